What follows belongs to an exercise in optimizing a design on an open flow for small area; a production flow would make more cautious choices.
RTL that was checked went through simulation tests only; none was proved equivalent to the original.
The runs stand in the order in which they began. Some may have run side by side, so a run need not build on the results above it, and the first need not be the original design.
The series may have gaps, and a smaller design here may also do less where the tests do not look.
Only the layout flow was run in run 12; the RTL was not checked for function there.
The clock port is modelled as an ideal driver, which makes a skipped or thinned clock tree look cheaper than it is; a real chip needs a root buffer or a tree.
Power and IR drop assume default switching activity.

==> design.v <==
module VGA(
    input wire clk,
	input wire rst,
	input wire [15:0] H_Sync,
	input wire [15:0] H_BP,
	input wire [15:0] H_Act,
	input wire [15:0] H_FP,
	input wire [15:0] V_Sync,
	input wire [15:0] V_BP,
	input wire [15:0] V_Act,
	input wire [15:0] V_FP,
	output reg  DE_out,
	output reg 	H_Sync_out,
	output reg 	V_Sync_out,
	output reg tc,
	output reg [12:0] Hor_cnt,
	output reg [11:0] Ver_cnt
);
	reg H_DE;
	reg V_DE;
	always @(posedge clk) begin
		if(rst == 1'b0) begin
			Hor_cnt 	<= 1'b0;
			H_Sync_out	<= 1'b0;
			H_DE		<= 1'b0;
			tc			<= 1'b0;
		end else begin
			if(Hor_cnt == H_Sync + H_BP + H_Act + H_FP - 1'b1) begin
				Hor_cnt <= 1'b0;
			end else begin
				Hor_cnt <= Hor_cnt + 1'b1;
			end
			if(Hor_cnt == H_Sync + H_BP + H_Act + H_FP - 1'b1) begin  
				H_Sync_out	<= 1'b1;
				H_DE 		<= 1'b0;
			end
			else if(Hor_cnt == H_Sync - 1'b1 ) begin	 
				H_Sync_out 	<= 1'b0;
				H_DE		<= 1'b0;
			end
			else if(Hor_cnt == H_Sync + H_BP - 1'b1) begin  
				H_Sync_out	<= 1'b0;
				H_DE		<= 1'b1;
			end
			else if (Hor_cnt == H_Sync + H_BP + H_Act - 1'b1)begin  
				H_Sync_out	<= 1'b0;
				H_DE 		<= 1'b0;
			end
			if (Hor_cnt == H_Sync + H_BP + H_Act + H_FP - 2'b10) begin
				tc <= 1'b1;
			end else begin
				tc <= 1'b0;
			end
		end
	end
	always @(posedge clk) begin
		if(rst == 1'b0) begin
			Ver_cnt		<= 1'b0;
			V_Sync_out 	<= 1'b0;
			V_DE 		<= 1'b0;
			DE_out 		<= 1'b0;
		end else if(tc) begin
			if(Ver_cnt == V_Sync + V_BP + V_Act + V_FP - 1'b1) begin
				Ver_cnt <= 1'b0;
			end else begin
				Ver_cnt <= Ver_cnt + 1'b1;
			end
			if(Ver_cnt == V_Sync + V_BP + V_Act + V_FP - 1'b1) begin  
				V_Sync_out	<= 1'b1;
				V_DE 		<= 1'b0;
			end
			else if(Ver_cnt == V_Sync - 1'b1) begin	 
				V_Sync_out	<= 1'b0;
				V_DE 		<= 1'b0;
			end
			else if(Ver_cnt == V_Sync + V_BP - 1'b1) begin  
				V_Sync_out	<= 1'b0;
				V_DE		<= 1'b1;
			end
			else if(Ver_cnt  == V_Sync + V_BP + V_Act - 1'b1) begin  
				V_Sync_out	<= 1'b0;
				V_DE		<= 1'b0;
			end
		end else begin
			DE_out <= H_DE & V_DE;
		end
	end
endmodule
==> run.sh <==
#!/bin/bash
# synth_recipe.tcl (not shown) runs the flow's synth.tcl, then flattens the netlist and writes it again
# the make line also repeats each setting of config.mk as NAME=value (left out here)
make -C /OpenROAD-flow-scripts/flow DESIGN_CONFIG=/design/flow/config.mk WORK_HOME=/design/flow/orfs CLKGATE_MAP_FILE= SYNTH_SCRIPT=/design/flow/synth_recipe.tcl finish
==> config.mk <==
export PLATFORM = sky130hd
export DESIGN_NAME = VGA
export DESIGN_NICKNAME = VGA
export VERILOG_FILES = /design/flow/design.v
export SDC_FILE = /design/flow/constraint.sdc
export NUM_CORES = 4
export LEC_CHECK = 0
export CAP_MARGIN = 20
export CORE_MARGIN = 2
export CORE_UTILIZATION = 40
export SLEW_MARGIN = 20
==> constraint.sdc <==
create_clock -name core_clock -period 10.0 [get_ports {clk}]
set_input_delay 2.0000 -clock core_clock [delete_from_list [all_inputs] [get_ports {clk}]]
set_output_delay 2.0000 -clock core_clock [all_outputs]
set_load 0.01 [all_outputs]
==> key figures, run 1 <==
Yosys
  – Synth area leaders: ha_1, xnor2_1, xor2_1
  – Most numerous cell in the Yosys netlist: xnor2_1
  – Synthesized netlist cell count: roughly 1.4k
  – Register area share after synthesis: 6.08%
  – Ys flop type: dfxtp_1
  – Cell Area, Synth: 10200 µm²
  – Distinct cell type count after synthesis: 98
  – Syn Nets: ~1.7k
  – Ys async rst share: 0%
  – FF+latch count, synth: 31
  – Post-Syn Area per Cell: between 7 and 8 µm²
  – Warnings from Yosys: 1
  – Post-synth top cells: xnor2_1, inv_1, ha_1
  – EDFF count, synth: 0
  – Post-synth top area share: around 14%
  – Synth area leader: ha_1

Place
  – DPL Wire Length: 26000 µm
  – Placement-stage cell area: between 10000 and 15000 µm²
  – Setup slack at placement: roughly 0.7 ns
  – Number of port buffers: 158
  – GP Congestion: approximately 0.90
  – Placed Cells: approximately 1.9k

Floorplanning
  – Die H: between 150 and 200 µm
  – Die area: around 27000 µm²
  – Core area: between 20000 and 30000 µm²
  – Starting Density: between 40% and 50%
  – # IOs: approximately 160
  – Die X: about 160 µm
  – # rows: 58

Cells and area
  – Fin cells: approximately 1.9k
  – Synth-to-Final Area Change: 19.4%
  – Final instance area: around 12000 µm²
  – Final design utilization: 48.6%
  – Layout cell share with drive strength beyond 1: around 2.8%
  – Nets: around 1.8k

Drt
  – Drt wl/cell: around 17 µm
  – Via density: 5.68
  – Iteration-0 DRC count of the detailed router: 798
  – Routed Antenna Nets: 0
  – Via count: between 10k and 15k
  – Remaining DRCs: 0
  – Router iterations before antenna repair: 5
  – WL final: roughly 31000 µm

Clocking
  – Gates resized, CTS repair: 0
  – Reg clk slew, reported paths: approximately 0.050 ns
  – Buffer levels on the longest clock path: 2
  – TritonCTS sink count: 31
  – TritonCTS buffer count: 5
  – Insertion delay to the later sink of the worst-skew pair: around 0.28 ns
  – Post-CTS Setup Repair Bufs: 0
  – H-tree Lvls: 2
  – Clock Root Buffer: clkbuf_16
  – CTS tree: yes
  – Hold_buf cts: 0

Timing
  – Minimum clock period: just over 9 ns
  – Final Hold Vio Count: 0
  – Worst Skew: between 0.003 and 0.004 ns
  – Tcrit/Tclk final: around nine tenths
  – Maximum clock rate: between 100 and 150 MHz
  – Final slew viol count: 0
  – Final setup margin: 0.910 ns
  – Slew of the pin with the lowest slew margin: approximately 0.88 ns
  – Setup TNS: 0 ns
  – Unrepaired setup endpoints after global routing: no
  – Relative slew margins: about two fifths
  – Hold_ws: approximately 0.5 ns
  – Final Setup Violations: 0

Worst setup path
  – Setup crit start kind: input port
  – Crit Path Max Fanout: 11
  – Kind of critical path: in2reg
  – CP arrival: 9.26 ns
  – Worst setup EP type: register
  – Req. time, crit path: between 10 and 15 ns

Power
  – Power per cell area: roughly 180 nW/µm²
  – Power, Total: 2.19 mW
  – Worst VDD drop: 123 µV
  – Leakage: a little under 5 nW

Global route
  – First-pass GRT wire length: approximately 50000 µm
  – Pin count of the biggest net entering global routing: 19
  – Vias in the first global route: around 10k
  – Total track usage: between 20% and 30%
  – Initial antenna violation count: 1
  – GRT overflow: 0

Min path
  – Hold WC Path Type: reg2reg

Run status
  – Outcome: finished clean

Run
  – Max cap viols: 0
==> worst max-delay path: stages <==
cell and delay (ns):
clkdlybuf4s50_1 0.50, ha_1 0.36, a211o_1 0.28, a21o_1 0.18, a2111oi_0 0.59, o21bai_1 0.22, and2_1 0.23, ha_1 0.34
a2111oi_0 0.57, a21oi_1 0.17, xor2_1 0.39, inv_1 0.13, ha_1 0.30, inv_1 0.04, ha_1 0.42, a21oi_1 0.33
nor3_1 0.11, or4_1 0.49, nand4b_1 0.19, or4_1 0.42, a211o_1 0.29, or2_2 0.30, o21ai_1 0.12, buf_4 0.20
nor2_1 0.07
==> registers in the layout (all words and copies together), names as in the netlist <==
signal,count
DE_out,1
H_DE,1
H_Sync_out,1
Hor_cnt,13
V_DE,1
V_Sync_out,1
Ver_cnt,12
tc,1
==> metal layers <==
layer,global-route usage [%],vias to the layer above,share of wire [%]
li1,-,5484,-
met1,28.9,4881,45
met2,40.6,258,48
met3,2.90,33,5.3
met4,3.55,0,1.4
met5,0,-,0
==> layout make-up <==
cell class	count	area, µm²
Fill cell	2631	12900
Antenna cell	1	2.50
Multi-Input combinational cell	1225	8960
Sequential cell	31	621
Clock inverter	1	5.00
Inverter	121	454
Clock buffer	7	133
Timing Repair Buffer	161	1600
Tap cell	330	413
==> final timing paths <==
| path | start | end | slack (ns) | depth (start not counted) |
|---|---|---|---|---|
| max | V_Sync[1] | Ver_cnt[11] | 0.91 | 25 |
| min | V_DE | DE_out | 0.49 | 2 |
| max reg2reg | Ver_cnt[9] | Ver_cnt[11] | 6.59 | 11 |
| min reg2reg | V_DE | DE_out | 0.49 | 2 |
==> report_power, final <==
part	leakage, nW	internal [mW]	switching (mW)
logic	4.55	0.814	1.10
clock network	0.0679	0.0919	0.0557
registers	0.250	0.125	0.00422
total	4.87	1.03	1.16
==> cells in the final DEF, fill, tap and decap left out, types with 8 or more instances in the layout <==
cell type and n:
a211o_1 12, nand2_1 84, mux2i_1 9, nand2b_1 14, dfxtp_1 31, a21o_1 35
nand3b_1 8, o21ai_0 66, nor4_1 20, a31oi_1 17, nand3_1 60, ha_1 115
o2111ai_1 8, xor2_1 79, or3_1 19, and2_1 20, inv_1 120, o211ai_1 15
nand4_1 27, o21ai_1 9, o21a_1 12, o22ai_1 8, a21oi_1 63, o21bai_1 10
or4_1 9, clkdlybuf4s50_1 158, and3_1 12, nor2b_1 14, nor3_1 67, a2111oi_0 8
nor2_1 94, nor3b_1 11, a211oi_1 16, or2_2 10, xnor2_1 135
==> cell families (layout without fill, tap and decap cells) <==
| kind of cell | after synthesis | after routing | synth area share, % |
|---|---|---|---|
| AO/OA/AOI/OAI | 374 | 374 | 26.2 |
| XOR/XNOR | 219 | 219 | 19.4 |
| adder cells (fa/ha/maj) | 121 | 121 | 15.3 |
| buffers and inverters | 165 | 290 | 6.15 |
| flip-flops | 31 | 31 | 6.08 |
| multiplexers | 10 | 10 | 0.993 |
| other | 0 | 1 | 0 |
| AND/OR/NAND/NOR | 501 | 501 | 25.9 |
==> run 2: changes to the inputs <==
==> design.v (replaced) <==
module VGA(
    input wire clk,
	input wire rst,
	input wire [15:0] H_Sync,
	input wire [15:0] H_BP,
	input wire [15:0] H_Act,
	input wire [15:0] H_FP,
	input wire [15:0] V_Sync,
	input wire [15:0] V_BP,
	input wire [15:0] V_Act,
	input wire [15:0] V_FP,
	output reg  DE_out,
	output reg 	H_Sync_out,
	output reg 	V_Sync_out,
	output wire tc,
	output reg [12:0] Hor_cnt,
	output reg [11:0] Ver_cnt
);
	reg [12:0] hd;
	reg [1:0]  hnp;
	reg [11:0] vd;
	reg [1:0]  vnp;
	wire hev = (hd == 13'd1);
	wire vev = (vd == 12'd1);
	assign tc = hev & (hnp == 2'd0);
	wire H_DE = (hnp == 2'd3);
	wire V_DE = (vnp == 2'd3);
	wire [1:0] hsel = rst ? hnp : 2'd0;
	wire [1:0] vsel = rst ? vnp : 2'd0;
	reg [12:0] hlen;
	reg [11:0] vlen;
	always @(*) begin
		case (hsel)
			2'd0: hlen = H_Sync[12:0];
			2'd1: hlen = H_BP[12:0];
			2'd2: hlen = H_Act[12:0];
			default: hlen = H_FP[12:0];
		endcase
		case (vsel)
			2'd0: vlen = V_Sync[11:0];
			2'd1: vlen = V_BP[11:0];
			2'd2: vlen = V_Act[11:0];
			default: vlen = V_FP[11:0];
		endcase
	end
	always @(posedge clk) begin
		if (rst == 1'b0 || hev)
			hd <= hlen;
		else
			hd <= hd - 1'b1;
		if (rst == 1'b0) begin
			hnp        <= 2'd1;
			Hor_cnt    <= 13'd0;
			H_Sync_out <= 1'b0;
		end else begin
			if (hev) begin
				hnp        <= hnp + 1'b1;
				H_Sync_out <= (hnp == 2'd0);
			end
			if (tc)
				Hor_cnt <= 13'd0;
			else
				Hor_cnt <= Hor_cnt + 1'b1;
		end
	end
	always @(posedge clk) begin
		if (rst == 1'b0 || (tc && vev))
			vd <= vlen;
		else if (tc)
			vd <= vd - 1'b1;
		if (rst == 1'b0) begin
			vnp        <= 2'd1;
			Ver_cnt    <= 12'd0;
			V_Sync_out <= 1'b0;
			DE_out     <= 1'b0;
		end else if (tc) begin
			if (vev) begin
				vnp        <= vnp + 1'b1;
				V_Sync_out <= (vnp == 2'd0);
			end
			if (vev && vnp == 2'd0)
				Ver_cnt <= 12'd0;
			else
				Ver_cnt <= Ver_cnt + 1'b1;
		end else begin
			DE_out <= H_DE & V_DE;
		end
	end
endmodule
--- a/config.mk
+++ b/config.mk
@@ -5,6 +5,7 @@
 export SDC_FILE = /design/flow/constraint.sdc
 export NUM_CORES = 4
 export LEC_CHECK = 0
+export ABC_AREA = 1
 export CAP_MARGIN = 20
 export CORE_MARGIN = 2
 export CORE_UTILIZATION = 40
==> key figures, run 2 <==
Worst setup path
  – Setup crit start kind: input port
  – Crit path from: rst
  – Reg-to-reg critical path startpoint: hd[0]
  – Req. time, crit path: between 10 and 15 ns
  – Cell Chain, Critical Path: clkdlybuf4s50_1 > nand2_1 > nor2_1 > nand2_1 > nand3_1 > a21oi_1 > o21ai_0
  – Worst setup EP type: register
  – Largest stage delay, worst path: a little over 0.8 ns
  – Buf+Inv Stages, Crit Path: 1
  – CP delay by family, top: simple AND/OR/NAND/NOR gates
  – Top cell by count, worst path: nand2_1
  – Kind of critical path: in2reg
  – Critical-path top delay cell: clkdlybuf4s50_1
  – CP arrival: 4.22 ns
  – Crit Path Max Fanout: 13

Clocking
  – CTS tree: yes
  – Clock Root Buffer: clkbuf_8
  – Post-CTS Setup Repair Bufs: 0
  – Buffer levels on the longest clock path: 2
  – TritonCTS sink count: 57
  – Gates resized, CTS repair: 0
  – H-tree Lvls: 3
  – Insertion delay to the later sink of the worst-skew pair: ~0.34 ns
  – Hold_buf cts: 0
  – TritonCTS buffer count: 9
  – Reg clk slew, reported paths: 0.07 ns

Floorplanning
  – # IOs: ~160
  – # rows: 34
  – Die H: slightly below 100 µm
  – Core area: slightly below 9000 µm²
  – Starting Density: roughly two fifths
  – Die area: 9890 µm²
  – Die X: just under 100 µm

Yosys
  – Post-synth top area share: between 20% and 30%
  – Ys async rst share: 0%
  – Cell Area, Synth: ~3600 µm²
  – Post-synth top cells: nand2_1, nor2_1, dfxtp_1
  – Synth area leader: dfxtp_1
  – Register area share after synthesis: 34.6%
  – Synthesized netlist cell count: roughly 550
  – Synth area leaders: dfxtp_1, nand2_1, edfxtp_1
  – Post-Syn Area per Cell: between 6 and 7 µm²
  – EDFF count, synth: 12
  – FF+latch count, synth: 57
  – Most numerous cell in the Yosys netlist: nand2_1
  – Ys flop type: dfxtp_1
  – Warnings from Yosys: 1
  – Syn Nets: 693
  – Distinct cell type count after synthesis: 34

Global route
  – Vias in the first global route: between 3k and 4k
  – Total track usage: between 20% and 30%
  – Pin count of the biggest net entering global routing: 28
  – GRT overflow: 0
  – Initial antenna violation count: 0
  – First-pass GRT wire length: about 18000 µm

Timing
  – Slew of the pin with the lowest slew margin: a little over 1 ns
  – Final Hold Vio Count: 0
  – Worst Skew: between 0.008 and 0.009 ns
  – Unrepaired setup endpoints after global routing: no
  – Maximum clock rate: roughly 250 MHz
  – Minimum clock period: 4.05 ns
  – Final Setup Violations: 0
  – Final slew viol count: 0
  – Hold_ws: between 0.4 and 0.5 ns
  – Relative slew margins: between 30% and 40%
  – Setup TNS: 0 ns
  – Tcrit/Tclk final: approximately two fifths

Place
  – Number of port buffers: 130
  – GP Congestion: about 0.87
  – DPL Wire Length: approximately 8000 µm

Drt
  – Via count: a little under 4k
  – Remaining DRCs: 0
  – WL final: ~10000 µm
  – Routed Antenna Nets: 0
  – Via density: about 4.9
  – Router iterations before antenna repair: 4
  – Drt wl/cell: 13.1 µm
  – Iteration-0 DRC count of the detailed router: between 100 and 150

Cells and area
  – FF/Latch Area: roughly 1300 µm²
  – # fillers: 840
  – Area of the multi-input gates: ~2100 µm²
  – Most common cell after layout, fill and taps aside: nand2_1
  – Top flop regs: Hor_cnt (13), hd (13)
  – Layout cell share with drive strength beyond 1: 5.10%
  – Synth-to-Final Area Change: 42.2%
  – Nets: about 820
  – # diodes: 0
  – Commonest cells after routing, fill and taps aside: nand2_1, clkdlybuf4s50_1, nor2_1

Min path
  – Hold WC Path Type: reg2reg
  – HP Start: V_Sync_out

Power
  – Power per cell area: between 100 and 150 nW/µm²
  – Leakage: 2.01 nW
  – Worst VDD drop: about 66 µV

Run status
  – Outcome: finished clean

Run
  – Max cap viols: 0
==> run 2: final cells by class <==
| type | instances | area share, % |
|---|---|---|
| multi-input cells | 439 | 41.1 |
| repair buffers | 130 | 25.1 |
| clock inverters | 6 | 0.772 |
| well taps | 108 | 2.61 |
| inverters | 44 | 3.23 |
| flip-flops and latches | 57 | 24.3 |
| clock buffers | 10 | 2.87 |
==> run 2: logic make-up (layout without fill, tap and decap cells) <==
group	count (synthesis)	after routing	synth area share (%)
adder cells (fa/ha/maj)	10	10	3.43
AO/OA/AOI/OAI	69	69	9.89
XOR/XNOR	18	18	4.33
flip-flops	57	57	34.6
buffers and inverters	57	190	6.97
AND/OR/NAND/NOR	342	342	40.8
==> run 2: final timing paths <==
kind	endpoint	slack (ns)	depth (start not counted)
worst max register to register	vd[8]	7.81	5
worst min register to register	V_Sync_out	0.48	2
worst max-delay path	vd[6]	5.95	7
worst min-delay path	V_Sync_out	0.48	2
==> run 2: worst register-to-register path, delay by kind of cell, from the launching register on <==
| kind | cells | cell delay (ns) |
|---|---|---|
| adder cells (fa/ha/maj) | 1 | 0.20 |
| flip-flops | 1 | 0.38 |
| AND/OR/NAND/NOR | 4 | 1.23 |
==> run 2: power breakdown <==
group	internal (mW)	switching, mW	total [mW]
Sequential	0.250	0.0130	0.263
Combinational	0.0624	0.0538	0.116
Clock	0.104	0.0980	0.202
==> run 2: stage by stage <==
step	setup slack [ns]	cells	utilization, %	cell area [µm²]	power [mW]
floorplan	7.06	553	-	3640	0.327
global placement	5.64	778	57.0	4990	0.382
detailed placement	5.62	778	57.0	4990	0.384
CTS	5.97	794	59.2	5180	0.589
global route	5.67	794	59.2	5180	0.615
finish	5.95	794	59.2	5180	0.582
==> run 2: per-layer routing <==
metal / up-vias / routed length [µm] / track usage [%]
met5: - / 0 / 0
met4: 0 / 123 / 6.74
met3: 12 / 474 / 4.92
met2: 76 / 5010 / 37.3
met1: 1758 / 4800 / 28.1
li1: 2052 / - / -
==> run 3: changes to the inputs <==
==> flow/run.sh (new file) <==
#!/bin/bash
# Standard ORFS layout, with three changes that only reduce cell area:
#  - the combinational logic of the standard synthesis is re-mapped by ABC for area
#    (registers untouched),
#  - ports are buffered with sky130_fd_sc_hd__buf_1,
#  - CTS uses small clock buffers and no dummy loads.
set -euo pipefail
W=$PWD
F=$W/flow
R=$W/orfs/results/$FLOW_PLATFORM/VGA/base
LIBF=$FLOW_HOME/platforms/sky130hd/lib/sky130_fd_sc_hd__tt_025C_1v80.lib
DONTUSE=$(sed -n '/DONT_USE_CELLS +=/,/^#/p' $FLOW_HOME/platforms/sky130hd/config.mk | grep -o 'sky130_fd_sc_hd__[a-z0-9_]*' | tr '\n' ' ')
export BUFFER_PORTS_ARGS="-buffer_cell sky130_fd_sc_hd__buf_1"
export CTS_ARGS="-sink_clustering_enable -repair_clock_nets -buf_list sky130_fd_sc_hd__clkbuf_4 -root_buf sky130_fd_sc_hd__clkbuf_4 -dont_use_dummy_load"

bash standard.sh synth > $W/log_std_synth.txt 2>&1
cp $R/1_2_yosys.v $W/std_1_2_yosys.v
LIBF=$LIBF INV=$W/std_1_2_yosys.v OUTV=$W/reabc_1_2_yosys.v ABCS=$F/area.abc DONTUSE="$DONTUSE" \
  yosys -c $F/reabc.tcl > $W/log_reabc.txt 2>&1
cp $W/reabc_1_2_yosys.v $R/1_2_yosys.v
rm -f $R/1_synth.odb
bash standard.sh synth > $W/log_std_synth2.txt 2>&1
bash standard.sh finish > $W/log_std_finish.txt 2>&1
==> flow/area.abc (new file) <==
strash
dch -f
amap
==> flow/reabc.tcl (new file) <==
# Re-map the combinational logic of the standard synthesis netlist for area.
# Registers and tie cells are kept as they are (same instances, names and cells).
yosys -import
set lib $::env(LIBF)
read_liberty -ignore_miss_func $lib
foreach m [list dfxtp_1 dfxtp_2 dfxtp_4 edfxtp_1 dfrtp_1 dfstp_2 conb_1] { catch { blackbox sky130_fd_sc_hd__$m } }
read_verilog $::env(INV)
hierarchy -top $::env(FLOW_TOP)
flatten
opt_clean
techmap
opt -fast
set dont [list]
foreach c $::env(DONTUSE) { lappend dont -dont_use $c }
abc -script $::env(ABCS) -liberty $lib {*}$dont
opt_clean -purge
stat -liberty $lib
write_verilog -noattr -nohex -nodec $::env(OUTV)
==> standard.sh (new file) <==
#!/bin/bash
# synth_recipe.tcl (not shown) runs the flow's synth.tcl, then flattens the netlist and writes it again
# the make line also repeats each setting of config.mk as NAME=value (left out here)
make -C /OpenROAD-flow-scripts/flow DESIGN_CONFIG=/design/flow/config.mk WORK_HOME=/design/flow/orfs CLKGATE_MAP_FILE= SYNTH_SCRIPT=/design/flow/synth_recipe.tcl "${@:-finish}"
--- a/config.mk
+++ b/config.mk
@@ -5,7 +5,6 @@
 export SDC_FILE = /design/flow/constraint.sdc
 export NUM_CORES = 4
 export LEC_CHECK = 0
-export ABC_AREA = 1
 export CAP_MARGIN = 20
 export CORE_MARGIN = 2
 export CORE_UTILIZATION = 40
removed: run.sh
==> key figures, run 3 <==
Worst setup path
  – Top cell by count, worst path: clkinv_1
  – CP arrival: 4.52 ns
  – Reg-to-reg critical path startpoint: hnp[0]
  – Worst r2r dst: vd[7]
  – Cell Chain, Critical Path: buf_1 > clkinv_1 > nor2_2 > clkinv_1 > o22a_1
  – Worst setup EP type: register
  – Worst reg2reg setup slack: 6.31 ns
  – Kind of critical path: in2reg
  – Setup crit start kind: input port
  – Largest stage delay, worst path: about 0.70 ns
  – Critical-path top delay cell: nor2_2
  – Crit Path Max Fanout: 16
  – Worst reg2reg path depth: 7
  – Req. time, crit path: ~10 ns

Drt
  – Iteration-0 DRC count of the detailed router: 179
  – Via density: 5.41
  – Via count: between 3k and 4k
  – Remaining DRCs: 0
  – Router iterations before antenna repair: 5
  – WL final: 8590 µm
  – Routed Antenna Nets: 0
  – Drt wl/cell: about 14 µm

Clocking
  – H-tree Lvls: 3
  – CTS tree: yes
  – Gates resized, CTS repair: 0
  – Post-CTS Setup Repair Bufs: 0
  – Buffer levels on the longest clock path: 2
  – TritonCTS sink count: between 50 and 60
  – Hold_buf cts: 0
  – TritonCTS buffer count: 9
  – Clock Root Buffer: clkbuf_4
  – Reg clk slew, reported paths: about 0.08 ns
  – Insertion delay to the later sink of the worst-skew pair: a little over 0.4 ns

Floorplanning
  – Die X: ~91 µm
  – Die area: slightly above 8000 µm²
  – Starting Density: between 40 and 50%
  – Core area: 7290 µm²
  – # rows: 31
  – # IOs: roughly 160
  – Die H: just over 90 µm

Global route
  – Initial antenna violation count: 0
  – First-pass GRT wire length: 14100 µm
  – Total track usage: between 20% and 30%
  – GRT overflow: 0
  – Vias in the first global route: slightly above 3k
  – Pin count of the biggest net entering global routing: 28

Place
  – Placement-stage cell area: approximately 3600 µm²
  – Number of port buffers: between 100 and 150
  – DPL Wire Length: around 6300 µm
  – GP Congestion: slightly below 0.8

Cells and area
  – Top flop regs: Hor_cnt (13), hd (13)
  – Nets: roughly 650
  – Final instance area: 3710 µm²
  – Synth-to-Final Area Change: 23.2%
  – Commonest cells after routing, fill and taps aside: buf_1, nor2_1, dfxtp_1
  – Layout cell share with drive strength beyond 1: under 10%
  – # diodes: 0
  – Most common cell after layout, fill and taps aside: buf_1

Timing
  – Maximum clock rate: approximately 230 MHz
  – Relative slew margins: a little over a third
  – Setup TNS: 0 ns
  – Worst Skew: approximately 0.040 ns
  – Final Hold Vio Count: 0
  – Slew of the pin with the lowest slew margin: between 0.9 and 1 ns
  – Unrepaired setup endpoints after global routing: no
  – Final slew viol count: 0
  – Minimum clock period: roughly 4.4 ns
  – Tcrit/Tclk final: between 40% and 50%
  – Final Setup Violations: 0

Run status
  – Outcome: finished clean

Power
  – Worst VDD drop: around 65 µV
  – Leakage: ~1.2 nW
  – Power per cell area: between 100 and 150 nW/µm²

Yosys
  – Synthesized netlist cell count: 380
  – Warnings from Yosys: 1
  – Cell Area, Synth: between 3000 and 4000 µm²
  – Syn Nets: 510
  – Post-Syn Area per Cell: between 7 and 8 µm²

Run
  – Max cap viols: 0

Min path
  – Hold WC Path Type: reg2reg
  – HP Start: Hor_cnt[12]
  – Hold Path Cell Cnt: 1
  – Hold endpoint: Hor_cnt[12]
## run 3: worst max-delay path by stage
stage          start  endpoint  slack (ns)  depth (start not counted)
6_report         rst     vd[7]        5.61                          5
3_3_place_gp     rst    vd[11]        4.86                          5
3_5_place_dp     rst     vd[7]        4.87                          5
5_1_grt          rst     vd[7]        5.32                          5
4_1_cts          rst     vd[7]        5.24                          5
2_1_floorplan    rst     vd[0]        5.93                          3
## run 3: worst max-delay path, delay by kind of cell
| family | cells | cell delay [ns] |
|---|---|---|
| AND/OR/NAND/NOR | 1 | 0.70 |
| buffers and inverters | 3 | 1.48 |
| AO/OA/AOI/OAI | 1 | 0.33 |
## run 3: metrics by stage
stage               hold WS, ns  cells  setup WS, ns  total power, mW  utilization (%)
floorplan                 0.459    380          5.93            0.305                -
global placement          0.456    611          4.86            0.334             49.9
detailed placement        0.456    611          4.87            0.335             49.9
CTS                       0.469    620          5.24            0.450             50.9
global route              0.488    620          5.32            0.471             50.9
finish                    0.468    620          5.61            0.446             50.9
## run 3: report_power, final
| group | switching [mW] | leakage [nW] | internal [mW] |
|---|---|---|---|
| clock network | 0.0744 | 0.0414 | 0.0417 |
| registers | 0.00967 | 0.482 | 0.249 |
| logic | 0.0385 | 0.716 | 0.0320 |
## run 3: routing by layer
metal / share of wire, % / GRT usage [%] / vias to the layer above / wire length [µm]
li1: - / - / 1726 / -
met1: 46 / 27.2 / 1503 / 3960
met2: 45 / 34.1 / 118 / 3830
met3: 8.2 / 5.34 / 10 / 704
met4: 1.0 / 7.07 / 0 / 89
met5: 0 / 0 / - / 0
## run 3: cell type report
type                       count  area [µm²]
fill                         752        3580
multi-input combinational    281        1600
sequential                    57        1260
timing repair buffer         132         503
inverter                      42         158
tap                           99         124
clock buffer                   9        67.6
==> run 4: changes to the inputs <==
==> design.v (replaced) <==
module VGA(
    input wire clk,
	input wire rst,
	input wire [15:0] H_Sync,
	input wire [15:0] H_BP,
	input wire [15:0] H_Act,
	input wire [15:0] H_FP,
	input wire [15:0] V_Sync,
	input wire [15:0] V_BP,
	input wire [15:0] V_Act,
	input wire [15:0] V_FP,
	output reg  DE_out,
	output reg 	H_Sync_out,
	output reg 	V_Sync_out,
	output wire tc,
	output reg [12:0] Hor_cnt,
	output reg [11:0] Ver_cnt
);
	reg [12:0] hd;
	reg [1:0]  hnp;
	reg [11:0] vd;
	reg [1:0]  vnp;
	wire hev = (hd == 13'd1);
	wire vev = (vd == 12'd1);
	assign tc = hev & (hnp == 2'd0);
	wire H_DE = (hnp == 2'd3);
	wire V_DE = (vnp == 2'd3);
	wire hl0 = ~rst | (hev & (hnp == 2'd0));
	wire hl1 =  rst &  hev & (hnp == 2'd1);
	wire hl2 =  rst &  hev & (hnp == 2'd2);
	wire hl3 =  rst &  hev & (hnp == 2'd3);
	wire vt  = tc & vev;
	wire vl0 = ~rst | (vt & (vnp == 2'd0));
	wire vl1 =  rst &  vt & (vnp == 2'd1);
	wire vl2 =  rst &  vt & (vnp == 2'd2);
	wire vl3 =  rst &  vt & (vnp == 2'd3);
	wire [12:0] hdec = hd - 1'b1;
	wire [11:0] vdec = vd - tc;
	always @(posedge clk) begin
		hd <= ({13{rst}} & hdec)
		    | ({13{hl0}} & H_Sync[12:0]) | ({13{hl1}} & H_BP[12:0])
		    | ({13{hl2}} & H_Act[12:0])  | ({13{hl3}} & H_FP[12:0]);
		vd <= ({12{rst}} & vdec)
		    | ({12{vl0}} & V_Sync[11:0]) | ({12{vl1}} & V_BP[11:0])
		    | ({12{vl2}} & V_Act[11:0])  | ({12{vl3}} & V_FP[11:0]);
		if (rst == 1'b0 || tc)
			Hor_cnt <= 13'd0;
		else
			Hor_cnt <= Hor_cnt + 1'b1;
		if (rst == 1'b0 || (vt && vnp == 2'd0))
			Ver_cnt <= 12'd0;
		else
			Ver_cnt <= Ver_cnt + tc;
		if (rst == 1'b0) begin
			hnp        <= 2'd1;
			H_Sync_out <= 1'b0;
		end else if (hev) begin
			hnp        <= hnp + 1'b1;
			H_Sync_out <= (hnp == 2'd0);
		end
		if (rst == 1'b0) begin
			vnp        <= 2'd1;
			V_Sync_out <= 1'b0;
		end else if (vt) begin
			vnp        <= vnp + 1'b1;
			V_Sync_out <= (vnp == 2'd0);
		end
		if (rst == 1'b0)
			DE_out <= 1'b0;
		else if (!tc)
			DE_out <= H_DE & V_DE;
	end
endmodule
==> flow/run.sh (replaced) <==
#!/bin/bash
# Standard ORFS layout, with three changes that only reduce cell area:
#  - the combinational logic of the standard synthesis is re-mapped by ABC for area
#    (registers untouched); the smallest of a few ABC scripts is kept,
#  - ports are buffered with sky130_fd_sc_hd__buf_1,
#  - CTS uses small clock buffers, large sink clusters and no dummy loads.
set -euo pipefail
W=$PWD
F=$W/flow
R=$W/orfs/results/$FLOW_PLATFORM/VGA/base
LIBF=$FLOW_HOME/platforms/sky130hd/lib/sky130_fd_sc_hd__tt_025C_1v80.lib
DONTUSE=$(sed -n '/DONT_USE_CELLS +=/,/^#/p' $FLOW_HOME/platforms/sky130hd/config.mk | grep -o 'sky130_fd_sc_hd__[a-z0-9_]*' | tr '\n' ' ')
export BUFFER_PORTS_ARGS="-buffer_cell sky130_fd_sc_hd__buf_1"
export CTS_ARGS="${CTS_OVERRIDE:--sink_clustering_enable -repair_clock_nets -sink_clustering_size 64 -sink_clustering_max_diameter 300 -buf_list sky130_fd_sc_hd__clkbuf_8 -root_buf sky130_fd_sc_hd__clkbuf_8 -dont_use_dummy_load}"

bash standard.sh synth > $W/log_std_synth.txt 2>&1
cp $R/1_2_yosys.v $W/std_1_2_yosys.v
best=""; besta=""
for s in $F/area*.abc; do
  n=$(basename $s .abc)
  LIBF=$LIBF INV=$W/std_1_2_yosys.v OUTV=$W/reabc_$n.v ABCS=$s DONTUSE="$DONTUSE" \
    yosys -c $F/reabc.tcl > $W/log_reabc_$n.txt 2>&1 || continue
  a=$(grep 'Chip area' $W/log_reabc_$n.txt | tail -1 | awk '{print $NF}')
  if [[ -z "$best" ]] || awk "BEGIN{exit !($a < $besta)}"; then best=$n; besta=$a; fi
done
echo "re-mapped netlist: $best ($besta um2)" > $W/log_reabc_choice.txt
cp $W/reabc_$best.v $R/1_2_yosys.v
rm -f $R/1_synth.odb
bash standard.sh synth > $W/log_std_synth2.txt 2>&1
bash standard.sh finish > $W/log_std_finish.txt 2>&1
==> flow/area1.abc (new file) <==
strash
dch -f
amap
==> flow/area2.abc (new file) <==
strash
&get -n
&dch -f
&nf -R 1000
&put
==> flow/area3.abc (new file) <==
strash
&get -n
&fraig -x
&put
scorr
dc2
strash
&get -n
&dch -f
&nf -a
&put
==> flow/area4.abc (new file) <==
strash
dch -f
map -a
strash
dch -f
amap
--- a/flow/reabc.tcl
+++ b/flow/reabc.tcl
@@ -14,5 +14,7 @@
 foreach c $::env(DONTUSE) { lappend dont -dont_use $c }
 abc -script $::env(ABCS) -liberty $lib {*}$dont
 opt_clean -purge
+yosys rename -hide w:*.*
+opt_clean -purge
 stat -liberty $lib
 write_verilog -noattr -nohex -nodec $::env(OUTV)
--- a/config.mk
+++ b/config.mk
@@ -5,6 +5,7 @@
 export SDC_FILE = /design/flow/constraint.sdc
 export NUM_CORES = 4
 export LEC_CHECK = 0
+export ABC_AREA = 1
 export CAP_MARGIN = 20
 export CORE_MARGIN = 2
 export CORE_UTILIZATION = 40
removed: flow/area.abc
==> key figures, run 4 <==
Run status
  – Outcome: finished clean

Min path
  – Hold WC Path Type: reg2reg
  – HP Start: DE_out

Timing
  – Slew of the pin with the lowest slew margin: between 0.7 and 0.8 ns
  – Unrepaired setup endpoints after global routing: no
  – Setup TNS: 0 ns
  – Final Setup Violations: 0
  – Maximum clock rate: roughly 230 MHz
  – Worst Skew: roughly 0.021 ns
  – Final slew viol count: 0
  – Tcrit/Tclk final: roughly 44%
  – Minimum clock period: 4.42 ns
  – Final Hold Vio Count: 0
  – Relative slew margins: 52.5%

Cells and area
  – Fin cells: 551
  – Most common cell after layout, fill and taps aside: buf_1
  – # fillers: 645
  – Nets: between 600 and 700
  – Top flop regs: Hor_cnt (13), hd (13)
  – Final instance area: ~3400 µm²
  – Synth-to-Final Area Change: 29.1%
  – Commonest cells after routing, fill and taps aside: buf_1, nor2_1, dfxtp_1
  – # diodes: 0
  – Layout cell share with drive strength beyond 1: 3.38%

Floorplanning
  – # IOs: 159
  – Die X: 84.8 µm
  – Die H: 84.8 µm
  – Starting Density: approximately 41%
  – Die area: between 7000 and 8000 µm²
  – Core area: approximately 6300 µm²
  – # rows: 29

Global route
  – Total track usage: ~20%
  – Pin count of the biggest net entering global routing: 31
  – Initial antenna violation count: 0
  – Vias in the first global route: 2597
  – First-pass GRT wire length: between 10000 and 15000 µm
  – GRT overflow: 0

Run
  – Max cap viols: 0

Drt
  – Via count: ~2.9k
  – Via density: around 5.3
  – Remaining DRCs: 0
  – WL final: 7080 µm
  – Iteration-0 DRC count of the detailed router: 151
  – Drt wl/cell: roughly 13 µm
  – Router iterations before antenna repair: 5
  – Routed Antenna Nets: 0

Yosys
  – Warnings from Yosys: 1
  – Synthesized netlist cell count: roughly 330
  – Syn Nets: 458
  – Post-Syn Area per Cell: ~8 µm²
  – Cell Area, Synth: 2610 µm²

Power
  – Worst VDD drop: approximately 80 µV
  – Power per cell area: about 130 nW/µm²
  – Leakage: between 1 and 1.5 nW

Worst setup path
  – Req. time, crit path: approximately 10 ns
  – Crit Path Max Fanout: 30
  – CP arrival: approximately 4.6 ns
  – Crit path from: rst
  – Kind of critical path: in2reg
  – Worst setup EP type: register
  – Reg-to-reg critical path startpoint: hd[6]
  – Setup crit start kind: input port

Clocking
  – Clock Root Buffer: clkbuf_8
  – TritonCTS buffer count: 9
  – H-tree Lvls: 3
  – Reg clk slew, reported paths: 0.06 ns
  – Hold_buf cts: 0
  – Buffer levels on the longest clock path: 2
  – Gates resized, CTS repair: 0
  – TritonCTS sink count: 57
  – Post-CTS Setup Repair Bufs: 0
  – Insertion delay to the later sink of the worst-skew pair: between 0.3 and 0.4 ns
  – CTS tree: yes

Place
  – DPL Wire Length: between 5000 and 6000 µm
  – Number of port buffers: 130
  – Placed Cells: about 540
  – Placement-stage cell area: roughly 3200 µm²
  – GP Congestion: between 0.7 and 0.8
run 4: through the flow:
step                util (%)  total power, mW  hold WS (ns)  worst slack (ns)
CTS                     53.4            0.459         0.461              5.53
global route            53.4            0.477         0.501              5.31
floorplan                  -            0.277         0.470              6.19
global placement        51.4            0.299         0.445              5.26
detailed placement      51.4            0.300         0.453              5.23
finish                  53.4            0.453         0.459              5.58
run 4: path summary, 6_finish.rpt:
| kind | to | slack (ns) | cells after the start |
|---|---|---|---|
| min | DE_out | 0.46 | 2 |
| min reg2reg | DE_out | 0.46 | 2 |
| max reg2reg | vd[11] | 6.12 | 16 |
| max | vd[7] | 5.58 | 7 |
run 4: critical path, stage by stage:
cell and delay, ns:
buf_1 0.39, clkinv_1 0.12, buf_4 0.26, nor2_1 0.55, clkinv_1 0.64, a221oi_1 0.48, o21ai_0 0.14
run 4: cell type report:
class | instances | area [µm²] | share of cell area [%]
Clock buffer | 9 | 124 | 3.67
Inverter | 30 | 113 | 3.34
Multi-Input combinational cell | 241 | 1360 | 40.3
Sequential cell | 57 | 1140 | 33.8
Tap cell | 77 | 96.3 | 2.86
Timing Repair Buffer | 137 | 541 | 16.0
run 4: metal layers:
metal / wire, µm / track usage (%)
met1: 3330 / 26.4
met2: 3130 / 32.1
met3: 563 / 6.69
met4: 59 / 4.33
met5: 0 / 0
run 4: power breakdown:
group / switching [mW] / total, mW / internal (mW)
clock: 0.0778 / 0.158 / 0.0797
combinational: 0.0241 / 0.0483 / 0.0242
sequential: 0.00802 / 0.247 / 0.239
==> run 5: changes to the inputs <==
--- a/flow/run.sh
+++ b/flow/run.sh
@@ -3,7 +3,8 @@
 #  - the combinational logic of the standard synthesis is re-mapped by ABC for area
 #    (registers untouched); the smallest of a few ABC scripts is kept,
 #  - ports are buffered with sky130_fd_sc_hd__buf_1,
-#  - CTS uses small clock buffers, large sink clusters and no dummy loads.
+#  - the clock tree is one level: the clock port drives 4 clkbuf_8, one per quarter
+#    of the registers (flow/clock_groups.tcl, run after CTS).
 set -euo pipefail
 W=$PWD
 F=$W/flow
@@ -11,7 +12,9 @@
 LIBF=$FLOW_HOME/platforms/sky130hd/lib/sky130_fd_sc_hd__tt_025C_1v80.lib
 DONTUSE=$(sed -n '/DONT_USE_CELLS +=/,/^#/p' $FLOW_HOME/platforms/sky130hd/config.mk | grep -o 'sky130_fd_sc_hd__[a-z0-9_]*' | tr '\n' ' ')
 export BUFFER_PORTS_ARGS="-buffer_cell sky130_fd_sc_hd__buf_1"
-export CTS_ARGS="${CTS_OVERRIDE:--sink_clustering_enable -repair_clock_nets -sink_clustering_size 64 -sink_clustering_max_diameter 300 -buf_list sky130_fd_sc_hd__clkbuf_8 -root_buf sky130_fd_sc_hd__clkbuf_8 -dont_use_dummy_load}"
+export CTS_ARGS="-sink_clustering_enable -repair_clock_nets -buf_list sky130_fd_sc_hd__clkbuf_8 -root_buf sky130_fd_sc_hd__clkbuf_8 -dont_use_dummy_load"
+export POST_CTS_TCL=$F/clock_groups.tcl
+export FLOW_CLK=clk CLK_GROUPS=4 CLK_GROUP_BUF=sky130_fd_sc_hd__clkbuf_8
 
 bash standard.sh synth > $W/log_std_synth.txt 2>&1
 cp $R/1_2_yosys.v $W/std_1_2_yosys.v
==> flow/clock_groups.tcl (new file) <==
# Rebuild the clock network as a single level: the clock port drives
# CLK_GROUPS buffers (CLK_GROUP_BUF), each placed at the centre of its group of
# flip-flops and driving that group's clock pins. Every register goes through
# exactly one buffer of the same type, so the tree stays balanced.
set block [ord::get_db_block]
set clkport [$block findBTerm $::env(FLOW_CLK)]
set clknet [$clkport getNet]

# collect the register clock pins and the clock buffers that CTS left
set sinks {}
set bufs {}
set todo [list $clknet]
while {[llength $todo]} {
  set n [lindex $todo 0]; set todo [lrange $todo 1 end]
  foreach it [$n getITerms] {
    set inst [$it getInst]
    set m [[$inst getMaster] getName]
    if {[$it isOutputSignal]} { continue }
    if {[string match "sky130_fd_sc_hd__clkbuf_*" $m] || [string match "sky130_fd_sc_hd__clkinv_*" $m]} {
      lappend bufs $inst
      lappend todo [[$inst findITerm X] getNet]
    } else {
      lappend sinks $it
    }
  }
}
foreach inst $bufs {
  set out [[$inst findITerm X] getNet]
  foreach it [$inst getITerms] { $it disconnect }
  odb::dbInst_destroy $inst
  if {$out != $clknet} { catch { odb::dbNet_destroy $out } }
}

# split the sinks into groups: halves by x, then each half by y, as often as needed
proc pin_xy {it} {
  set inst [$it getInst]
  set b [$inst getBBox]
  return [list [expr {([$b xMin] + [$b xMax]) / 2}] [expr {([$b yMin] + [$b yMax]) / 2}]]
}
proc split_groups {groups want} {
  set axis 0
  while {[llength $groups] < $want} {
    set next {}
    foreach g $groups {
      set sorted [lsort -integer -index $axis [lmap it $g { concat [pin_xy $it] [list $it] }]]
      set h [expr {[llength $sorted] / 2}]
      lappend next [lmap e [lrange $sorted 0 [expr {$h - 1}]] { lindex $e 2 }]
      lappend next [lmap e [lrange $sorted $h end] { lindex $e 2 }]
    }
    set groups $next
    set axis [expr {1 - $axis}]
  }
  return $groups
}
set groups [split_groups [list $sinks] $::env(CLK_GROUPS)]

set master [[ord::get_db] findMaster $::env(CLK_GROUP_BUF)]
set k 0
foreach g $groups {
  set net [odb::dbNet_create $block "clknet_grp_$k"]
  $net setSigType CLOCK
  set inst [odb::dbInst_create $block $master "clkbuf_grp_$k"]
  $inst setSourceType TIMING
  [$inst findITerm A] connect $clknet
  [$inst findITerm X] connect $net
  set sx 0; set sy 0
  foreach it $g {
    $it disconnect
    $it connect $net
    lassign [pin_xy $it] x y
    incr sx $x; incr sy $y
  }
  set n [llength $g]
  $inst setLocation [expr {$sx / $n}] [expr {$sy / $n}]
  $inst setPlacementStatus PLACED
  puts "clock group $k: [llength $g] sinks"
  incr k
}

detailed_placement
check_placement -verbose
estimate_parasitics -placement
set worst 0
foreach pin [get_pins -hierarchical */CLK] {
  set s [get_property $pin slew_max]; if {$s > $worst} {set worst $s}
}
puts "clock groups: worst register clock pin slew $worst"
--- a/config.mk
+++ b/config.mk
@@ -6,7 +6,7 @@
 export NUM_CORES = 4
 export LEC_CHECK = 0
 export ABC_AREA = 1
-export CAP_MARGIN = 20
+export CAP_MARGIN = 0
 export CORE_MARGIN = 2
 export CORE_UTILIZATION = 40
-export SLEW_MARGIN = 20
+export SLEW_MARGIN = 0
==> key figures, run 5 <==
Place
  – Number of port buffers: 130
  – GP Congestion: between 0.7 and 0.8
  – DPL Wire Length: between 5000 and 6000 µm

Worst setup path
  – CP delay by family, top: buffers and inverters
  – Critical-path top delay cell: clkinv_1
  – CP arrival: 4.57 ns
  – Req. time, crit path: around 10 ns
  – Buf+Inv Stages, Crit Path: 4
  – Crit Path Max Fanout: 30
  – Cell Chain, Critical Path: buf_1 > clkinv_1 > buf_4 > nor2_1 > clkinv_1 > a221oi_1 > o21ai_0
  – Worst reg2reg path depth: 16
  – Kind of critical path: in2reg
  – Top cell by count, worst path: clkinv_1
  – Worst setup EP type: register
  – Setup crit start kind: input port
  – Largest stage delay, worst path: between 0.6 and 0.7 ns
  – CP Depth: 7

Floorplanning
  – # IOs: 159
  – Die area: 7190 µm²
  – Die X: 84.8 µm
  – Core area: approximately 6300 µm²
  – Die H: between 80 and 90 µm
  – # rows: 29
  – Starting Density: about two fifths

Run
  – Max cap viols: 0

Run status
  – Outcome: finished clean

Global route
  – Met2 usage: 31.6%
  – Grt peak-use layer: met2
  – First-pass GRT wire length: 11700 µm
  – GRT met1 Usage: 26.7%
  – Pin count of the biggest net entering global routing: 31
  – Vias in the first global route: 2563
  – Met3 GRT Util: approximately 5.2%
  – Total track usage: approximately a fifth
  – Initial antenna violation count: 0
  – GRT overflow: 0

Cells and area
  – Nets: 601
  – Top flop regs: Hor_cnt (13), hd (13)
  – Layout cell share with drive strength beyond 1: 2.35%
  – # fillers: 651
  – # diodes: 0
  – Synth-to-Final Area Change: 26.5%
  – Most common cell after layout, fill and taps aside: buf_1
  – Final design utilization: between 50% and 60%
  – Commonest cells after routing, fill and taps aside: buf_1, nor2_1, dfxtp_1

Timing
  – Tcrit/Tclk final: approximately 45%
  – Slew of the pin with the lowest slew margin: between 0.7 and 0.8 ns
  – Minimum clock period: around 4.5 ns
  – Relative slew margins: 53.0%
  – Setup TNS: 0 ns
  – Final Hold Vio Count: 0
  – Maximum clock rate: approximately 220 MHz
  – Unrepaired setup endpoints after global routing: no
  – Worst Skew: approximately 0.0075 ns
  – Final Setup Violations: 0
  – Final slew viol count: 0

Clocking
  – TritonCTS sink count: 57
  – Insertion delay to the later sink of the worst-skew pair: roughly 0.15 ns
  – Reg clk slew, reported paths: ~0.090 ns

Power
  – Power per cell area: approximately 120 nW/µm²
  – Worst VDD drop: between 80 and 90 µV
  – Leakage: approximately 1.1 nW

Yosys
  – Warnings from Yosys: 1
  – Cell Area, Synth: around 2600 µm²
  – Synthesized netlist cell count: 328
  – Post-Syn Area per Cell: 7.96 µm²
  – Syn Nets: 458

Drt
  – Drt wl/cell: around 13 µm
  – Iteration-0 DRC count of the detailed router: 144
  – WL final: 6990 µm
  – Router iterations before antenna repair: 5
  – Via density: 5.29
  – Routed Antenna Nets: 0
  – Via count: a little under 3k
  – Remaining DRCs: 0

Min path
  – Hold WC Path Type: reg2reg
  – Hold Path Cell Cnt: 2
[run 5: changes by cell type in the layout (fill, tap and decap cells not counted)]
cell,previous run,this run
clkbuf_8,9,4
[run 5: through the flow]
| stage | power, mW | hold slack, ns | setup slack [ns] | cell area [µm²] | cells |
|---|---|---|---|---|---|
| after global placement | 0.299 | 0.445 | 5.26 | 3250 | 542 |
| after global routing | 0.412 | 0.510 | 5.15 | 3300 | 546 |
| after detailed placement | 0.300 | 0.453 | 5.23 | 3250 | 542 |
| final | 0.389 | 0.462 | 5.46 | 3300 | 546 |
| after floorplan | 0.277 | 0.470 | 6.19 | 2610 | 328 |
[run 5: layout make-up, clock buffers not listed]
cell class	instances	area, µm²	share of cell area (%)
Multi-Input combinational cell	241	1360	41.1
Tap cell	77	96.3	2.92
Timing Repair Buffer	137	541	16.4
Sequential cell	57	1140	34.5
Inverter	30	113	3.41
[run 5: power by group]
part	switching, mW	internal, mW	leakage (nW)
combinational	0.0239	0.0242	0.641
sequential	0.00801	0.238	0.469
clock	0.0576	0.0369	0.0288
[run 5: per-layer routing]
metal	share of wire, %	vias up	wire (µm)
li1	-	1513	-
met1	47	1271	3310
met2	45	107	3120
met3	8.0	0	560
met4	0	0	0
met5	0	-	0
[run 5: worst register-to-register path, stage by stage, from the launching register on]
cell and delay, ns:
dfxtp_1 0.33, nor4_1 0.33, nand3_1 0.15, nor2_1 0.20, clkinv_1 0.18, nor3_1 0.34, clkinv_1 0.21, nor2_1 0.17
clkinv_1 0.10, nor2_1 0.16, nand2_1 0.16, nor2_1 0.18, or4b_1 0.47, nor4_1 0.47, nand2_1 0.09, o21ai_0 0.08
o221ai_1 0.11
[run 5: path summary, 6_finish.rpt]
kind | to | startpoint | slack, ns
min | DE_out | DE_out | 0.46
min reg2reg | DE_out | DE_out | 0.46
max | vd[7] | rst | 5.46
max reg2reg | vd[11] | hd[6] | 6.11
==> run 6: changes to the inputs <==
--- a/config.mk
+++ b/config.mk
@@ -6,7 +6,7 @@
 export NUM_CORES = 4
 export LEC_CHECK = 0
 export ABC_AREA = 1
-export CAP_MARGIN = 0
+export CAP_MARGIN = 20
 export CORE_MARGIN = 2
 export CORE_UTILIZATION = 40
-export SLEW_MARGIN = 0
+export SLEW_MARGIN = 20
==> key figures, run 6 <==
Run status
  – Outcome: finished clean

Worst setup path
  – Crit Path Max Fanout: 30
  – Req. time, crit path: around 10 ns
  – CP arrival: 4.57 ns
  – Crit path from: rst
  – Reg-to-reg critical path startpoint: hd[6]
  – Worst setup EP type: register
  – Critical-path top delay cell: clkinv_1
  – CP Depth: 7
  – CP delay by family, top: buffers and inverters
  – Setup crit start kind: input port
  – Worst reg2reg setup slack: 6.11 ns
  – Worst reg2reg path depth: 16
  – Buf+Inv Stages, Crit Path: 4
  – Cell Chain, Critical Path: buf_1 > clkinv_1 > buf_4 > nor2_1 > clkinv_1 > a221oi_1 > o21ai_0
  – Largest stage delay, worst path: 0.63 ns
  – Top cell by count, worst path: clkinv_1
  – Worst r2r dst: vd[11]
  – CP endpoint: vd[7]
  – Kind of critical path: in2reg

Cells and area
  – # diodes: 0
  – Area of the multi-input gates: 1360 µm²
  – Final design utilization: 52.3%
  – Nets: 601
  – Layout cell share with drive strength beyond 1: under 10%
  – Most common cell after layout, fill and taps aside: buf_1
  – Commonest cells after routing, fill and taps aside: buf_1, nor2_1, dfxtp_1
  – # fillers: about 650
  – FF/Latch Area: ~1100 µm²
  – Synth-to-Final Area Change: 26.5%
  – Top flop regs: Hor_cnt (13), hd (13)

Global route
  – Vias in the first global route: around 2.6k
  – GRT overflow: 0
  – Pin count of the biggest net entering global routing: 31
  – Initial antenna violation count: 0
  – First-pass GRT wire length: roughly 12000 µm
  – Total track usage: 19.7%

Timing
  – Unrepaired setup endpoints after global routing: no
  – Relative slew margins: 53.0%
  – Final Setup Violations: 0
  – Setup TNS: 0 ns
  – Slew of the pin with the lowest slew margin: approximately 0.70 ns
  – Worst Skew: roughly 0.0075 ns
  – Maximum clock rate: ~220 MHz
  – Tcrit/Tclk final: between 40 and 50%
  – Final Hold Vio Count: 0
  – Final slew viol count: 0
  – Minimum clock period: 4.54 ns

Clocking
  – TritonCTS sink count: between 50 and 60
  – Insertion delay to the later sink of the worst-skew pair: approximately 0.15 ns
  – Reg clk slew, reported paths: around 0.090 ns

Floorplanning
  – Starting Density: about two fifths
  – Die X: 84.8 µm
  – # IOs: around 160
  – Die H: about 85 µm
  – # rows: 29
  – Die area: around 7200 µm²
  – Core area: 6310 µm²

Yosys
  – Post-Syn Area per Cell: between 7 and 8 µm²
  – Synthesized netlist cell count: around 330
  – Warnings from Yosys: 1
  – Cell Area, Synth: roughly 2600 µm²
  – Syn Nets: 458

Min path
  – Hold WC Path Type: reg2reg

Place
  – Number of port buffers: between 100 and 150
  – GP Congestion: about 0.75
  – DPL Wire Length: between 5000 and 6000 µm

Power
  – Worst VDD drop: around 86 µV
  – Leakage: about 1.1 nW
  – Power per cell area: between 100 and 150 nW/µm²

Drt
  – Remaining DRCs: 0
  – Router iterations before antenna repair: 5
  – Iteration-0 DRC count of the detailed router: between 100 and 150
  – Via density: 5.29
  – Routed Antenna Nets: 0
  – Drt wl/cell: between 10 and 15 µm
  – Via count: approximately 2.9k
  – WL final: ~7000 µm

Run
  – Max cap viols: 0
[run 6: cell counts in the layout (fill, tap and decap cells not counted)]
No cell type changed its count.
[run 6: through the flow]
| step | std cells | total power, mW | area, µm² | setup slack, ns | hold slack (ns) |
|---|---|---|---|---|---|
| floorplan | 328 | 0.277 | 2610 | 6.19 | 0.470 |
| global placement | 542 | 0.299 | 3250 | 5.26 | 0.445 |
| detailed placement | 542 | 0.300 | 3250 | 5.23 | 0.453 |
| global route | 546 | 0.412 | 3300 | 5.15 | 0.510 |
| finish | 546 | 0.389 | 3300 | 5.46 | 0.462 |
[run 6: power breakdown]
part | leakage (nW) | internal, mW | total [mW] | switching, mW
registers | 0.469 | 0.238 | 0.246 | 0.00801
logic | 0.641 | 0.0242 | 0.0481 | 0.0239
clock network | 0.0288 | 0.0369 | 0.0945 | 0.0576
[run 6: area by class of cell, clock buffers not listed]
class	instances	area share [%]
multi-input combinational	241	41.1
sequential	57	34.5
timing repair buffer	137	16.4
inverter	30	3.41
tap	77	2.92
[run 6: per-layer routing]
layer / GRT usage (%) / part of all wire [%] / routed length [µm] / vias to the layer above
li1: - / - / - / 1513
met1: 26.7 / 47 / 3310 / 1271
met2: 31.6 / 45 / 3120 / 107
met3: 5.21 / 8.0 / 560 / 0
met4: 4.33 / 0 / 0 / 0
met5: 0 / 0 / 0 / -
[run 6: how the worst min path moves through the flow]
stage	start	endpoint	slack [ns]	cells after the start
floorplan	Hor_cnt[0]	Hor_cnt[0]	0.47	1
global placement	Hor_cnt[0]	Hor_cnt[0]	0.45	1
detailed placement	DE_out	DE_out	0.45	2
global route	Hor_cnt[0]	Hor_cnt[0]	0.51	1
finish	DE_out	DE_out	0.46	2
[run 6: worst reg2reg max path: stages (launching register included)]
cell and delay, ns:
dfxtp_1 0.33, nor4_1 0.33, nand3_1 0.15, nor2_1 0.20
clkinv_1 0.18, nor3_1 0.34, clkinv_1 0.21, nor2_1 0.17
clkinv_1 0.10, nor2_1 0.16, nand2_1 0.16, nor2_1 0.18
or4b_1 0.47, nor4_1 0.47, nand2_1 0.09, o21ai_0 0.08
o221ai_1 0.11
==> run 7: changes to the inputs <==
--- a/config.mk
+++ b/config.mk
@@ -9,4 +9,5 @@
 export CAP_MARGIN = 20
 export CORE_MARGIN = 2
 export CORE_UTILIZATION = 40
+export GPL_TIMING_DRIVEN = 0
 export SLEW_MARGIN = 20
==> key figures, run 7 <==
Timing
  – Unrepaired setup endpoints after global routing: no
  – Final Hold Vio Count: 0
  – Final slew viol count: 0
  – Worst Skew: slightly below 0.009 ns
  – Slew of the pin with the lowest slew margin: roughly 0.9 ns
  – Final Setup Violations: 0
  – Hold_ws: ~0.47 ns
  – Setup TNS: 0 ns
  – Tcrit/Tclk final: 52.2%
  – Maximum clock rate: between 150 and 200 MHz
  – Minimum clock period: around 5.2 ns
  – Relative slew margins: a little under two fifths

Cells and area
  – Commonest cells after routing, fill and taps aside: buf_1, nor2_1, dfxtp_1
  – Fin cells: between 500 and 600
  – Top flop regs: Hor_cnt (13), hd (13)
  – Synth-to-Final Area Change: 25.4%
  – Nets: between 500 and 600
  – # fillers: about 640
  – Final instance area: approximately 3300 µm²
  – Final design utilization: about half
  – Most common cell after layout, fill and taps aside: buf_1
  – Layout cell share with drive strength beyond 1: under 10%
  – # diodes: 0

Drt
  – Drt wl/cell: roughly 13 µm
  – Iteration-0 DRC count of the detailed router: 151
  – Via density: ~5.4
  – Routed Antenna Nets: 0
  – Remaining DRCs: 0
  – Router iterations before antenna repair: 4
  – WL final: around 6900 µm
  – Via count: between 2k and 3k

Worst setup path
  – Buf+Inv Stages, Crit Path: 3
  – CP delay by family, top: buffers and inverters
  – Req. time, crit path: approximately 10 ns
  – Cell Chain, Critical Path: buf_1 > clkinv_1 > nor2_1 > clkinv_1 > a221oi_1 > o21ai_0
  – Setup crit start kind: input port
  – Largest stage delay, worst path: 0.81 ns
  – Kind of critical path: in2reg
  – Worst setup EP type: register
  – Crit Path Max Fanout: 30
  – Worst reg2reg path depth: 16
  – CP Depth: 6
  – Worst reg2reg setup slack: between 5 and 6 ns
  – Critical-path top delay cell: clkinv_1
  – Top cell by count, worst path: clkinv_1
  – CP arrival: 5.24 ns

Yosys
  – Syn Nets: approximately 460
  – Warnings from Yosys: 1
  – Cell Area, Synth: roughly 2600 µm²
  – Synthesized netlist cell count: 328
  – Post-Syn Area per Cell: between 7 and 8 µm²

Power
  – Pint: ~0.3 mW
  – Worst VDD drop: ~94 µV
  – NetSw: 0.0911 mW
  – Power per cell area: 119 nW/µm²
  – Combinational group share of total power: 12.2%
  – Clock power share: about a quarter
  – Sw Ratio: a little under a quarter
  – Leakage: 1.11 nW
  – Flop pwr share: 63.1%

Place
  – Placed Cells: around 540
  – Number of port buffers: 130
  – GP Congestion: roughly 0.76
  – DPL Wire Length: between 5000 and 6000 µm
  – Placement-stage cell area: 3220 µm²

Floorplanning
  – Die X: 84.8 µm
  – Starting Density: between 40 and 50%
  – Die area: between 7000 and 8000 µm²
  – # IOs: around 160
  – Die H: 84.8 µm
  – Core area: 6310 µm²
  – # rows: 29

Global route
  – Initial antenna violation count: 0
  – Total track usage: between 10% and 20%
  – First-pass GRT wire length: approximately 12000 µm
  – Vias in the first global route: between 2k and 3k
  – Pin count of the biggest net entering global routing: 31
  – GRT overflow: 0

Clocking
  – TritonCTS sink count: 57
  – Insertion delay to the later sink of the worst-skew pair: ~0.15 ns
  – Reg clk slew, reported paths: 0.10 ns

Run status
  – Outcome: finished clean

Min path
  – Hold WC Path Type: reg2reg
  – Hold Path Cell Cnt: 1

Run
  – Max cap viols: 0
## run 7: final cells by class, clock buffers not listed
type	instances	area, µm²	share of cell area [%]
Timing Repair Buffer	130	488	14.9
Multi-Input combinational cell	241	1380	42.2
Sequential cell	57	1140	34.8
Tap cell	77	96.3	2.94
Inverter	30	113	3.44
## run 7: final timing paths
kind	end	from
max	vd[7]	rst
min	Hor_cnt[0]	Hor_cnt[0]
max reg2reg	vd[11]	hd[6]
min reg2reg	Hor_cnt[0]	Hor_cnt[0]
## run 7: power groups by stage
stage	logic, mW	registers [mW]	clock network (mW)
floorplan	0.0266	0.250	0
global placement	0.0472	0.251	0
detailed placement	0.0481	0.251	0
global route	0.0553	0.248	0.108
finish	0.0478	0.246	0.0963
## run 7: through the flow
step           setup slack [ns]  power [mW]
3_5_place_dp               4.50       0.300
3_3_place_gp               4.45       0.298
2_1_floorplan              6.19       0.277
5_1_grt                    4.43       0.412
6_report                   4.78       0.390
## run 7: layer usage
| layer | vias to the layer above | global-route usage, % | part of all wire [%] |
|---|---|---|---|
| li1 | 1498 | - | - |
| met1 | 1273 | 26.4 | 46 |
| met2 | 108 | 31.3 | 44 |
| met3 | 8 | 5.80 | 8.5 |
| met4 | 0 | 4.18 | 1.5 |
| met5 | - | 0 | 0 |
==> run 8: changes to the inputs <==
--- a/config.mk
+++ b/config.mk
@@ -8,6 +8,7 @@
 export ABC_AREA = 1
 export CAP_MARGIN = 20
 export CORE_MARGIN = 2
-export CORE_UTILIZATION = 40
+export CORE_UTILIZATION = 70
 export GPL_TIMING_DRIVEN = 0
+export PLACE_DENSITY = 0.8
 export SLEW_MARGIN = 20
==> key figures, run 8 <==
Drt
  – Routed Antenna Nets: 0
  – Router iterations before antenna repair: 5
  – Drt wl/cell: about 16 µm
  – Via density: roughly 6.4
  – Iteration-0 DRC count of the detailed router: 353
  – Remaining DRCs: 0
  – WL final: 8370 µm
  – Via count: around 3.2k

Worst setup path
  – Crit Path Max Fanout: 30
  – Worst setup EP type: register
  – Req. time, crit path: 10.02 ns
  – CP arrival: 5.35 ns
  – Largest stage delay, worst path: about 0.8 ns
  – Critical-path top delay cell: clkinv_1
  – Worst reg2reg setup slack: ~5.5 ns
  – Cell Chain, Critical Path: buf_1 > clkinv_1 > nor2_1 > clkinv_1 > a221oi_1 > o21ai_0
  – CP delay by family, top: buffers and inverters
  – Kind of critical path: in2reg
  – Top cell by count, worst path: clkinv_1
  – Setup crit start kind: input port
  – Buf+Inv Stages, Crit Path: 3

Timing
  – Unrepaired setup endpoints after global routing: no
  – Relative slew margins: approximately two fifths
  – Final Setup Violations: 0
  – Final Hold Vio Count: 0
  – Minimum clock period: 5.33 ns
  – Final slew viol count: 0
  – Tcrit/Tclk final: between 50% and 60%
  – Setup TNS: 0 ns
  – Worst Skew: between 0.005 and 0.006 ns
  – Maximum clock rate: between 150 and 200 MHz
  – Slew of the pin with the lowest slew margin: 0.909 ns

Cells and area
  – Commonest cells after routing, fill and taps aside: buf_1, nor2_1, dfxtp_1
  – Layout cell share with drive strength beyond 1: between 1.5 and 2%
  – Most common cell after layout, fill and taps aside: buf_1
  – Nets: roughly 590
  – # fillers: between 150 and 200
  – Top flop regs: Hor_cnt (13), hd (13)
  – Synth-to-Final Area Change: 24.1%
  – # diodes: 0

Floorplanning
  – # IOs: 159
  – Die H: around 65 µm
  – Die area: roughly 4200 µm²
  – Core area: about 3600 µm²
  – Die X: between 60 and 70 µm
  – # rows: 22
  – Starting Density: ~70%

Clocking
  – TritonCTS sink count: 57
  – Reg clk slew, reported paths: approximately 0.090 ns
  – Insertion delay to the later sink of the worst-skew pair: 0.15 ns

Yosys
  – Post-Syn Area per Cell: about 8.0 µm²
  – Cell Area, Synth: ~2600 µm²
  – Synthesized netlist cell count: approximately 330
  – Warnings from Yosys: 1
  – Syn Nets: 458

Min path
  – Hold WC Path Type: reg2reg

Power
  – Power per cell area: 122 nW/µm²
  – Leakage: 1.11 nW
  – Power, Total: between 0.3 and 0.4 mW
  – Worst VDD drop: 93.8 µV

Global route
  – Vias in the first global route: approximately 3.0k
  – Pin count of the biggest net entering global routing: 31
  – Total track usage: between 30% and 40%
  – Initial antenna violation count: 0
  – First-pass GRT wire length: 12700 µm
  – GRT overflow: 0

Run status
  – Outcome: finished clean

Place
  – GP Congestion: 0.860
  – Number of port buffers: 130
  – DPL Wire Length: 5660 µm

Run
  – Max cap viols: 0
[run 8: cell counts in the layout (fill, tap and decap cells not counted)]
Identical to the previous run, type by type.
[run 8: where the power goes]
group / internal [mW] / total, mW / switching, mW
Clock: 0.0369 / 0.0950 / 0.0580
Sequential: 0.238 / 0.247 / 0.00894
Combinational: 0.0240 / 0.0521 / 0.0282
[run 8: tightest hold or removal path: cells and delay by family, from the launching register on]
kind             cells  cell delay [ns]
flip-flops           1             0.32
AO/OA/AOI/OAI        1             0.06
AND/OR/NAND/NOR      1             0.06
[run 8: area by class of cell, clock buffers not listed]
class / instances / area [µm²] / area share [%]
Multi-Input combinational cell: 241 / 1380 / 42.7
Tap cell: 48 / 60.1 / 1.85
Timing Repair Buffer: 130 / 488 / 15.1
Sequential cell: 57 / 1140 / 35.2
Inverter: 30 / 113 / 3.48
[run 8: final timing paths]
check / startpoint / to / cells after the start
max: rst / vd[5] / 6
min: DE_out / DE_out / 2
max reg2reg: hd[6] / vd[11] / 16
min reg2reg: DE_out / DE_out / 2
[run 8: through the flow]
stage | utilization, % | worst slack [ns] | cell area [µm²] | std cells | hold slack [ns]
floorplan | - | 6.19 | 2610 | 328 | 0.470
global placement | 86.9 | 4.78 | 3160 | 506 | 0.444
detailed placement | 87.4 | 4.70 | 3170 | 506 | 0.460
global route | 89.2 | 4.53 | 3240 | 510 | 0.496
finish | 89.2 | 4.67 | 3240 | 510 | 0.480
[run 8: per-layer routing]
layer	GRT usage (%)	vias to the layer above	wire length, µm
met2	69.8	247	4160
met1	39.1	1464	2970
met4	24.5	0	359
met5	0	-	0
li1	-	1494	-
met3	9.38	42	882
==> run 9: changes to the inputs <==
--- a/flow/run.sh
+++ b/flow/run.sh
@@ -3,7 +3,7 @@
 #  - the combinational logic of the standard synthesis is re-mapped by ABC for area
 #    (registers untouched); the smallest of a few ABC scripts is kept,
 #  - ports are buffered with sky130_fd_sc_hd__buf_1,
-#  - the clock tree is one level: the clock port drives 4 clkbuf_8, one per quarter
+#  - the clock tree is one level: the clock port drives 4 buf_6, one per quarter
 #    of the registers (flow/clock_groups.tcl, run after CTS).
 set -euo pipefail
 W=$PWD
@@ -14,7 +14,7 @@
 export BUFFER_PORTS_ARGS="-buffer_cell sky130_fd_sc_hd__buf_1"
 export CTS_ARGS="-sink_clustering_enable -repair_clock_nets -buf_list sky130_fd_sc_hd__clkbuf_8 -root_buf sky130_fd_sc_hd__clkbuf_8 -dont_use_dummy_load"
 export POST_CTS_TCL=$F/clock_groups.tcl
-export FLOW_CLK=clk CLK_GROUPS=4 CLK_GROUP_BUF=sky130_fd_sc_hd__clkbuf_8
+export FLOW_CLK=clk CLK_GROUPS=4 CLK_GROUP_BUF=sky130_fd_sc_hd__buf_6
 
 bash standard.sh synth > $W/log_std_synth.txt 2>&1
 cp $R/1_2_yosys.v $W/std_1_2_yosys.v
==> flow/area5.abc (new file) <==
strash
ifraig
dch -f
map -a
strash
dch -f
amap
==> flow/area6.abc (new file) <==
strash
dc2
dch -f
amap
==> flow/area7.abc (new file) <==
strash
dch -f
map -a
strash
dch -f
map -a
strash
dch -f
amap
--- a/config.mk
+++ b/config.mk
@@ -8,7 +8,6 @@
 export ABC_AREA = 1
 export CAP_MARGIN = 20
 export CORE_MARGIN = 2
-export CORE_UTILIZATION = 70
+export CORE_UTILIZATION = 40
 export GPL_TIMING_DRIVEN = 0
-export PLACE_DENSITY = 0.8
 export SLEW_MARGIN = 20
==> key figures, run 9 <==
Cells and area
  – Synth-to-Final Area Change: 25.1%
  – # diodes: 0
  – Nets: 594
  – Layout cell share with drive strength beyond 1: under 10%
  – Top flop regs: Hor_cnt (13), hd (13)
  – Most common cell after layout, fill and taps aside: buf_1
  – Commonest cells after routing, fill and taps aside: buf_1, nor2_1, dfxtp_1

Global route
  – Pin count of the biggest net entering global routing: 31
  – Vias in the first global route: approximately 2.6k
  – GRT overflow: 0
  – Total track usage: between 10% and 20%
  – First-pass GRT wire length: 11500 µm
  – Initial antenna violation count: 0

Worst setup path
  – Largest stage delay, worst path: 0.81 ns
  – Kind of critical path: in2reg
  – Worst setup EP type: register
  – Cell Chain, Critical Path: buf_1 > clkinv_1 > nor2_1 > clkinv_1 > a221oi_1 > o21ai_0
  – Crit Path Max Fanout: 30
  – Top cell by count, worst path: clkinv_1
  – Critical-path top delay cell: clkinv_1
  – Req. time, crit path: 10.00 ns
  – Setup crit start kind: input port
  – CP arrival: between 5 and 6 ns
  – Worst reg2reg setup slack: around 5.5 ns

Run
  – Max cap viols: 0

Floorplanning
  – Die area: between 7000 and 8000 µm²
  – # rows: 29
  – Die X: roughly 85 µm
  – # IOs: between 150 and 200
  – Core area: 6310 µm²
  – Die H: 84.8 µm
  – Starting Density: roughly two fifths

Timing
  – Setup TNS: 0 ns
  – Hold_ws: approximately 0.47 ns
  – Worst Skew: 0.00881 ns
  – Unrepaired setup endpoints after global routing: no
  – Final Hold Vio Count: 0
  – Maximum clock rate: between 150 and 200 MHz
  – Minimum clock period: approximately 5.2 ns
  – Slew of the pin with the lowest slew margin: 0.935 ns
  – Tcrit/Tclk final: ~52%
  – Final slew viol count: 0
  – Relative slew margins: about 37%
  – Final Setup Violations: 0

Power
  – Worst VDD drop: a little over 90 µV
  – Power per cell area: around 120 nW/µm²
  – Leakage: around 1.1 nW

Clocking
  – TritonCTS sink count: 57
  – Insertion delay to the later sink of the worst-skew pair: approximately 0.13 ns
  – Reg clk slew, reported paths: roughly 0.1 ns

Drt
  – WL final: just under 7000 µm
  – Drt wl/cell: around 13 µm
  – Remaining DRCs: 0
  – Router iterations before antenna repair: 4
  – Routed Antenna Nets: 0
  – Via density: roughly 5.3
  – Via count: 2883
  – Iteration-0 DRC count of the detailed router: 150

Run status
  – Outcome: finished clean

Place
  – GP Congestion: approximately 0.76
  – Number of port buffers: 130
  – DPL Wire Length: 5190 µm

Yosys
  – Post-Syn Area per Cell: around 8.0 µm²
  – Syn Nets: 458
  – Warnings from Yosys: 1
  – Synthesized netlist cell count: approximately 330
  – Cell Area, Synth: 2610 µm²

Min path
  – Hold WC Path Type: reg2reg
run 9: final cells by class, clock buffers not listed:
class                           instances  area [µm²]
Fill cell                             642        3050
Multi-Input combinational cell        241        1380
Timing Repair Buffer                  130         488
Inverter                               30         113
Tap cell                               77        96.3
Sequential cell                        57        1140
run 9: metal layers:
layer  share of wire, %  track usage [%]
met1                 46             26.4
met2                 44             31.3
met3                8.3             5.80
met4                1.6             4.62
met5                  0                0
run 9: final timing paths:
kind / from / end / cells past startpoint
setup / recovery: rst / vd[7] / 6
setup reg to reg: hd[6] / vd[11] / 16
hold reg to reg: DE_out / DE_out / 2
hold / removal: DE_out / DE_out / 2
run 9: where the power goes:
part | leakage [nW] | switching, mW | internal, mW
registers | 0.469 | 0.00794 | 0.238
logic | 0.612 | 0.0239 | 0.0239
clock network | 0.0242 | 0.0599 | 0.0323
total | 1.10 | 0.0917 | 0.295
run 9: critical path: cells and delay by family:
kind / cells / cell delay, ns
buffers and inverters: 3 / 1.82
AND/OR/NAND/NOR: 1 / 0.79
AO/OA/AOI/OAI: 2 / 0.62
run 9: metrics by stage:
step	setup WS, ns	instances	area, µm²	util (%)	power, mW
finish	4.76	539	3270	51.7	0.386
global route	4.41	539	3270	51.7	0.407
floorplan	6.19	328	2610	-	0.277
global placement	4.45	535	3200	50.6	0.298
detailed placement	4.50	535	3220	51.0	0.300
==> run 10: changes to the inputs <==
==> flow/area10.abc (new file) <==
strash
dch -f
amap -F 50 -A 50 -m
==> flow/area8.abc (new file) <==
strash
dch -f
amap -F 50 -A 50
==> flow/area9.abc (new file) <==
strash
dc2
dch -f
amap -F 50 -A 50
==> key figures, run 10 <==
Yosys
  – Post-Syn Area per Cell: slightly above 8 µm²
  – Warnings from Yosys: 1
  – Cell Area, Synth: roughly 2600 µm²
  – Syn Nets: 446
  – Synthesized netlist cell count: ~320

Drt
  – Drt wl/cell: between 10 and 15 µm
  – Via density: between 5 and 6
  – WL final: around 6800 µm
  – Router iterations before antenna repair: 5
  – Via count: 2817
  – Iteration-0 DRC count of the detailed router: 141
  – Remaining DRCs: 0
  – Routed Antenna Nets: 0

Min path
  – Hold Path Cell Cnt: 1
  – Hold endpoint: Hor_cnt[0]
  – Hold WC Path Type: reg2reg
  – HP Start: Hor_cnt[0]

Cells and area
  – Most common cell after layout, fill and taps aside: buf_1
  – Commonest cells after routing, fill and taps aside: buf_1, dfxtp_1, nor2_1
  – Final design utilization: about half
  – # fillers: ~670
  – Fin cells: approximately 530
  – Synth-to-Final Area Change: 26.8%
  – Top flop regs: Hor_cnt (13), hd (13)
  – # diodes: 0
  – Layout cell share with drive strength beyond 1: under 10%
  – Nets: between 500 and 600

Worst setup path
  – Req. time, crit path: ~10 ns
  – Reg-to-reg critical path startpoint: hd[5]
  – Worst setup EP type: register
  – Setup crit start kind: input port
  – Worst r2r dst: vd[11]
  – Worst reg2reg setup slack: just over 6 ns
  – CP arrival: about 5.2 ns
  – Crit Path Max Fanout: 26
  – Worst reg2reg path depth: 12
  – Kind of critical path: in2reg

Place
  – Placed Cells: roughly 530
  – GP Congestion: 0.738
  – Number of port buffers: 130
  – DPL Wire Length: 5290 µm

Power
  – Clock power share: a little under a quarter
  – Combinational group share of total power: between 10 and 15%
  – NetSw: 0.0897 mW
  – Pint: between 0.2 and 0.3 mW
  – Flop pwr share: between 60 and 70%
  – Power per cell area: 118 nW/µm²
  – Sw Ratio: 23.4%
  – Leakage: 1.11 nW
  – Worst VDD drop: approximately 100 µV

Floorplanning
  – Starting Density: 41.0%
  – Die area: between 7000 and 8000 µm²
  – # rows: 29
  – Core area: 6280 µm²
  – Die X: about 84 µm
  – # IOs: between 150 and 200
  – Die H: around 84 µm

Clocking
  – Reg clk slew, reported paths: approximately 0.11 ns
  – TritonCTS sink count: 57
  – Insertion delay to the later sink of the worst-skew pair: about 0.13 ns

Global route
  – Initial antenna violation count: 0
  – Vias in the first global route: 2526
  – First-pass GRT wire length: 11000 µm
  – Total track usage: roughly 19%
  – GRT overflow: 0
  – Pin count of the biggest net entering global routing: 27

Timing
  – Setup TNS: 0 ns
  – Final Setup Violations: 0
  – Tcrit/Tclk final: between 50% and 60%
  – Worst Skew: 0.0147 ns
  – Unrepaired setup endpoints after global routing: no
  – Maximum clock rate: 194 MHz
  – Minimum clock period: around 5.2 ns
  – Hold_ws: just under 0.5 ns
  – Slew of the pin with the lowest slew margin: between 0.8 and 0.9 ns
  – Final slew viol count: 0
  – Relative slew margins: a little over two fifths
  – Final Hold Vio Count: 0

Run status
  – Outcome: finished clean

Run
  – Max cap viols: 0
run 10: worst max-delay path, cell delays in order:
cell and delay, ns:
buf_1 0.52, clkinv_1 0.81, nor2_1 0.45, clkinv_1 0.59, a222oi_1 0.60, o221ai_1 0.18
run 10: cell type report, clock buffers not listed:
| type | count | area (µm²) | share of cell area [%] |
|---|---|---|---|
| Multi-Input combinational cell | 223 | 1330 | 40.7 |
| Sequential cell | 57 | 1140 | 35.0 |
| Timing Repair Buffer | 134 | 515 | 15.8 |
| Inverter | 36 | 135 | 4.14 |
| Tap cell | 77 | 96.3 | 2.95 |
run 10: power by group through the flow:
stage | sequential [mW] | clock, mW | combinational [mW]
2_1_floorplan | 0.250 | 0 | 0.0261
3_3_place_gp | 0.251 | 0 | 0.0471
3_5_place_dp | 0.251 | 0 | 0.0482
5_1_grt | 0.247 | 0.102 | 0.0548
6_report | 0.246 | 0.0902 | 0.0480
run 10: layer usage:
metal / routed length (µm) / global-route usage, % / up-vias
met2: 3250 / 31.9 / 74
li1: - / - / 1472
met4: 48 / 3.08 / 0
met5: 0 / 0 / -
met3: 463 / 4.42 / 3
met1: 3080 / 24.1 / 1268
run 10: how the worst max path moves through the flow:
stage	from	to	slack, ns
floorplan	rst	vd[7]	6.08
global placement	rst	vd[7]	4.20
detailed placement	rst	hd[11]	4.66
global route	rst	hd[11]	4.46
finish	rst	vd[0]	4.84
run 10: per-stage QoR:
step	power (mW)	area, µm²	setup WS, ns
finish	0.384	3260	4.84
global route	0.404	3260	4.46
detailed placement	0.299	3220	4.66
global placement	0.298	3160	4.20
floorplan	0.276	2570	6.08
==> run 11: changes to the inputs <==
--- a/config.mk
+++ b/config.mk
@@ -6,8 +6,8 @@
 export NUM_CORES = 4
 export LEC_CHECK = 0
 export ABC_AREA = 1
-export CAP_MARGIN = 20
+export CAP_MARGIN = 0
 export CORE_MARGIN = 2
 export CORE_UTILIZATION = 40
 export GPL_TIMING_DRIVEN = 0
-export SLEW_MARGIN = 20
+export SLEW_MARGIN = 0
==> key figures, run 11 <==
Run status
  – Outcome: finished clean

Floorplanning
  – # rows: 29
  – Core area: 6280 µm²
  – Die H: 84.2 µm
  – # IOs: between 150 and 200
  – Die area: slightly above 7000 µm²
  – Die X: 84.2 µm
  – Starting Density: 41.0%

Power
  – Power per cell area: 118 nW/µm²
  – NetSw: 0.0885 mW
  – Sw Ratio: a little under a quarter
  – Worst VDD drop: around 110 µV
  – Leakage: 1.10 nW
  – Pint: ~0.29 mW
  – Flop pwr share: around 64%
  – Clock power share: a little under a quarter
  – Combinational group share of total power: around 13%

Cells and area
  – Nets: between 500 and 600
  – Area of the multi-input gates: about 1300 µm²
  – FF/Latch Area: around 1100 µm²
  – # fillers: 658
  – Final instance area: ~3200 µm²
  – Most common cell after layout, fill and taps aside: buf_1
  – Synth-to-Final Area Change: 26.3%
  – Final design utilization: about half
  – Layout cell share with drive strength beyond 1: between 2 and 3%
  – # diodes: 0
  – Commonest cells after routing, fill and taps aside: buf_1, dfxtp_1, nor2_1
  – Top flop regs: Hor_cnt (13), hd (13)

Yosys
  – Syn Nets: roughly 450
  – Warnings from Yosys: 1
  – Synthesized netlist cell count: between 300 and 400
  – Cell Area, Synth: about 2600 µm²
  – Post-Syn Area per Cell: 8.14 µm²

Worst setup path
  – CP arrival: ~5.1 ns
  – CP delay by family, top: buffers and inverters
  – Cell Chain, Critical Path: buf_1 > clkinv_1 > nor2_1 > clkinv_1 > a222oi_1 > o221ai_1
  – Buf+Inv Stages, Crit Path: 3
  – Worst setup EP type: register
  – Crit Path Max Fanout: 26
  – Largest stage delay, worst path: approximately 0.82 ns
  – Setup crit start kind: input port
  – Top cell by count, worst path: clkinv_1
  – Req. time, crit path: 10.00 ns
  – Critical-path top delay cell: clkinv_1
  – Kind of critical path: in2reg

Drt
  – Via density: roughly 5.3
  – Remaining DRCs: 0
  – Via count: approximately 2.8k
  – Routed Antenna Nets: 0
  – WL final: 6780 µm
  – Router iterations before antenna repair: 5
  – Drt wl/cell: about 13 µm
  – Iteration-0 DRC count of the detailed router: between 150 and 200

Timing
  – Tcrit/Tclk final: 51.2%
  – Maximum clock rate: about 200 MHz
  – Final Hold Vio Count: 0
  – Slew of the pin with the lowest slew margin: 0.898 ns
  – Unrepaired setup endpoints after global routing: no
  – Final Setup Violations: 0
  – Worst Skew: roughly 0.012 ns
  – Final setup margin: ~4.9 ns
  – Relative slew margins: between 30% and 40%
  – Setup TNS: 0 ns
  – Minimum clock period: between 5 and 6 ns
  – Final slew viol count: 0

Clocking
  – Reg clk slew, reported paths: around 0.1 ns
  – TritonCTS sink count: 57
  – Insertion delay to the later sink of the worst-skew pair: 0.13 ns

Global route
  – GRT overflow: 0
  – Pin count of the biggest net entering global routing: 27
  – Total track usage: 18.7%
  – First-pass GRT wire length: about 11000 µm
  – Vias in the first global route: 2487
  – Initial antenna violation count: 0

Place
  – Setup slack at placement: 4.63 ns
  – Number of port buffers: 130
  – GP Congestion: 0.738
  – DPL Wire Length: 5220 µm
  – Placement-stage cell area: approximately 3200 µm²

Min path
  – Hold WC Path Type: reg2reg

Run
  – Max cap viols: 0
[run 11: changes by cell type in the layout (fill, tap and decap cells not counted), sizes merged]
cell  before  now
buf      138  136
[run 11: area by class of cell, clock buffers not listed]
cell class	instances	area share, %
flip-flops and latches	57	35.1
well taps	77	2.96
inverters	36	4.16
repair buffers	132	15.5
multi-input cells	223	40.9
[run 11: path summary, 6_finish.rpt]
path              startpoint         end  slack, ns  cells past startpoint
hold reg to reg   Hor_cnt[0]  Hor_cnt[0]       0.49                      1
setup reg to reg       hd[5]      vd[11]       6.15                     12
hold / removal    Hor_cnt[0]  Hor_cnt[0]       0.49                      1
setup / recovery         rst       vd[0]       4.88                      6
[run 11: power groups by stage]
| stage | registers (mW) | logic [mW] | clock network [mW] |
|---|---|---|---|
| 6_report | 0.246 | 0.0479 | 0.0889 |
| 5_1_grt | 0.247 | 0.0547 | 0.101 |
| 3_5_place_dp | 0.251 | 0.0483 | 0 |
| 3_3_place_gp | 0.251 | 0.0471 | 0 |
| 2_1_floorplan | 0.250 | 0.0261 | 0 |
[run 11: worst register-to-register path: cells and delay by family, from the launching register on]
kind                   cells  cell delay (ns)
AO/OA/AOI/OAI              3             0.41
buffers and inverters      3             0.70
flip-flops                 1             0.33
AND/OR/NAND/NOR            6             2.34
[run 11: through the flow]
stage | cells | power, mW | hold slack, ns
2_1_floorplan | 316 | 0.276 | 0.484
3_3_place_gp | 523 | 0.298 | 0.466
3_5_place_dp | 525 | 0.299 | 0.468
5_1_grt | 529 | 0.403 | 0.508
6_report | 529 | 0.383 | 0.489
[run 11: routing by layer]
| metal | up-vias | wire length [µm] | GRT usage [%] |
|---|---|---|---|
| met2 | 63 | 3260 | 32.8 |
| met3 | 5 | 356 | 3.34 |
| met1 | 1272 | 3090 | 23.4 |
| li1 | 1469 | - | - |
| met5 | - | 0 | 0 |
| met4 | 0 | 72 | 5.72 |
==> run 12: changes to the inputs <==
--- a/design.v
+++ b/design.v
@@ -20,8 +20,29 @@
 	reg [1:0]  hnp;
 	reg [11:0] vd;
 	reg [1:0]  vnp;
-	wire hev = (hd == 13'd1);
-	wire vev = (vd == 12'd1);
+	wire [13:0] hz;
+	wire [12:0] vz;
+	wire [13:0] hc;
+	wire [12:0] vc;
+	assign hz[0] = 1'b1;
+	assign vz[0] = tc;
+	assign hc[0] = 1'b1;
+	assign vc[0] = tc;
+	genvar i;
+	generate
+		for (i = 0; i < 13; i = i + 1) begin : hchain
+			assign hz[i+1] = hz[i] & ~hd[i];
+			assign hc[i+1] = hc[i] & Hor_cnt[i];
+		end
+		for (i = 0; i < 12; i = i + 1) begin : vchain
+			assign vz[i+1] = vz[i] & ~vd[i];
+			assign vc[i+1] = vc[i] & Ver_cnt[i];
+		end
+	endgenerate
+	wire hup0 = ~|hd[12:1];
+	wire vup0 = ~|vd[11:1];
+	wire hev = hd[0] & hup0;
+	wire vev = vd[0] & vup0;
 	assign tc = hev & (hnp == 2'd0);
 	wire H_DE = (hnp == 2'd3);
 	wire V_DE = (vnp == 2'd3);
@@ -34,8 +55,10 @@
 	wire vl1 =  rst &  vt & (vnp == 2'd1);
 	wire vl2 =  rst &  vt & (vnp == 2'd2);
 	wire vl3 =  rst &  vt & (vnp == 2'd3);
-	wire [12:0] hdec = hd - 1'b1;
-	wire [11:0] vdec = vd - tc;
+	wire [12:0] hdec = hd ^ hz[12:0];
+	wire [11:0] vdec = vd ^ vz[11:0];
+	wire [12:0] hinc = Hor_cnt ^ hc[12:0];
+	wire [11:0] vinc = Ver_cnt ^ vc[11:0];
 	always @(posedge clk) begin
 		hd <= ({13{rst}} & hdec)
 		    | ({13{hl0}} & H_Sync[12:0]) | ({13{hl1}} & H_BP[12:0])
@@ -46,11 +69,11 @@
 		if (rst == 1'b0 || tc)
 			Hor_cnt <= 13'd0;
 		else
-			Hor_cnt <= Hor_cnt + 1'b1;
+			Hor_cnt <= hinc;
 		if (rst == 1'b0 || (vt && vnp == 2'd0))
 			Ver_cnt <= 12'd0;
 		else
-			Ver_cnt <= Ver_cnt + tc;
+			Ver_cnt <= vinc;
 		if (rst == 1'b0) begin
 			hnp        <= 2'd1;
 			H_Sync_out <= 1'b0;
==> key figures, run 12 <==
Worst setup path
  – Crit Path Max Fanout: 27
  – Req. time, crit path: around 10 ns
  – Kind of critical path: in2reg
  – Setup crit start kind: input port
  – Worst setup EP type: register
  – CP arrival: 4.98 ns

Yosys
  – Post-Syn Area per Cell: 7.92 µm²
  – Syn Nets: around 450
  – Warnings from Yosys: 1
  – Synthesized netlist cell count: around 320
  – Cell Area, Synth: approximately 2600 µm²

Global route
  – Vias in the first global route: 2548
  – First-pass GRT wire length: between 10000 and 15000 µm
  – Pin count of the biggest net entering global routing: 28
  – Initial antenna violation count: 0
  – Total track usage: between 10% and 20%
  – GRT overflow: 0

Timing
  – Setup TNS: 0 ns
  – Minimum clock period: approximately 5.0 ns
  – Tcrit/Tclk final: about 50%
  – Worst Skew: 0.0128 ns
  – Slew of the pin with the lowest slew margin: between 0.9 and 1 ns
  – Final Hold Vio Count: 0
  – Final slew viol count: 0
  – Unrepaired setup endpoints after global routing: no
  – Maximum clock rate: around 200 MHz
  – Final Setup Violations: 0
  – Relative slew margins: a little under two fifths

Power
  – Worst VDD drop: approximately 81 µV
  – Leakage: roughly 1.1 nW
  – Power per cell area: roughly 120 nW/µm²

Cells and area
  – Commonest cells after routing, fill and taps aside: buf_1, dfxtp_1, nor2_1
  – Fin cells: between 500 and 600
  – Nets: about 590
  – Layout cell share with drive strength beyond 1: about 2.2%
  – Top flop regs: Hor_cnt (13), hd (13)
  – Synth-to-Final Area Change: 25.8%
  – Most common cell after layout, fill and taps aside: buf_1
  – # fillers: 660
  – # diodes: 0

Floorplanning
  – Die H: between 80 and 90 µm
  – # IOs: roughly 160
  – Starting Density: about two fifths
  – Core area: approximately 6300 µm²
  – Die area: 7070 µm²
  – # rows: 29
  – Die X: 84.1 µm

Drt
  – WL met1: approximately 3200 µm
  – Met3 WL: 453 µm
  – Via count: 2825
  – Iteration-0 DRC count of the detailed router: between 200 and 250
  – Routed Antenna Nets: 0
  – DR top layer: met4
  – Via density: 5.27
  – Router iterations before antenna repair: 8
  – Remaining DRCs: 0
  – Drt wl/cell: 12.8 µm
  – Met2 WL post-DR: about 3100 µm
  – WL final: approximately 7000 µm

Run
  – Max cap viols: 0

Clocking
  – TritonCTS sink count: 57
  – Reg clk slew, reported paths: approximately 0.1 ns
  – Insertion delay to the later sink of the worst-skew pair: between 0.1 and 0.15 ns

Place
  – DPL Wire Length: roughly 5100 µm
  – Placed Cells: around 530
  – GP Congestion: approximately 0.79
  – Number of port buffers: 130

Run status
  – Outcome: finished clean

Min path
  – Hold WC Path Type: reg2reg
run 12: path summary, 6_finish.rpt:
kind | from | to | slack (ns) | depth (start not counted)
setup / recovery | rst | hd[7] | 5.02 | 6
hold / removal | Ver_cnt[11] | Ver_cnt[11] | 0.46 | 1
setup reg to reg | hd[3] | vd[11] | 5.46 | 26
hold reg to reg | Ver_cnt[11] | Ver_cnt[11] | 0.46 | 1
run 12: cell type report, clock buffers not listed:
| cell class | instances | area [µm²] | share of cell area (%) |
|---|---|---|---|
| Multi-Input combinational cell | 228 | 1300 | 40.4 |
| Sequential cell | 57 | 1140 | 35.4 |
| Inverter | 39 | 146 | 4.54 |
| Timing Repair Buffer | 131 | 495 | 15.4 |
| Tap cell | 77 | 96.3 | 2.99 |
run 12: where the power goes:
group / internal [mW] / switching, mW
clock network: 0.0322 / 0.0580
logic: 0.0229 / 0.0226
registers: 0.238 / 0.00777
total: 0.294 / 0.0883
run 12: per-layer routing:
| layer | vias to the layer above | GRT usage [%] |
|---|---|---|
| met3 | 9 | 3.56 |
| li1 | 1475 | - |
| met4 | 0 | 7.04 |
| met2 | 85 | 32.0 |
| met1 | 1256 | 24.8 |
| met5 | - | 0 |
run 12: per-stage QoR:
stage	hold slack, ns	utilization [%]	area (µm²)	worst slack [ns]	total power [mW]
after floorplan	0.473	-	2560	6.05	0.275
final	0.457	51.4	3230	5.02	0.382
after global placement	0.450	50.2	3150	4.79	0.296
after detailed placement	0.440	50.4	3160	4.70	0.297
after global routing	0.476	51.4	3230	4.61	0.402
run 12: critical path: stages:
cell      delay, ns
buf_1          0.39
clkinv_1       0.78
nor2_1         0.51
clkinv_1       0.62
a222oi_1       0.53
o211ai_1       0.14
==> run 13: changes to the inputs <==
--- a/design.v
+++ b/design.v
@@ -20,29 +20,8 @@
 	reg [1:0]  hnp;
 	reg [11:0] vd;
 	reg [1:0]  vnp;
-	wire [13:0] hz;
-	wire [12:0] vz;
-	wire [13:0] hc;
-	wire [12:0] vc;
-	assign hz[0] = 1'b1;
-	assign vz[0] = tc;
-	assign hc[0] = 1'b1;
-	assign vc[0] = tc;
-	genvar i;
-	generate
-		for (i = 0; i < 13; i = i + 1) begin : hchain
-			assign hz[i+1] = hz[i] & ~hd[i];
-			assign hc[i+1] = hc[i] & Hor_cnt[i];
-		end
-		for (i = 0; i < 12; i = i + 1) begin : vchain
-			assign vz[i+1] = vz[i] & ~vd[i];
-			assign vc[i+1] = vc[i] & Ver_cnt[i];
-		end
-	endgenerate
-	wire hup0 = ~|hd[12:1];
-	wire vup0 = ~|vd[11:1];
-	wire hev = hd[0] & hup0;
-	wire vev = vd[0] & vup0;
+	wire hev = (hd == 13'd1);
+	wire vev = (vd == 12'd1);
 	assign tc = hev & (hnp == 2'd0);
 	wire H_DE = (hnp == 2'd3);
 	wire V_DE = (vnp == 2'd3);
@@ -55,10 +34,8 @@
 	wire vl1 =  rst &  vt & (vnp == 2'd1);
 	wire vl2 =  rst &  vt & (vnp == 2'd2);
 	wire vl3 =  rst &  vt & (vnp == 2'd3);
-	wire [12:0] hdec = hd ^ hz[12:0];
-	wire [11:0] vdec = vd ^ vz[11:0];
-	wire [12:0] hinc = Hor_cnt ^ hc[12:0];
-	wire [11:0] vinc = Ver_cnt ^ vc[11:0];
+	wire [12:0] hdec = hd - 1'b1;
+	wire [11:0] vdec = vd - tc;
 	always @(posedge clk) begin
 		hd <= ({13{rst}} & hdec)
 		    | ({13{hl0}} & H_Sync[12:0]) | ({13{hl1}} & H_BP[12:0])
@@ -69,11 +46,11 @@
 		if (rst == 1'b0 || tc)
 			Hor_cnt <= 13'd0;
 		else
-			Hor_cnt <= hinc;
+			Hor_cnt <= Hor_cnt + 1'b1;
 		if (rst == 1'b0 || (vt && vnp == 2'd0))
 			Ver_cnt <= 12'd0;
 		else
-			Ver_cnt <= vinc;
+			Ver_cnt <= Ver_cnt + tc;
 		if (rst == 1'b0) begin
 			hnp        <= 2'd1;
 			H_Sync_out <= 1'b0;
--- a/config.mk
+++ b/config.mk
@@ -8,6 +8,7 @@
 export ABC_AREA = 1
 export CAP_MARGIN = 0
 export CORE_MARGIN = 2
-export CORE_UTILIZATION = 40
+export CORE_UTILIZATION = 70
 export GPL_TIMING_DRIVEN = 0
+export PLACE_DENSITY = 0.85
 export SLEW_MARGIN = 0
==> key figures, run 13 <==
Worst setup path
  – Crit Path Max Fanout: 26
  – Setup crit start kind: input port
  – CP arrival: 5.17 ns
  – Req. time, crit path: approximately 10 ns
  – Cell Chain, Critical Path: buf_1 > clkinv_1 > nor2_1 > clkinv_1 > a221oi_1 > o21ai_0
  – Largest stage delay, worst path: slightly above 0.8 ns
  – Kind of critical path: in2reg
  – Worst setup EP type: register
  – Top cell by count, worst path: clkinv_1
  – Critical-path top delay cell: clkinv_1

Yosys
  – Post-Syn Area per Cell: slightly above 8 µm²
  – Syn Nets: between 400 and 500
  – Cell Area, Synth: 2570 µm²
  – Warnings from Yosys: 1
  – Synthesized netlist cell count: ~320

Clocking
  – Insertion delay to the later sink of the worst-skew pair: 0.13 ns
  – Reg clk slew, reported paths: approximately 0.1 ns
  – TritonCTS sink count: between 50 and 60

Cells and area
  – # fillers: around 190
  – Commonest cells after routing, fill and taps aside: buf_1, dfxtp_1, nor2_1
  – Top flop regs: Hor_cnt (13), hd (13)
  – Layout cell share with drive strength beyond 1: under 10%
  – Final design utilization: 89.0%
  – Synth-to-Final Area Change: 24.8%
  – Nets: around 590
  – Most common cell after layout, fill and taps aside: buf_1
  – Fin cells: roughly 500
  – # diodes: 0

Timing
  – Minimum clock period: about 5.2 ns
  – Unrepaired setup endpoints after global routing: no
  – Setup TNS: 0 ns
  – Final slew viol count: 0
  – Relative slew margins: roughly a tenth
  – Worst Skew: roughly 0.016 ns
  – Final Setup Violations: 0
  – Slew of the pin with the lowest slew margin: 1.35 ns
  – Final setup margin: 4.82 ns
  – Hold_ws: about 0.50 ns
  – Final Hold Vio Count: 0
  – Tcrit/Tclk final: around 52%
  – Maximum clock rate: about 190 MHz

Floorplanning
  – Core area: approximately 3600 µm²
  – Starting Density: between 70% and 80%
  – # IOs: approximately 160
  – # rows: 22
  – Die H: 64.6 µm
  – Die X: 64.6 µm
  – Die area: 4180 µm²

Place
  – Number of port buffers: 130
  – GP Congestion: 0.795
  – DPL Wire Length: 5540 µm
  – Placed Cells: approximately 500
  – Setup slack at placement: 4.83 ns

Power
  – Leakage: between 1 and 1.5 nW
  – NetSw: approximately 0.093 mW
  – Sw Ratio: around a quarter
  – Combinational group share of total power: 13.1%
  – Flop pwr share: a little under two thirds
  – Clock power share: a little under a quarter
  – Pint: 0.294 mW
  – Worst VDD drop: 136 µV
  – Power per cell area: around 120 nW/µm²

Drt
  – Drt wl/cell: ~16 µm
  – Via density: 6.23
  – Routed Antenna Nets: 0
  – Remaining DRCs: 0
  – Iteration-0 DRC count of the detailed router: approximately 340
  – Via count: approximately 3.1k
  – Router iterations before antenna repair: 7
  – WL final: between 8000 and 9000 µm

Global route
  – First-pass GRT wire length: between 10000 and 15000 µm
  – Pin count of the biggest net entering global routing: 27
  – Vias in the first global route: 2760
  – Initial antenna violation count: 0
  – GRT overflow: 0
  – Total track usage: between 30% and 40%

Min path
  – Hold WC Path Type: reg2reg

Run status
  – Outcome: finished clean

Run
  – Max cap viols: 0
## run 13: area by class of cell, clock buffers not listed
cell class,count,area (µm²),share of cell area (%)
multi-input cells,223,1310,40.9
flip-flops and latches,57,1140,35.5
repair buffers,134,515,16.1
inverters,36,135,4.21
well taps,48,60.1,1.87
## run 13: critical path: cells and delay by family
family	cells	cell delay (ns)
AND/OR/NAND/NOR	1	0.49
buffers and inverters	3	2.00
AO/OA/AOI/OAI	2	0.68
## run 13: power groups by stage
stage	Combinational, mW	Clock, mW	Sequential [mW]
after floorplan	0.0261	0	0.250
after global placement	0.0460	0	0.250
after detailed placement	0.0484	0	0.251
after global routing	0.0554	0.0960	0.248
final	0.0507	0.0895	0.247
## run 13: worst paths after layout
| kind | startpoint | to | slack [ns] | depth (start not counted) |
|---|---|---|---|---|
| worst max-delay path | rst | hd[9] | 4.82 | 6 |
| worst max register to register | hd[6] | vd[5] | 5.88 | 12 |
| worst min register to register | Ver_cnt[8] | Ver_cnt[8] | 0.50 | 2 |
| worst min-delay path | Ver_cnt[8] | Ver_cnt[8] | 0.50 | 2 |
## run 13: per-layer routing
layer / share of wire, % / routed length (µm) / up-vias / track usage [%]
li1: - / - / 1462 / -
met1: 38 / 3100 / 1438 / 44.6
met2: 51 / 4180 / 198 / 69.5
met3: 7.8 / 632 / 27 / 7.99
met4: 2.5 / 201 / 0 / 13.6
met5: 0 / 0 / - / 0
## run 13: through the flow
step | total power, mW | cell area (µm²)
final | 0.387 | 3210
after global routing | 0.399 | 3210
after detailed placement | 0.300 | 3160
after global placement | 0.296 | 3120
after floorplan | 0.276 | 2570

-- afterwards: timing with drivers on the ports --
Ports are ideal in the flow. The routed layouts listed here were re-timed in OpenROAD. Step 1 assumes that a clkbuf_16 drives the clock port and a buf_2 every other input. Step 2 moves the port delays by t, midway between the first and last clock arrival at a register: inputs arrive t later, outputs are due t later. That takes back most of the time a late clock gives input paths. Three values: ideal, step 1, step 2; two values: the first two.
run | t (ns) | slack for setup (ns) | hold slack, ns | worst setup path after step 2 | latest minus earliest clock arrival (ns)
run 1 | 0.311 | 0.910 / 0.922 / 0.610 | 0.493 / 0.493 / 0.493 | input to register | 0.003 / 0.003
run 2 | 0.370 | 5.954 / 5.924 / 5.553 | 0.476 / 0.476 / 0.476 | input to register | 0.009 / 0.009
run 3 | 0.417 | 5.610 / 5.613 / 5.196 | 0.468 / 0.468 / 0.468 | input to register | 0.040 / 0.040
run 4 | 0.347 | 5.578 / 5.580 / 5.234 | 0.459 / 0.459 / 0.459 | input to register | 0.021 / 0.021
run 5 | 0.206 | 5.455 / 5.487 / 5.281 | 0.462 / 0.462 / 0.462 | input to register | 0.008 / 0.008
run 6 | 0.206 | 5.455 / 5.487 / 5.281 | 0.462 / 0.462 / 0.462 | input to register | 0.008 / 0.008
run 7 | 0.207 | 4.782 / 4.812 / 4.605 | 0.466 / 0.466 / 0.466 | input to register | 0.009 / 0.009
run 8 | 0.208 | 4.671 / 4.706 / 4.498 | 0.480 / 0.480 / 0.480 | input to register | 0.005 / 0.006
run 9 | 0.189 | 4.759 / 4.792 / 4.604 | 0.467 / 0.467 / 0.467 | input to register | 0.008 / 0.009
run 10 | 0.188 | 4.842 / 4.878 / 4.690 | 0.488 / 0.488 / 0.488 | input to register | 0.014 / 0.015
run 11 | 0.186 | 4.878 / 4.908 / 4.721 | 0.489 / 0.489 / 0.489 | input to register | 0.012 / 0.011
run 12 | 0.184 | 5.025 / 5.063 / 4.878 | 0.457 / 0.457 / 0.457 | input to register | 0.012 / 0.013
run 13 | 0.189 | 4.822 / 4.860 / 4.671 | 0.504 / 0.504 / 0.504 | input to register | 0.016 / 0.016
After both steps every run listed still meets setup and hold. The setup slack of run 3, which loses most, moves by +0.003 ns with the drivers and by -0.414 ns with both steps.
